This is an optimization exercise on Yosys and OpenROAD, whose aim is small area, a short achievable clock period and few clock cycles, not a production implementation.
RTL that was checked went through simulation tests only; none was proved equivalent to the original.
Order is by start time. A run may have started before the one above it ended, and the first run may already hold edits.
Not every run is shown, and edits may drop behaviour that the tests do not exercise.
For run 2, only the layout was checked, not whether the RTL still works.
No activity file was given, so power comes from the tool's default toggle rates.

===== design.v =====
package rv32_pkg;
  parameter int DATA_WIDTH = 32;
  parameter logic [4:0] FUNCT3_ADD  = 5'd0;
  parameter logic [4:0] FUNCT3_SUB  = 5'd1;
  parameter logic [4:0] FUNCT3_SLL  = 5'd2;
  parameter logic [4:0] FUNCT3_SLT  = 5'd3;
  parameter logic [4:0] FUNCT3_SLTU = 5'd4;
  parameter logic [4:0] FUNCT3_XOR  = 5'd5;
  parameter logic [4:0] FUNCT3_SRL  = 5'd6;
  parameter logic [4:0] FUNCT3_OR   = 5'd7;
  parameter logic [4:0] FUNCT3_AND  = 5'd8;
  parameter logic [4:0] FUNCT7_SRA  = 5'd9;
endpackage
import rv32_pkg::*;
module division
(
    input logic clk_i, 
    input logic rst_ni,
    input logic Division_START,  
    input logic [31:0] dividend,  
    input logic [31:0] divisor,  
    output logic [63:0] remainder,  
    output logic Division_DONE,  
    output logic [31:0] quotient,  
    output logic stall_o  
    );
    typedef enum logic {IDLE,STALL} state_t;
    typedef enum logic {GREATER_EQUAL_THAN_ZERO,LESS_THAN_ZERO} Test_remainder_flag_t;
    logic [31:0] dividend_reg;  
    logic signed [63:0] divisor_reg;
    logic signed [63:0] remainder_reg;
    logic [31:0] quotient_reg;
    logic [5:0] counter;
    logic Division_DONE_reg;
    state_t current_state, next_state;  
    Test_remainder_flag_t Test_remainder_flag;  
    assign stall_o = current_state;  
 always_ff @(posedge clk_i or negedge rst_ni) begin  
    if(rst_ni == 1'b0) begin  
        current_state <= IDLE;
    end else begin
        current_state <= next_state;  
        end
 end
 always_comb begin  
   next_state = current_state;
    unique case(current_state)
        IDLE:next_state = (Division_START) ? STALL : IDLE;  
        STALL: next_state = (Division_DONE_reg) ? IDLE : STALL;  
        default: next_state = current_state;
    endcase
 end
   logic signed [64:0] remainder_test_comparison;  
   logic [63:0] remainder_test_mux;
   logic [63:0] divisor_comb;
   logic [31:0] quotient_comb; 
   assign  remainder_test_comparison = {1'b0, remainder_reg} - {1'b0, divisor_reg};  
   assign Test_remainder_flag = (remainder_test_comparison[64]) ? LESS_THAN_ZERO : GREATER_EQUAL_THAN_ZERO;  
    always_comb begin
        case(Test_remainder_flag)  
            GREATER_EQUAL_THAN_ZERO: begin
                remainder_test_mux = remainder_test_comparison[63:0];  
                quotient_comb = (quotient_reg << 1) | 1'b1;  
                divisor_comb = divisor_reg >> 1;  
            end
            LESS_THAN_ZERO: begin
                quotient_comb = (quotient_reg << 1) | 1'b0;  
                remainder_test_mux = remainder_reg;  
                divisor_comb = divisor_reg >> 1;  
            end
            default: begin  
                quotient_comb = (quotient_reg << 1) | 1'b0;
                remainder_test_mux = remainder_reg;  
                divisor_comb = divisor_reg >> 1; 
            end
        endcase
    end
    always_ff @(posedge clk_i or negedge rst_ni) begin
        if(rst_ni == 1'b0) begin
            dividend_reg <= 32'd0;
            divisor_reg <= 64'd0;
            remainder_reg <= 64'd0;
            quotient_reg <=  32'd0;
            Division_DONE_reg <= 1'b0; 
            counter <= 6'd0;
        end else begin
            case(current_state)
                IDLE: begin                               
                    dividend_reg <= dividend;  
                    divisor_reg <= divisor << 32;    
                    remainder_reg <= {32'd0,dividend};   
                    Division_DONE_reg <= 1'b0;
                    counter <= 6'd0;
                    quotient_reg <=  32'd0; 
                end
                STALL: begin
                  if(!Division_DONE_reg) begin  
                    remainder_reg <= remainder_test_mux; 
                    quotient_reg <= quotient_comb;                                  
                    divisor_reg <= divisor_comb;
                    counter <= counter + 1'b1;
                    if(counter == 6'd32) begin
                        Division_DONE_reg <= 1'b1;
                    end else begin
                        Division_DONE_reg <= 1'b0;
                    end
                  end else begin
                    Division_DONE_reg <= 1'b0;  
                  end
                end
            endcase
        end 
    end
    assign remainder = remainder_reg;
    assign quotient = quotient_reg;
    assign Division_DONE = Division_DONE_reg;
endmodule
import rv32_pkg::*;
module execute
(
 input  logic                           clk_i,  
 input  logic                           rst_ni,  
 input  logic                           ctrl_i,  
 input  logic  [DATA_WIDTH-1:0]         op_a_i,  
 input  logic  [DATA_WIDTH-1:0]         op_b_i,  
 input  logic  [4:0]                    ALU_OP,
 output logic  [DATA_WIDTH-1:0]         alu_res_o,  
 output logic                           branch_taken_o,  
 output logic                           stall_o  
);
    parameter FUNCT7_MUL = 5'd13;
    parameter FUNCT7_MULH = 5'd14;
    parameter FUNCT7_MULHSU = 5'd15;
    parameter FUNCT_MULHU = 5'd16;
    parameter FUNCT_XOR = 5'd17;
    parameter FUNCT_BEQ = 5'd18;
    parameter FUNCT_BNE = 5'd19;
    parameter FUNCT_BLT = 5'd20;
    parameter FUNCT_BGE = 5'd21;
    parameter FUNCT_BLTU = 5'd22;
    parameter FUNCT_BGEU = 5'd23;
    parameter FUNCT_DIVU = 5'd24;
    parameter FUNCT_REMU = 5'd25;
    parameter FUNCT_DIV = 5'd26;
    parameter FUNCT_REM = 5'd27;
    logic [DATA_WIDTH*2:0] MULTIPLY_REG;  
    logic [DATA_WIDTH-1:0] ALU_OUTPUT_COMB;
    always_ff @(posedge clk_i or negedge rst_ni) begin
        if(rst_ni == 1'b0) 
            alu_res_o <= 32'd0;
        else if(ctrl_i && !stall_o) begin  
            alu_res_o <= ALU_OUTPUT_COMB;           
        end
    end
    logic Division_START; 
    logic Division_DONE;
    logic [DATA_WIDTH-1:0] divisor;  
    logic [DATA_WIDTH-1:0] dividend;  
    logic [DATA_WIDTH-1:0] quotient;  
    logic [DATA_WIDTH-1:0] result_fix;  
    logic [DATA_WIDTH-1:0] remainder;  
    logic sign_bit;  
    logic signed_overflow;
    division Unit(
    .clk_i(clk_i),
    .rst_ni(rst_ni),
    .Division_START(Division_START),
    .dividend(dividend),
    .divisor(divisor),
    .remainder(remainder),
    .Division_DONE(Division_DONE),
    .quotient(quotient),
    .stall_o()
    );
    assign stall_o = Division_START && !Division_DONE;
    always_comb begin  
        ALU_OUTPUT_COMB = 32'b0;  
        MULTIPLY_REG = 64'b0;
        branch_taken_o = 1'b0;
        divisor = 32'b0;
        dividend = 32'b0;
        Division_START = 1'b0;
        sign_bit = 1'b0;
        result_fix = 32'b0;
        signed_overflow = 1'b0;
        case(ALU_OP)
            FUNCT3_ADD: ALU_OUTPUT_COMB = op_a_i + op_b_i; 
            FUNCT3_SUB: ALU_OUTPUT_COMB = $signed(op_a_i) - $signed(op_b_i); 
            FUNCT3_SLL: ALU_OUTPUT_COMB = op_a_i << op_b_i[4:0];
            FUNCT3_SLT: ALU_OUTPUT_COMB = ($signed(op_a_i) < $signed(op_b_i)) ? 32'd1 : 32'd0;  
            FUNCT3_SLTU: ALU_OUTPUT_COMB = (op_a_i < op_b_i) ? 32'd1 : 32'd0;  
            FUNCT3_XOR: ALU_OUTPUT_COMB = op_a_i ^ op_b_i;  
            FUNCT3_SRL: ALU_OUTPUT_COMB = op_a_i >> op_b_i[4:0];
            FUNCT3_OR: ALU_OUTPUT_COMB = op_a_i | op_b_i;
            FUNCT3_AND: ALU_OUTPUT_COMB = op_a_i & op_b_i;
            FUNCT7_SRA: ALU_OUTPUT_COMB = $signed(op_a_i) >>> op_b_i[4:0];
            FUNCT_XOR: ALU_OUTPUT_COMB = op_a_i ^ op_b_i;
            FUNCT_BEQ: branch_taken_o = ($signed(op_a_i) == $signed(op_b_i)) ? 32'd1 : 32'd0;
            FUNCT_BNE: branch_taken_o = ($signed(op_a_i) != $signed(op_b_i)) ? 32'd1 : 32'd0;
            FUNCT_BLT: branch_taken_o = ($signed(op_a_i) < $signed(op_b_i)) ? 32'd1 : 32'd0;
            FUNCT_BLTU: branch_taken_o = (op_a_i < op_b_i) ? 32'd1 : 32'd0;
            FUNCT_BGE: branch_taken_o = ($signed(op_a_i) >= $signed(op_b_i)) ? 32'd1 : 32'd0;
            FUNCT_BGEU: branch_taken_o = (op_a_i >= op_b_i) ? 32'd1 : 32'd0;
            FUNCT7_MUL: begin  
                MULTIPLY_REG = op_a_i * op_b_i; 
                ALU_OUTPUT_COMB = MULTIPLY_REG[31:0];      
            end
            FUNCT7_MULH: begin
                MULTIPLY_REG = $signed(op_a_i) * $signed(op_b_i);   
                ALU_OUTPUT_COMB = MULTIPLY_REG[63:32];             
            end
            FUNCT7_MULHSU: begin  
                MULTIPLY_REG = $signed({op_a_i[31], op_a_i}) * $signed({1'b0, op_b_i});  
                ALU_OUTPUT_COMB = MULTIPLY_REG[63:32]; 
            end
            FUNCT_MULHU: begin  
                MULTIPLY_REG = op_a_i * op_b_i; 
                ALU_OUTPUT_COMB = MULTIPLY_REG[63:32]; 
            end
            FUNCT_DIVU: begin
                dividend = op_a_i;
                divisor =  op_b_i;
                Division_START = (ctrl_i && op_b_i != 32'd0) ? 1'b1 : 1'b0;  
                ALU_OUTPUT_COMB = (op_b_i != 32'd0) ? quotient : 32'hFFFF_FFFF;  
            end
            FUNCT_REMU: begin
                dividend = op_a_i;
                divisor =  op_b_i;
                Division_START = (ctrl_i && op_b_i != 32'd0) ? 1'b1 : 1'b0;  
                ALU_OUTPUT_COMB = (op_b_i != 32'd0) ? remainder : op_a_i;  
            end
            FUNCT_REM: begin
                signed_overflow = (op_a_i == 32'h8000_0000) && (op_b_i == 32'hFFFF_FFFF);  
                dividend = (op_a_i[31] == 1'b1) ? ~op_a_i + 1'b1 : op_a_i;  
                divisor =  (op_b_i[31] == 1'b1) ? ~op_b_i + 1'b1 : op_b_i;  
                Division_START = (ctrl_i && op_b_i != 32'd0 && signed_overflow == 1'b0) ? 1'b1 : 1'b0;  
                sign_bit = op_a_i[31];  
                result_fix = (sign_bit == 1'b1) ? ~remainder + 1'b1 : remainder;  
                if(op_b_i == 32'd0) begin  
                    ALU_OUTPUT_COMB = op_a_i;  
                end else if(signed_overflow) begin
                        ALU_OUTPUT_COMB = 32'b0;  
                    end else begin
                    ALU_OUTPUT_COMB = result_fix;  
                    end            
            end
            FUNCT_DIV: begin            
                signed_overflow = (op_a_i == 32'h8000_0000) && (op_b_i == 32'hFFFF_FFFF);  
                dividend = (op_a_i[31] == 1'b1) ? ~op_a_i + 1'b1 : op_a_i;  
                divisor =  (op_b_i[31] == 1'b1) ? ~op_b_i + 1'b1 : op_b_i;  
                Division_START = (ctrl_i && op_b_i != 32'd0 && signed_overflow == 1'b0) ? 1'b1 : 1'b0;  
                sign_bit = op_a_i[31] ^ op_b_i[31];  
                result_fix = (sign_bit == 1'b1) ? ~quotient + 1'b1 : quotient;  
                if(op_b_i == 32'd0) begin   
                    ALU_OUTPUT_COMB = 32'hFFFF_FFFF;  
                end else if(signed_overflow) begin
                        ALU_OUTPUT_COMB = 32'h8000_0000;  
                    end else begin
                    ALU_OUTPUT_COMB = result_fix;  
                    end
            end
            default: begin
                ALU_OUTPUT_COMB = 32'b0;  
                MULTIPLY_REG = 64'b0;
                branch_taken_o = 1'b0;
                divisor = 32'b0;
                dividend = 32'b0;
                Division_START = 1'b0;
                sign_bit = 1'b0;
                result_fix = 32'b0;
                signed_overflow = 1'b0;
            end
       endcase
    end
endmodule

===== run.sh =====
#!/bin/bash
# synth_recipe.tcl (not shown) runs the flow's synth.tcl, then flattens the netlist and writes it again
# the make line also repeats each setting of config.mk as NAME=value (left out here)
make -C /OpenROAD-flow-scripts/flow DESIGN_CONFIG=/design/flow/config.mk WORK_HOME=/design/flow/orfs CLKGATE_MAP_FILE= SYNTH_SCRIPT=/design/flow/synth_recipe.tcl finish

===== config.mk =====
export PLATFORM = sky130hd
export DESIGN_NAME = execute
export DESIGN_NICKNAME = execute
export VERILOG_FILES = /design/flow/design.v
export SDC_FILE = /design/flow/constraint.sdc
export NUM_CORES = 4
export LEC_CHECK = 0
export CAP_MARGIN = 20
export CORE_MARGIN = 2
export CORE_UTILIZATION = 40
export PLACE_DENSITY = 0.6
export SETUP_SLACK_MARGIN = 0.4
export SLEW_MARGIN = 20

===== constraint.sdc =====
create_clock -name core_clock -period 12.0 [get_ports {clk_i}]
set_input_delay 2.4000 -clock core_clock [delete_from_list [all_inputs] [get_ports {clk_i}]]
set_output_delay 2.4000 -clock core_clock [all_outputs]
set_load 0.01 [all_outputs]

==> impl_results.md, run 1 <==
* Htree depth at 4
* Latest clock arrival within the worst-skew pair at 530 ps
* Final GP Congestion at 1.07
* CTS tree: yes
* Slew margin rel. at 13.0%
* Layout cells sized above 1 at 5.54%
* R2r startpoint: Unit.remainder_reg[8]
* ANT nets after route at 0
* Pins Over Slew Limit at 0
* Outcome: finished clean
* Design Area, Final at 109,000 µm²
* Reg2reg end: Unit.remainder_reg[20]
* Endpoint arrival time on the critical path at 11,870 ps
* Synth Register Bits at 200
* Area post-placement at 108,000 µm²
* Worst slew pin tran at 1290 ps
* Ys Warns at 3
* Mapped Area at 102,000 µm²
* Global-route wire length before repair at 652 mm
* Post-route DRC violation count at 0
* CTS Buffer Depth at 2
* Worst Hold Path EP: Unit.Division_DONE_reg
* PortBufs at 105
* Initial antenna violation count at 49
* Final HPWL DP at 383 mm
* Fin util at 42.9%
* Number of global-route vias before repair at 89,354
* Reg2Reg Depth at 14
* Busiest grt layer: met2
* Crit path max fanout at 21
* Row count at 185
* Filler instances at 25,729
* Clock transition at path regs at 80 ps
* M1 GR Usage at 45.4%
* CP most frequent cell: fa_1
* Tcrit/Tclk final at 95.9%
* Total CTS buffers at 17
* Syn avg cell area at 8.73 µm²
* WL final at 457 mm
* CTS root buf: clkbuf_16
* Met2 Resource Use GR at 52.9%
* Setup Crit Path Kind: in -> reg
* HP Class: reg -> reg
* Critical Path RT at 12,360 ps
* Clock skew at 25.7 ps
* RSZ-0062 raised after global routing: no
* Cell Count, Final, Fillers Out at 15,074
* Via count at 87,185
* Post-synth EDFFs at 0
* Syn Nets at 14,902
* Total gr overflow at 0
* Avg WL per Cell at 30.3 µm
* Met3 global-route usage at 9.61%
* Largest net degree at the start of global routing at 115
* Starting density of the core at 40.3%
* Overall die area at 260,000 µm²
* Sequential fraction of the synthesis area at 4.89%
* Tmin final at 11,510 ps
* Post-synthesis cell type count at 95
* CP max-delay cell: a311oi_1
* # setup viols final at 0
* Crit end category: flop
* Initial DRC Count at 9,972
* Critical Path Start: op_b_i[16]
* First-pass DRT Iterations at 6
* Critical path launch point type: input port
* DP Cell Count at 15,018
* Clock sink count at 200
* Hold Crit Start: Unit.counter[4]
* # IOs at 106
* Global router's overall resource usage at 35.4%
* Max Cap Viol at 0
* Fin nets at 14,849
* DR vias/cell at 5.78
* R2R Setup Slk at 6790 ps
* Max Clk Rate at 86.9 MHz
* Largest stage delay, worst path at 640 ps
* Final hold violations at 0
* Top_reg_cell synth: dfrtp_1
* Worst hold stages at 1
* Core Area at 254,000 µm²
* Post-Synthesis Cells at 11,727
* Die height at 510 µm
* Async set-or-reset flop fraction in the synthesized netlist at 100%
* Area grow syn2layout at 6.59%
* Die Width at 510 µm
-- through the flow --
| step | setup TNS (ps) | hold slack, ps | setup WS [ps] |
|---|---|---|---|
| floorplan | 0 | 448 | 540 |
| global placement | -584 | 470 | -198 |
| detailed placement | -666 | 471 | -199 |
| CTS | 0 | 487 | 578 |
| global route | 0 | 524 | 409 |
| finish | 0 | 488 | 487 |
-- placed cells by master, fill, tap and decap left out, types with 66 or more instances in the layout --
cell,n
inv_1,2862
fa_1,2277
nand2_1,1039
nor2_1,968
ha_1,825
a21oi_1,518
o21ai_0,384
buf_4,379
dfrtp_1,198
xnor2_1,155
mux2i_1,147
nor3_1,134
nand3_1,119
a21o_1,115
nand4_1,100
xor2_1,93
a211oi_1,70
o211ai_1,66
-- repair_timing --
item | in CTS | in global routing
gates resized for setup | 2 | 5
hold buffers | 0 | 0
pin swaps | 0 | 0
setup buffers | 0 | 2
endpoints found under the hold margin | 0 | 0
endpoints found under the setup margin | 2 | 3
-- worst max-delay path by stage --
stage / to / slack, ps / cells past startpoint
after floorplan: alu_res_o[29] / 540 / 33
after global placement: alu_res_o[11] / -200 / 28
after detailed placement: alu_res_o[11] / -200 / 28
after CTS: alu_res_o[26] / 580 / 29
after global routing: alu_res_o[11] / 410 / 32
final: alu_res_o[26] / 490 / 29
-- cells by family (layout without fill, tap and decap cells) --
logic type / count (synthesis) / after routing / synth area share [%]
compound gates: 1785 / 1785 / 11.3
xor+xnor: 248 / 248 / 2.12
fa+ha+maj: 3103 / 3103 / 54.6
buf+inv: 3462 / 3421 / 12.7
flops: 200 / 200 / 4.89
mux: 219 / 219 / 2.90
other cells: 0 / 22 / 0
simple gates: 2710 / 2710 / 11.5
-- synthesized netlist by cell type (all sizes together), types with 93 or more instances --
cell type	n	area, µm²
nor2	978	3680
dfrtp	200	5000
nand3	121	616
buf	150	602
inv	2875	10800
ha	825	10300
nor3	137	686
fa	2278	45600
a21o	115	863
nand2	1040	3910
a21oi	519	2600
xnor2	155	1360
clkbuf	417	1570
mux2i	147	1470
xor2	93	815
o21ai	398	2000
nand4	100	626
-- final cells by class --
| class | count | area (µm²) | area share [%] |
|---|---|---|---|
| multi-input combinational | 8065 | 84500 | 77.4 |
| inverter | 2895 | 10900 | 9.97 |
| sequential | 200 | 5010 | 4.59 |
| tap | 3366 | 4210 | 3.86 |
| timing repair buffer | 495 | 3900 | 3.57 |
| clock buffer | 19 | 453 | 0.415 |
| clock inverter | 12 | 158 | 0.144 |
| antenna | 22 | 55.1 | 0.0504 |
-- per-layer routing --
metal,part of all wire (%),up-vias
met5,0.046,-
met4,8.0,29
met3,11,1195
met2,43,5013
met1,38,44450
li1,-,36498
-- critical path: cells and delay by family --
| kind | cells | cell delay (ps) |
|---|---|---|
| buffers and inverters | 9 | 1500 |
| AOI/OAI and AO/OA | 9 | 2760 |
| xor gates and xnor gates | 1 | 90 |
| adders and majority gates | 10 | 5110 |
Testbench counts, summed over its fixed seeds: cycles 31,958.
Power of run 1 is left out: the tool's default activity adds up to more than one toggle a clock period on the data nets, which glitch-free logic cannot reach.
==> run 2: changes to the inputs <==
==> design.v (replaced) <==
package rv32_pkg;
  parameter int DATA_WIDTH = 32;
  parameter logic [4:0] FUNCT3_ADD  = 5'd0;
  parameter logic [4:0] FUNCT3_SUB  = 5'd1;
  parameter logic [4:0] FUNCT3_SLL  = 5'd2;
  parameter logic [4:0] FUNCT3_SLT  = 5'd3;
  parameter logic [4:0] FUNCT3_SLTU = 5'd4;
  parameter logic [4:0] FUNCT3_XOR  = 5'd5;
  parameter logic [4:0] FUNCT3_SRL  = 5'd6;
  parameter logic [4:0] FUNCT3_OR   = 5'd7;
  parameter logic [4:0] FUNCT3_AND  = 5'd8;
  parameter logic [4:0] FUNCT7_SRA  = 5'd9;
endpackage
module division #(
    parameter int MW = 8
) (
    input  logic        clk_i,
    input  logic        rst_ni,
    input  logic        ctrl_i,
    input  logic [4:0]  op_i,
    input  logic [31:0] a_i,
    input  logic [31:0] b_i,
    output logic        sh_use_o,
    output logic [31:0] sh_val_o,
    output logic [4:0]  sh_amt_o,
    input  logic [31:0] sh_res_i,
    output logic        busy_o,      
    output logic        stall_o,
    output logic [31:0] res_o
);
    localparam int MK = 32 / MW;
    logic is_mul, is_div;
    assign is_mul = (op_i == 5'd13) || (op_i == 5'd14) || (op_i == 5'd15) || (op_i == 5'd16);
    assign is_div = (op_i[4:2] == 3'b110);
    assign busy_o = is_mul | is_div;
    logic [1:0]  ph;
    logic [4:0]  it;
    logic [32:0] acc;
    logic [31:0] lo;
    logic [31:0] dv;
    logic sa, sb;
    assign sa = (op_i == 5'd14) || (op_i == 5'd15);   
    assign sb = (op_i == 5'd14);                       
    logic [4:0] idx;
    assign idx = (ph == 2'd0) ? 5'd0 : (5'(MK - 1) - it);
    logic last_chunk;
    assign last_chunk = (idx == 5'(MK - 1));
    logic [MW-1:0] chunk;
    always_comb begin
        chunk = '0;
        for (int k = 0; k < MK; k++)
            if (idx == 5'(k)) chunk = b_i[k*MW +: MW];
    end
    logic signed [32:0]    a_ext;
    logic signed [MW:0]    c_ext;
    logic signed [32:0]    acc_in;
    logic signed [33+MW:0] msum;
    assign a_ext  = {sa & a_i[31], a_i};
    assign c_ext  = {last_chunk & sb & b_i[31], chunk};
    assign acc_in = (ph == 2'd0) ? 33'sd0 : $signed(acc);
    assign msum   = a_ext * c_ext + acc_in;
    logic [63:0] prod;
    assign prod = {msum[MW+31:0], lo[31:MW]};
    logic dsigned;
    assign dsigned = op_i[1];             
    logic [31:0] abs_a, abs_b;
    assign abs_a = (dsigned & a_i[31]) ? -a_i : a_i;
    assign abs_b = (dsigned & b_i[31]) ? -b_i : b_i;
    logic bz;
    assign bz = (b_i == 32'd0);
    function automatic logic [5:0] bitlen(input logic [31:0] x);
        bitlen = 6'd0;
        for (int k = 0; k < 32; k++)
            if (x[k]) bitlen = 6'(k + 1);
    endfunction
    logic [5:0] len_r, len_d;
    logic [6:0] sdiff;
    assign len_r = bitlen(acc[31:0]);
    assign len_d = bitlen(dv);
    assign sdiff = {1'b0, len_r} - {1'b0, len_d};
    logic q_zero;                  
    assign q_zero = sdiff[6] | (len_d == 6'd0);
    assign sh_use_o = (ph == 2'd1);
    assign sh_val_o = dv;
    assign sh_amt_o = sdiff[4:0];
    logic [32:0] trial;
    logic        ge;
    assign trial = {1'b0, acc[31:0]} - {1'b0, dv};
    assign ge    = ~trial[32];
    logic [31:0] r_next, q_next;
    assign r_next = ge ? trial[31:0] : acc[31:0];
    assign q_next = {lo[30:0], ge};
    logic neg;
    logic [31:0] dsel, dres;
    assign neg  = dsigned & (op_i[0] ? a_i[31] : (a_i[31] ^ b_i[31]) & ~bz);
    assign dsel = op_i[0] ? r_next : q_next;
    assign dres = neg ? -dsel : dsel;
    logic done;
    always_comb begin
        done = 1'b0;
        if (is_mul) done = (ph == 2'd2) && (it == 5'd0);
        if (is_div) done = ((ph == 2'd1) && q_zero) || ((ph == 2'd2) && (it == 5'd0));
    end
    assign stall_o = busy_o & ~done;
    always_comb begin
        res_o = dres;
        if (is_mul) res_o = (op_i == 5'd13) ? prod[31:0] : prod[63:32];
    end
    always_ff @(posedge clk_i or negedge rst_ni) begin
        if (!rst_ni) begin
            ph <= 2'd0;
            it <= 5'd0;
        end else begin
            if (ctrl_i && stall_o) begin
                ph <= (ph == 2'd0 && is_div) ? 2'd1 : 2'd2;
                if (ph == 2'd0) it <= 5'(MK - 2);
                else if (ph == 2'd1) it <= sdiff[4:0];
                else it <= it - 5'd1;
            end else begin
                ph <= 2'd0;
            end
        end
    end
    always_ff @(posedge clk_i) begin
        if (is_mul) begin
            acc <= 33'(msum >>> MW);
            lo  <= {msum[MW-1:0], lo[31:MW]};
        end else if (ph == 2'd0) begin
            acc <= {1'b0, abs_a};
            dv  <= abs_b;
            lo  <= {32{bz}};
        end else if (ph == 2'd1) begin
            dv  <= sh_res_i;
        end else begin
            acc <= {1'b0, r_next};
            dv  <= dv >> 1;
            lo  <= q_next;
        end
    end
endmodule
import rv32_pkg::*;
module execute
(
 input  logic                           clk_i,
 input  logic                           rst_ni,
 input  logic                           ctrl_i,
 input  logic  [DATA_WIDTH-1:0]         op_a_i,
 input  logic  [DATA_WIDTH-1:0]         op_b_i,
 input  logic  [4:0]                    ALU_OP,
 output logic  [DATA_WIDTH-1:0]         alu_res_o,
 output logic                           branch_taken_o,
 output logic                           stall_o
);
    logic        sub;
    logic [32:0] addsub;
    assign sub    = (ALU_OP != FUNCT3_ADD);
    assign addsub = {1'b0, op_a_i} + {1'b0, op_b_i ^ {32{sub}}} + {32'd0, sub};
    logic ltu, lts, eq;
    assign ltu = ~addsub[32];
    assign lts = (op_a_i[31] ^ op_b_i[31]) ? op_a_i[31] : addsub[31];
    assign eq  = (op_a_i == op_b_i);
    logic        sh_use;
    logic [31:0] sh_val, sh_res, md_res;
    logic [4:0]  sh_amt;
    logic        md_busy, md_stall;
    logic        sh_left, sh_arith;
    logic [31:0] sh_in, sh_rev, sh_out;
    logic [4:0]  sh_n;
    assign sh_left  = sh_use | (ALU_OP == FUNCT3_SLL);
    assign sh_arith = ~sh_use & (ALU_OP == FUNCT7_SRA) & op_a_i[31];
    assign sh_in    = sh_use ? sh_val : op_a_i;
    assign sh_n     = sh_use ? sh_amt : op_b_i[4:0];
    always_comb for (int k = 0; k < 32; k++) sh_rev[k] = sh_left ? sh_in[31-k] : sh_in[k];
    assign sh_out = 32'($signed({sh_arith, sh_rev}) >>> sh_n);
    always_comb for (int k = 0; k < 32; k++) sh_res[k] = sh_out[31-k];
    division #(.MW(8)) Unit (
        .clk_i    (clk_i),
        .rst_ni   (rst_ni),
        .ctrl_i   (ctrl_i),
        .op_i     (ALU_OP),
        .a_i      (op_a_i),
        .b_i      (op_b_i),
        .sh_use_o (sh_use),
        .sh_val_o (sh_val),
        .sh_amt_o (sh_amt),
        .sh_res_i (sh_res),
        .busy_o   (md_busy),
        .stall_o  (md_stall),
        .res_o    (md_res)
    );
    assign stall_o = md_stall;
    logic [31:0] res;
    always_comb begin
        res = 32'd0;
        case (ALU_OP)
            5'd0, 5'd1: res = addsub[31:0];
            5'd2:       res = sh_res;
            5'd3:       res = {31'd0, lts};
            5'd4:       res = {31'd0, ltu};
            5'd5, 5'd17: res = op_a_i ^ op_b_i;
            5'd6, 5'd9: res = sh_out;
            5'd7:       res = op_a_i | op_b_i;
            5'd8:       res = op_a_i & op_b_i;
            5'd13, 5'd14, 5'd15, 5'd16,
            5'd24, 5'd25, 5'd26, 5'd27: res = md_res;
            default:    res = 32'd0;
        endcase
    end
    always_comb begin
        case (ALU_OP)
            5'd18:   branch_taken_o = eq;
            5'd19:   branch_taken_o = ~eq;
            5'd20:   branch_taken_o = lts;
            5'd21:   branch_taken_o = ~lts;
            5'd22:   branch_taken_o = ltu;
            5'd23:   branch_taken_o = ~ltu;
            default: branch_taken_o = 1'b0;
        endcase
    end
    always_ff @(posedge clk_i or negedge rst_ni) begin
        if (!rst_ni)
            alu_res_o <= 32'd0;
        else if (ctrl_i && !stall_o)
            alu_res_o <= res;
    end
endmodule
==> run 2 against run 1 <==
Against the previous run: still clean on timing, DRC and antenna; register-to-register slack lost 4600 ps; hold slack better by 8.7 ps; clock-buffer cell count is 2 lower; critical path type is now in -> out.
==> impl_results.md, run 2 <==
* Max Clk Rate at 90.3 MHz (+3.9%)
* Slew margin rel. at 18.1% (+5.0 points)
* Via count at 32,796 (-62%)
* Leakage at 14.9 nW
* Post-route DRC violation count at 0 (unchanged)
* Core Area at 76,100 µm² (-70%)
* CTS root buf: clkbuf_16
* Final HPWL DP at 135 mm (-65%)
* Most frequent cells after synthesis: nand2_1 (527), inv_1 (445), nor2_1 (301), a21oi_1 (298), fa_1 (274)
* Sum of negative setup slack at 0 ps (unchanged)
* HP Class: reg -> reg
* Max reg flops at 33
* Overall die area at 79,300 µm² (-70%)
* Top_reg_cell synth: edfxtp_1
* Post-synthesis cell type count at 107 (+13%)
* Yosys top cell area share at 17.8% (-27 points)
* # setup viols final at 0 (unchanged)
* Largest area contributor in the netlist: fa_1
* Final hold violations at 0 (unchanged)
* Power Density at 291 nW/µm²
* Pins Over Slew Limit at 0 (unchanged)
* Critical path buffer and inverter count at 3 (-6)
* First-pass DRT Iterations at 7 (+1)
* Final GP Congestion at 1.09 (+1.3%)
* Latest clock arrival within the worst-skew pair at 480 ps (-50 ps)
* CTS Buffer Depth at 2 (unchanged)
* Syn avg cell area at 7.65 µm² (-12%)
* WL final at 167 mm (-63%)
* Global router's overall resource usage at 41.8% (+6.4 points)
* PortBufs at 105 (unchanged)
* Critical path launch point type: input port
* Worst slew pin tran at 1220 ps (-71.3 ps)
* Syn Nets at 4,601 (-69%)
* Postcts setup bufs at 0 (unchanged)
* ANT nets after route at 0 (unchanged)
* Total gr overflow at 0 (unchanged)
* Htree depth at 4 (unchanged)
* Sequential fraction of the synthesis area at 12.6% (+7.7 points)
* Filler instances at 7,895 (-69%)
* CTS tree: yes
* Peak supply drop at 296 µV
* Area grow syn2layout at 9.81%
* Count leader, synth: nand2_1
* Initial DRC Count at 4,116 (-59%)
* Fin nets at 4,598 (-69%)
* Layout cells sized above 1 at 6.34% (+0.81 points)
* CP max-delay cell: clkdlybuf4s50_1
* Row count at 101 (-45%)
* DR vias/cell at 6.47 (+12%)
* Post-synth EDFFs at 97 (+97)
* Avg WL per Cell at 33.0 µm (+8.8%)
* Outcome: finished clean
* Largest net degree at the start of global routing at 89 (-23%)
* Endpoint arrival time on the critical path at 8680 ps (-3190 ps)
* Post-Synthesis Cells at 4,025 (-66%)
* Worst-path cell chain: clkdlybuf4s50_1 > nor2_1 > nand2_1 > buf_4 > xnor2_1 > ha_1 > nor2b_1 > o2111ai_1 > and3_1 > o21ai_0 > a221o_1 > a41o_1 > a211oi_1 > nor2b_1 > o21ai_0 > a32oi_1 > xnor2_1 > o22ai_1 > and3_1 > clkdlybuf4s50_1
* Clock sink count at 136 (-32%)
* Mapped Area at 30,800 µm² (-70%)
* Fin util at 44.5% (+1.6 points)
* Critical Path RT at 9600 ps (-2760 ps)
* Ys Warns at 2 (-1)
* Final Total Pwr at 9.84 mW
* RSZ-0062 raised after global routing: no
* Clock skew at 12.0 ps (-13.7 ps)
* # resized after CTS at 0 (-2)
* Die Width at 282 µm (-45%)
* Initial antenna violation count at 14 (-71%)
* Clock transition at path regs at 70 ps (about the same)
* # IOs at 106 (unchanged)
* Number of global-route vias before repair at 30,590 (-66%)
* Crit end category: primary output
* Die height at 282 µm (-45%)
* Synth Register Bits at 136 (-32%)
* Tmin final at 11,080 ps (-437 ps)
* Most frequent cells in the layout: nand2_1 (524), inv_1 (444), nor2_1 (295)
* Largest stage delay, worst path at 860 ps (+220 ps)
* Largest reg by FF count: Unit.acc
* Worst Hold Slack at 496 ps (+8.66 ps)
* Setup Crit Path Kind: in -> out
* Total CTS buffers at 17 (unchanged)
* Crit path max fanout at 32 (+52%)
* Async set-or-reset flop fraction in the synthesized netlist at 28.7% (-71 points)
* Most common cell after layout, fill and taps aside: nand2_1
* Hold-fix buffers at CTS at 0 (unchanged)
* Max Cap Viol at 0 (unchanged)
* Starting density of the core at 40.5% (+0.25 points)
* Top cells by area, synth: fa_1 (18%), edfxtp_1 (9.5%), ha_1 (9.3%), nand2_1 (6.4%), inv_1 (5.4%)
* Tcrit/Tclk final at 92.3% (-3.6 points)
* Global-route wire length before repair at 233 mm (-64%)
* CP top delay family: compound AO/OA/AOI/OAI gates
## run 2: layout make-up
| class | count | area, µm² | area share, % |
|---|---|---|---|
| well taps | 1030 | 1290 | 3.81 |
| multi-input cells | 3191 | 24400 | 72.1 |
| repair buffers | 229 | 1970 | 5.84 |
| diodes | 6 | 15.0 | 0.0444 |
| clock buffers | 17 | 425 | 1.26 |
| flip-flops and latches | 136 | 3890 | 11.5 |
| clock inverters | 15 | 154 | 0.455 |
| inverters | 447 | 1680 | 4.96 |
## run 2: per-layer routing
layer	share of wire (%)	vias to the layer above	wire [µm]	track usage, %
met3	10	481	17300	10.1
met5	0.060	-	100	0
met1	39	16181	65900	54.3
met2	42	2130	71100	62.4
li1	-	13988	-	-
met4	7.7	16	13000	26.0
## run 2: kinds of logic after synthesis
| group | synth area share, % |
|---|---|
| AO/OA/AOI/OAI | 23.1 |
| XOR/XNOR | 5.66 |
| adder cells (fa/ha/maj) | 27.1 |
| buffers and inverters | 8.73 |
| flip-flops | 12.6 |
| multiplexers | 3.46 |
| AND/OR/NAND/NOR | 19.3 |
## run 2: path summary, 6_finish.rpt
check | startpoint | depth (start not counted) | slack [ps] | to
min in group asynchronous | rst_ni | 2 | 2030 | alu_res_o[16]
max in group asynchronous | rst_ni | 2 | 9400 | Unit.ph[1]
min reg2reg | alu_res_o[11] | 1 | 500 | alu_res_o[11]
min | alu_res_o[11] | 1 | 500 | alu_res_o[11]
max reg2reg | Unit.it[2] | 31 | 2230 | alu_res_o[29]
max | ALU_OP[2] | 20 | 920 | branch_taken_o
## run 2: power by group
part / switching, mW / internal (mW) / leakage [nW] / total (mW)
clock: 0.281 / 0.277 / 0.284 / 0.558
combinational: 5.62 / 2.74 / 13.0 / 8.37
sequential: 0.260 / 0.653 / 1.55 / 0.913
## run 2: worst reg2reg max path: cells and delay by family, from the launching register on
family | cells | cell delay (ps)
flip-flops | 1 | 420
AND/OR/NAND/NOR | 6 | 2190
buffers and inverters | 6 | 1090
adder cells (fa/ha/maj) | 7 | 2880
XOR/XNOR | 1 | 200
AO/OA/AOI/OAI | 11 | 2930
## run 2: metrics by stage
step / area, µm² / setup WS, ps / instances
2_1_floorplan: 30800 / 2250 / 4025
3_3_place_gp: 33200 / 952 / 5033
3_5_place_dp: 33200 / 811 / 5033
4_1_cts: 33800 / 1070 / 5065
5_1_grt: 33800 / 700 / 5066
6_report: 33800 / 924 / 5071
==> run 3: changes to the inputs <==
--- a/design.v
+++ b/design.v
@@ -51,21 +51,64 @@
         for (int k = 0; k < MK; k++)
             if (idx == 5'(k)) chunk = b_i[k*MW +: MW];
     end
-    logic signed [32:0]    a_ext;
-    logic signed [MW:0]    c_ext;
-    logic signed [32:0]    acc_in;
-    logic signed [33+MW:0] msum;
-    assign a_ext  = {sa & a_i[31], a_i};
-    assign c_ext  = {last_chunk & sb & b_i[31], chunk};
-    assign acc_in = (ph == 2'd0) ? 33'sd0 : $signed(acc);
-    assign msum   = a_ext * c_ext + acc_in;
+    logic [32:0] A;                        
+    assign A = {sa & a_i[31], a_i};
+    logic [MW:0] bw;                       
+    always_comb begin
+        bw = '0;
+        for (int k = 0; k < MK; k++)
+            if (idx == 5'(k)) bw = (k == 0) ? {b_i[MW-1:0], 1'b0} : b_i[k*MW-1 +: MW+1];
+    end
+    localparam int NW = 34 + MW;           
+    logic [NW-1:0] rows [MW/2];
+    logic [NW-1:0] negs;
+    always_comb begin
+        negs = '0;
+        for (int j = 0; j < MW/2; j++) begin
+            logic b1, b0, bm, one, two, ng;
+            logic [33:0] pp;
+            logic [33:0] A2;
+            bm = bw[2*j]; b0 = bw[2*j+1]; b1 = bw[2*j+2];
+            one = b0 ^ bm;
+            two = (b1 & ~b0 & ~bm) | (~b1 & b0 & bm);
+            ng  = b1;
+            A2  = {A[32], A};
+            for (int k = 0; k < 34; k++)
+                pp[k] = ((one & A2[k]) | (two & ((k == 0) ? 1'b0 : A2[k-1]))) ^ ng;
+            rows[j] = NW'({~pp[33], pp[32:0]}) << (2*j);
+            negs[2*j] = ng;
+        end
+    end
+    logic t;                               
+    assign t = last_chunk & ~sb & b_i[31];
+    logic [32:0] Ac;
+    assign Ac = A & {33{t}};
+    function automatic logic [NW-1:0] kconst(input int dummy);
+        kconst = '0;
+        for (int j = 0; j < MW/2; j++) kconst = kconst - (NW'(1) << (33 + 2*j));
+        kconst = kconst - (NW'(1) << 32);
+        kconst = kconst - (NW'(1) << (32 + MW));
+    endfunction
+    localparam logic [NW-1:0] KC = kconst(0);
+    logic [32:0] acc_in;
+    assign acc_in = (ph == 2'd0) ? 33'd0 : acc;
+    logic [NW-1:0] msum;
+    always_comb begin
+        msum = KC + NW'({~acc_in[32], acc_in[31:0]}) + negs
+             + (NW'({~Ac[32], Ac[31:0]}) << MW);
+        for (int j = 0; j < MW/2; j++) msum = msum + rows[j];
+    end
     logic [63:0] prod;
     assign prod = {msum[MW+31:0], lo[31:MW]};
     logic dsigned;
     assign dsigned = op_i[1];             
+    function automatic logic [31:0] cneg(input logic [31:0] x, input logic n);
+        for (int k = 0; k < 32; k++)
+            cneg[k] = x[k] ^ (n & ((k == 0) ? 1'b0 : |(x & ((32'd1 << k) - 32'd1))));
+    endfunction
     logic [31:0] abs_a, abs_b;
-    assign abs_a = (dsigned & a_i[31]) ? -a_i : a_i;
-    assign abs_b = (dsigned & b_i[31]) ? -b_i : b_i;
+    assign abs_a = cneg(a_i, dsigned & a_i[31]);
+    assign abs_b = cneg(b_i, dsigned & b_i[31]);
     logic bz;
     assign bz = (b_i == 32'd0);
     function automatic logic [5:0] bitlen(input logic [31:0] x);
@@ -87,14 +130,18 @@
     logic        ge;
     assign trial = {1'b0, acc[31:0]} - {1'b0, dv};
     assign ge    = ~trial[32];
-    logic [31:0] r_next, q_next;
+    logic [31:0] r_next, q_next, r_upd, q_upd;
+    logic        ge_upd;
     assign r_next = ge ? trial[31:0] : acc[31:0];
     assign q_next = {lo[30:0], ge};
+    assign ge_upd = ge & ph[1];
+    assign r_upd  = ge_upd ? trial[31:0] : acc[31:0];
+    assign q_upd  = {lo[30:0], ge_upd};
     logic neg;
     logic [31:0] dsel, dres;
     assign neg  = dsigned & (op_i[0] ? a_i[31] : (a_i[31] ^ b_i[31]) & ~bz);
     assign dsel = op_i[0] ? r_next : q_next;
-    assign dres = neg ? -dsel : dsel;
+    assign dres = cneg(dsel, neg);
     logic done;
     always_comb begin
         done = 1'b0;
@@ -123,19 +170,18 @@
     end
     always_ff @(posedge clk_i) begin
         if (is_mul) begin
-            acc <= 33'(msum >>> MW);
+            acc <= msum[MW+32:MW];
             lo  <= {msum[MW-1:0], lo[31:MW]};
         end else if (ph == 2'd0) begin
             acc <= {1'b0, abs_a};
-            dv  <= abs_b;
             lo  <= {32{bz}};
-        end else if (ph == 2'd1) begin
-            dv  <= sh_res_i;
         end else begin
-            acc <= {1'b0, r_next};
-            dv  <= dv >> 1;
-            lo  <= q_next;
+            acc <= {1'b0, r_upd};
+            lo  <= q_upd;
         end
+        if (ph == 2'd0) dv <= abs_b;
+        else if (ph == 2'd1) dv <= sh_res_i;
+        else dv <= dv >> 1;
     end
 endmodule
 import rv32_pkg::*;
@@ -152,13 +198,15 @@
  output logic                           stall_o
 );
     logic        sub;
-    logic [32:0] addsub;
-    assign sub    = (ALU_OP != FUNCT3_ADD);
-    assign addsub = {1'b0, op_a_i} + {1'b0, op_b_i ^ {32{sub}}} + {32'd0, sub};
-    logic ltu, lts, eq;
-    assign ltu = ~addsub[32];
-    assign lts = (op_a_i[31] ^ op_b_i[31]) ? op_a_i[31] : addsub[31];
-    assign eq  = (op_a_i == op_b_i);
+    logic [31:0] addsub;
+    assign sub    = (ALU_OP == FUNCT3_SUB);
+    assign addsub = op_a_i + (op_b_i ^ {32{sub}}) + {31'd0, sub};
+    logic [32:0] diff;
+    logic        ltu, lts, eq;
+    assign diff = {1'b0, op_a_i} - {1'b0, op_b_i};
+    assign ltu  = diff[32];
+    assign lts  = (op_a_i[31] ^ op_b_i[31]) ? op_a_i[31] : diff[31];
+    assign eq   = (op_a_i == op_b_i);
     logic        sh_use;
     logic [31:0] sh_val, sh_res, md_res;
     logic [4:0]  sh_amt;
@@ -193,7 +241,7 @@
     always_comb begin
         res = 32'd0;
         case (ALU_OP)
-            5'd0, 5'd1: res = addsub[31:0];
+            5'd0, 5'd1: res = addsub;
             5'd2:       res = sh_res;
             5'd3:       res = {31'd0, lts};
             5'd4:       res = {31'd0, ltu};
--- a/config.mk
+++ b/config.mk
@@ -7,7 +7,8 @@
 export LEC_CHECK = 0
 export CAP_MARGIN = 20
 export CORE_MARGIN = 2
-export CORE_UTILIZATION = 40
-export PLACE_DENSITY = 0.6
-export SETUP_SLACK_MARGIN = 0.4
+export CORE_UTILIZATION = 35
+export PLACE_DENSITY = 0.5
+export SETUP_SLACK_MARGIN = 4
 export SLEW_MARGIN = 20
+export TNS_END_PERCENT = 10
==> run 3 against run 2 <==
Against the previous run: die area is 5.6% higher; combinational power is 1% lower; routed wire length is 9.8% higher.
==> impl_results.md, run 3 <==
* Peak supply drop at 209 µV (-29%)
* Top_reg_cell synth: dfxtp_1
* Sw frac at 58.7% (-4.0 points)
* Global router's overall resource usage at 42.8% (+1.0 points)
* Sum of negative setup slack at 0 ps (unchanged)
* Power Density at 280 nW/µm² (-3.6%)
* Worst slew pin tran at 1310 ps (+90.4 ps)
* Layout cells sized above 1 at 16.6% (+10 points)
* Crit end category: flop
* Largest net degree at the start of global routing at 89 (unchanged)
* Critical Path RT at 12,310 ps (+2710 ps)
* Htree depth at 4 (unchanged)
* Die height at 289 µm (+2.8%)
* Core Area at 80,500 µm² (+5.9%)
* Busiest grt layer: met2
* Clock power frac at 6.0% (+0.3 points)
* Area post-placement at 30,800 µm² (-7.5%)
* Largest stage delay, worst path at 570 ps (-290 ps)
* Ys Warns at 3 (+1)
* Tcrit/Tclk final at 70.7% (-22 points)
* Count leader, synth: nand2_1
* CTS root buf: clkbuf_16
* Avg WL per Cell at 35.3 µm (+7.0%)
* Die Width at 289 µm (+2.8%)
* CTS Buffer Depth at 2 (unchanged)
* Sw power at 5.74 mW (-6.9%)
* First-pass DRT Iterations at 6 (-1)
* Design Area, Final at 34,900 µm² (+3.2%)
* Starting density of the core at 35.4% (-5.1 points)
* Max reg flops at 33 (unchanged)
* # IOs at 106 (unchanged)
* Most frequent cells in the layout: nand2_1 (405), nor2_1 (358), a21oi_1 (346)
* Syn avg cell area at 7.03 µm² (-8.2%)
* PortBufs at 105 (unchanged)
* Most common cell after layout, fill and taps aside: nand2_1
* Initial DRC Count at 5,080 (+23%)
* Post-synth EDFFs at 32 (-67%)
* Combinational Power Share at 84.7% (-0.4 points)
* M1 GR Usage at 54.6% (+0.27 points)
* Sequential fraction of the synthesis area at 11.4% (-1.3 points)
* WL final at 184 mm (+9.8%)
* Clock transition at path regs at 70 ps (about the same)
* CTS tree: yes
* Critical path launch point type: input port
* Max Clk Rate at 118 MHz (+31%)
* Met3 global-route usage at 14.3% (+4.2 points)
* Synth Register Bits at 136 (unchanged)
* Latest clock arrival within the worst-skew pair at 480 ps (about the same)
* Tmin final at 8480 ps (-2590 ps)
* Crit path max fanout at 14 (-56%)
* Post-route DRC violation count at 0 (unchanged)
* Largest area contributor in the netlist: ha_1
* Final GP Congestion at 1.05 (-3.6%)
* Final hold violations at 0 (unchanged)
* Outcome: finished clean
* Mapped Area at 28,500 µm² (-7.5%)
* Fin nets at 4,556 (-0.91%)
* CP most frequent cell: fa_2
* Endpoint arrival time on the critical path at 8800 ps (+120 ps)
* Initial antenna violation count at 14 (unchanged)
* Total gr overflow at 0 (unchanged)
* Area grow syn2layout at 22.5%
* Fin util at 43.3% (-1.1 points)
* Async set-or-reset flop fraction in the synthesized netlist at 28.7% (unchanged)
* Yosys top cell area share at 9.79% (-8.0 points)
* # setup viols final at 0 (unchanged)
* Most frequent cells after synthesis: nand2_1 (410), o21ai_0 (401), a21oi_1 (377), nor2_1 (373), clkbuf_1 (289)
* HP Class: reg -> reg
* Via count at 35,232 (+7.4%)
* Row count at 104 (+3.0%)
* Setup Crit Path Kind: in -> reg
* Overall die area at 83,700 µm² (+5.6%)
* Syn Nets at 4,479 (-2.7%)
* Worst-path cell chain: buf_6 > buf_6 > a222oi_1 > a21oi_2 > buf_4 > or2_4 > and3_4 > buf_4 > buf_8 > a221oi_4 > fa_2 > fa_2 > inv_1 > fa_2 > ha_4 > and4_4 > a221oi_4 > nand2_2 > a221o_1 > a21o_1 > xnor2_1 > o21ai_0 > o211ai_1 > o21ai_0
* Final Total Pwr at 9.78 mW (-0.57%)
* Int Pwr at 4.04 mW (+10%)
* Final HPWL DP at 131 mm (-3.3%)
* Number of global-route vias before repair at 32,804 (+7.2%)
* Clock skew at 14.3 ps (+2.30 ps)
* Met2 Resource Use GR at 60.5% (-1.9 points)
* ANT nets after route at 0 (unchanged)
* RSZ-0062 raised after global routing: yes
* Global-route wire length before repair at 253 mm (+8.7%)
* DR vias/cell at 6.77 (+4.6%)
* Cell Count, Final, Fillers Out at 5,206 (+2.7%)
* CP max-delay cell: fa_2
* DP Cell Count at 5,010 (-0.46%)
* Dpl ws at 1390 ps (+577 ps)
* Worst Hold Slack at 469 ps (-27.5 ps)
* Clock sink count at 136 (unchanged)
* Slew margin rel. at 11.7% (-6.3 points)
* Pins Over Slew Limit at 0 (unchanged)
* Min setup slack post-route at 3520 ps (+2590 ps)
* Max Cap Viol at 0 (unchanged)
* Total CTS buffers at 17 (unchanged)
* Top cells by area, synth: ha_1 (9.8%), fa_1 (9.1%), o21ai_0 (7.0%), a21oi_1 (6.6%), nand2_1 (5.4%)
* Sequential share of power at 9.3% (about the same)
* Leakage at 13.9 nW (-6.2%)
* Post-synthesis cell type count at 99 (-7.5%)
* Post-Synthesis Cells at 4,054 (+0.72%)
* Largest reg by FF count: Unit.acc
run 3: cells by family after synthesis:
kind of cell	Yosys count	synth area share, %
compound gates	1536	34.5
simple gates	1157	18.7
buf+inv	606	8.05
fa+ha+maj	354	19.0
xor+xnor	205	6.30
flops	136	11.4
mux	60	2.16
run 3: metal layers:
layer	vias to the layer above	share of wire, %
met5	-	0.060
met4	16	8.8
met3	725	14
met1	16910	38
li1	14852	-
met2	2729	40
run 3: final timing paths:
| check | startpoint | slack, ps | to | cells past startpoint |
|---|---|---|---|---|
| setup reg to reg | Unit.it[2] | 3690 | alu_res_o[12] | 26 |
| hold / removal | Unit.lo[1] | 470 | Unit.lo[2] | 2 |
| min in group asynchronous | rst_ni | 2010 | Unit.it[1] | 2 |
| setup / recovery | op_b_i[0] | 3520 | alu_res_o[17] | 24 |
| hold reg to reg | Unit.lo[1] | 470 | Unit.lo[2] | 2 |
| max in group asynchronous | rst_ni | 9530 | Unit.ph[0] | 2 |
run 3: timing repair:
action                     CTS  global route
pin swaps                   91           123
gates cloned                30             3
hold buffers                 0             0
setup endpoints to repair   67            53
gates resized for setup    376           214
setup buffers               99            30
run 3: area by class of cell:
type	count	area [µm²]
clock buffers	20	468
multi-input cells	3334	25000
repair buffers	359	3550
well taps	1060	1330
diodes	2	5.00
flip-flops and latches	136	3240
inverters	283	1180
fillers	8254	45600
clock inverters	12	138
run 3: power groups by stage:
stage / registers [mW] / clock network (mW) / logic (mW)
2_1_floorplan: 0.742 / 0 / 3.91
3_3_place_gp: 0.896 / 0 / 6.36
3_5_place_dp: 0.896 / 0 / 6.34
4_1_cts: 0.886 / 0.585 / 7.12
5_1_grt: 0.903 / 0.600 / 8.58
6_report: 0.914 / 0.585 / 8.28
run 3: critical path: cells and delay by family:
kind,cells,cell delay [ps]
compound gates,9,2550
xor+xnor,1,420
fa+ha+maj,4,1840
buf+inv,6,750
simple gates,4,800
Testbench counts for the RTL of run 3, summed over its fixed seeds: cycles 23,623.
==> run 4: changes to the inputs <==
==> design.v (replaced) <==
package rv32_pkg;
  parameter int DATA_WIDTH = 32;
  parameter logic [4:0] FUNCT3_ADD  = 5'd0;
  parameter logic [4:0] FUNCT3_SUB  = 5'd1;
  parameter logic [4:0] FUNCT3_SLL  = 5'd2;
  parameter logic [4:0] FUNCT3_SLT  = 5'd3;
  parameter logic [4:0] FUNCT3_SLTU = 5'd4;
  parameter logic [4:0] FUNCT3_XOR  = 5'd5;
  parameter logic [4:0] FUNCT3_SRL  = 5'd6;
  parameter logic [4:0] FUNCT3_OR   = 5'd7;
  parameter logic [4:0] FUNCT3_AND  = 5'd8;
  parameter logic [4:0] FUNCT7_SRA  = 5'd9;
endpackage
module division (
    input  logic        clk_i,
    input  logic        rst_ni,
    input  logic        ctrl_i,
    input  logic [4:0]  op_i,
    input  logic [31:0] a_i,
    input  logic [31:0] b_i,
    output logic        sh_use_o,
    output logic [31:0] sh_val_o,
    output logic [4:0]  sh_amt_o,
    input  logic [31:0] sh_res_i,
    output logic        first_o,     
    output logic        stall_o,
    output logic [31:0] res_o        
);
    localparam int NW = 43;             
    logic is_mul, is_div, is_br;
    assign is_mul = (op_i == 5'd13) || (op_i == 5'd14) || (op_i == 5'd15) || (op_i == 5'd16);
    assign is_div = (op_i[4:2] == 3'b110);
    assign is_br  = (op_i >= 5'd18) && (op_i <= 5'd23);
    logic [1:0]  ph;
    logic [4:0]  it;
    logic [34:0] sa, ca;                
    logic [7:0]  sl, cl;                
    logic [31:0] lo;                    
    assign first_o = (ph == 2'd0);
    logic sgna, sgnb;
    assign sgna = (op_i == 5'd14) || (op_i == 5'd15);   
    assign sgnb = (op_i == 5'd14);                       
    logic [1:0] idx;
    assign idx = (ph == 2'd0) ? 2'd0 : 2'(3'd4 - it[2:0]);
    logic last_chunk;
    assign last_chunk = (ph != 2'd0) && (it == 5'd1);
    logic [32:0] A;                        
    assign A = {sgna & a_i[31], a_i};
    logic [8:0] bw;                        
    always_comb begin
        case (idx)
            2'd0:    bw = {b_i[7:0], 1'b0};
            2'd1:    bw = b_i[15:7];
            2'd2:    bw = b_i[23:15];
            default: bw = b_i[31:23];
        endcase
    end
    logic [NW-1:0] rows [4];
    logic [3:0]    negs;
    always_comb begin
        for (int j = 0; j < 4; j++) begin
            logic b1, b0, bm, one, two;
            logic [33:0] pp;
            logic [33:0] A2;
            bm = bw[2*j]; b0 = bw[2*j+1]; b1 = bw[2*j+2];
            one = b0 ^ bm;
            two = (b1 & ~b0 & ~bm) | (~b1 & b0 & bm);
            negs[j] = b1;
            A2 = {A[32], A};
            for (int k = 0; k < 34; k++)
                pp[k] = ((one & A2[k]) | (two & ((k == 0) ? 1'b0 : A2[k-1]))) ^ b1;
            rows[j] = NW'({~pp[33], pp[32:0]}) << (2*j);
        end
        for (int j = 0; j < 3; j++) rows[j+1][2*j] = negs[j];
    end
    logic sgnb_q;
    always_ff @(posedge clk_i) sgnb_q <= sgnb;
    logic t;
    assign t = last_chunk & ~sgnb_q & b_i[31];
    logic [32:0] Ac;
    assign Ac = A & {33{t}};
    logic [8:0] lsum;
    assign lsum = {1'b0, sl} + {1'b0, cl};
    logic first;
    assign first = (ph == 2'd0);
    logic [NW-1:0] xrow;                   
    assign xrow = {1'b0, last_chunk & ~Ac[32], Ac[31:0], 1'b0, negs[3], 5'b0, ~first & lsum[8]};
    logic [NW-1:0] sin, cin;
    assign sin = first ? '0 : NW'(sa);
    assign cin = first ? '0 : NW'(ca);
    function automatic logic [2*NW-1:0] csa(input logic [NW-1:0] x, input logic [NW-1:0] y,
                                           input logic [NW-1:0] z);
        logic [NW-1:0] s, c;
        s = x ^ y ^ z;
        c = (x & y) | (x & z) | (y & z);
        csa = {c[NW-2:0], 1'b0, s};
    endfunction
    logic [NW-1:0] s1, c1, s2, c2, s3, c3, s4, c4, s5, c5;
    assign {c1, s1} = csa(rows[0], rows[1], rows[2]);
    assign {c2, s2} = csa(rows[3], xrow, sin);
    assign {c3, s3} = csa(s1, c1, s2);
    assign {c4, s4} = csa(c2, cin, s3);
    assign {c5, s5} = csa(c3, s4, c4);
    localparam logic [31:0] KHI = 32'h5555_5556;   
    logic [31:0] fs, fc, hi;
    assign fs = sa[31:0] ^ ca[31:0] ^ KHI;
    assign fc = {((sa[30:0] & ca[30:0]) | (sa[30:0] & KHI[30:0]) | (ca[30:0] & KHI[30:0])), 1'b0};
    assign hi = fs + fc + {31'd0, lsum[8]};
    logic [31:0] mres;
    assign mres = (op_i == 5'd13) ? {lsum[7:0], lo[31:8]} : hi;
    logic dsigned;
    assign dsigned = op_i[1];             
    function automatic logic [31:0] cneg(input logic [31:0] x, input logic n);
        for (int k = 0; k < 32; k++)
            cneg[k] = x[k] ^ (n & ((k == 0) ? 1'b0 : |(x & ((32'd1 << k) - 32'd1))));
    endfunction
    logic [31:0] abs_a, abs_b;
    assign abs_a = cneg(a_i, dsigned & a_i[31]);
    assign abs_b = cneg(b_i, dsigned & b_i[31]);
    logic bz;
    assign bz = (b_i == 32'd0);
    function automatic logic [5:0] bitlen(input logic [31:0] x);
        bitlen = 6'd0;
        for (int k = 0; k < 32; k++)
            if (x[k]) bitlen = 6'(k + 1);
    endfunction
    logic [31:0] acc, dv;
    assign acc = sa[31:0];
    assign dv  = ca[31:0];
    logic [5:0] len_r, len_d;
    logic [6:0] sdiff;
    assign len_r = bitlen(acc);
    assign len_d = bitlen(dv);
    assign sdiff = {1'b0, len_r} - {1'b0, len_d};
    logic q_zero;                  
    assign q_zero = sdiff[6] | (len_d == 6'd0);
    assign sh_use_o = (ph == 2'd1);
    assign sh_val_o = dv;
    assign sh_amt_o = sdiff[4:0];
    logic [32:0] trial;
    logic        ge;
    logic [31:0] r1, q1;
    assign trial = {1'b0, acc} - {1'b0, dv};
    assign ge = ~trial[32];                 
    assign r1 = ge ? trial[31:0] : acc;
    assign q1 = {lo[30:0], ge};
    logic [31:0] r_next, q_next;
    assign r_next = ph[1] ? r1 : acc;
    assign q_next = ph[1] ? q1 : lo;
    logic neg;
    logic [31:0] dsel, dres;
    assign neg  = dsigned & (op_i[0] ? a_i[31] : (a_i[31] ^ b_i[31]) & ~bz);
    assign dsel = op_i[0] ? r_next : q_next;
    assign dres = cneg(dsel, neg);
    assign res_o = is_mul ? mres : dres;
    logic done;
    always_comb begin
        done = 1'b0;
        if (is_mul || is_br) done = (ph == 2'd2) && (it == 5'd0);
        if (is_div) done = ((ph == 2'd1) && q_zero) || ((ph == 2'd2) && (it == 5'd0));
    end
    assign stall_o = (is_mul | is_div | is_br) & ~done;
    always_ff @(posedge clk_i or negedge rst_ni) begin
        if (!rst_ni) begin
            ph <= 2'd0;
            it <= 5'd0;
        end else begin
            if (ctrl_i && stall_o) begin
                ph <= (ph == 2'd0 && is_div) ? 2'd1 : 2'd2;
                if (ph == 2'd0) it <= is_mul ? 5'd3 : 5'd0;
                else if (ph == 2'd1) it <= sdiff[4:0];
                else it <= it - 5'd1;
            end else begin
                ph <= 2'd0;
            end
        end
    end
    always_ff @(posedge clk_i) begin
        if (is_mul) begin
            sa <= s5[42:8];
            ca <= c5[42:8];
            sl <= s5[7:0];
            cl <= c5[7:0];
            lo <= {lsum[7:0], lo[31:8]};
        end else if (ph == 2'd0) begin
            sa <= {3'b0, abs_a};
            ca <= {3'b0, abs_b};
            lo <= {32{bz}};
        end else begin
            sa <= {3'b0, r_next};
            ca <= {3'b0, (ph == 2'd1) ? sh_res_i : (dv >> 1)};
            lo <= q_next;
        end
    end
endmodule
import rv32_pkg::*;
module execute
(
 input  logic                           clk_i,
 input  logic                           rst_ni,
 input  logic                           ctrl_i,
 input  logic  [DATA_WIDTH-1:0]         op_a_i,
 input  logic  [DATA_WIDTH-1:0]         op_b_i,
 input  logic  [4:0]                    ALU_OP,
 output logic  [DATA_WIDTH-1:0]         alu_res_o,
 output logic                           branch_taken_o,
 output logic                           stall_o
);
    logic        sub;
    logic [31:0] addsub;
    assign sub    = (ALU_OP == FUNCT3_SUB);
    assign addsub = op_a_i + (op_b_i ^ {32{sub}}) + {31'd0, sub};
    logic [32:0] diff;                    
    logic        ltu, lts, eq;
    assign diff = {1'b0, op_a_i} - {1'b0, op_b_i};
    assign ltu  = diff[32];
    assign lts  = (op_a_i[31] ^ op_b_i[31]) ? op_a_i[31] : diff[31];
    assign eq   = (op_a_i == op_b_i);
    logic        sh_use;
    logic [31:0] sh_val, sh_res, md_res;
    logic [4:0]  sh_amt;
    logic        md_first;
    logic        sh_left, sh_arith;
    logic [31:0] sh_in, sh_rev, sh_out;
    logic [4:0]  sh_n;
    assign sh_left  = sh_use | (ALU_OP == FUNCT3_SLL);
    assign sh_arith = ~sh_use & (ALU_OP == FUNCT7_SRA) & op_a_i[31];
    assign sh_in    = sh_use ? sh_val : op_a_i;
    assign sh_n     = sh_use ? sh_amt : op_b_i[4:0];
    always_comb for (int k = 0; k < 32; k++) sh_rev[k] = sh_left ? sh_in[31-k] : sh_in[k];
    assign sh_out = 32'($signed({sh_arith, sh_rev}) >>> sh_n);
    always_comb for (int k = 0; k < 32; k++) sh_res[k] = sh_out[31-k];
    division Unit (
        .clk_i    (clk_i),
        .rst_ni   (rst_ni),
        .ctrl_i   (ctrl_i),
        .op_i     (ALU_OP),
        .a_i      (op_a_i),
        .b_i      (op_b_i),
        .sh_use_o (sh_use),
        .sh_val_o (sh_val),
        .sh_amt_o (sh_amt),
        .sh_res_i (sh_res),
        .first_o  (md_first),
        .stall_o  (stall_o),
        .res_o    (md_res)
    );
    logic cond;
    always_comb begin
        case (ALU_OP)
            5'd18:   cond = eq;
            5'd19:   cond = ~eq;
            5'd20:   cond = lts;
            5'd21:   cond = ~lts;
            5'd22:   cond = ltu;
            5'd23:   cond = ~ltu;
            default: cond = 1'b0;
        endcase
    end
    always_ff @(posedge clk_i or negedge rst_ni) begin
        if (!rst_ni)
            branch_taken_o <= 1'b0;
        else
            branch_taken_o <= ctrl_i & md_first & cond;
    end
    logic [31:0] res;
    always_comb begin
        res = 32'd0;
        case (ALU_OP)
            5'd0, 5'd1: res = addsub;
            5'd2:       res = sh_res;
            5'd3:       res = {31'd0, lts};
            5'd4:       res = {31'd0, ltu};
            5'd5, 5'd17: res = op_a_i ^ op_b_i;
            5'd6, 5'd9: res = sh_out;
            5'd7:       res = op_a_i | op_b_i;
            5'd8:       res = op_a_i & op_b_i;
            5'd13, 5'd14, 5'd15, 5'd16,
            5'd24, 5'd25, 5'd26, 5'd27: res = md_res;
            default:    res = 32'd0;
        endcase
    end
    always_ff @(posedge clk_i or negedge rst_ni) begin
        if (!rst_ni)
            alu_res_o <= 32'd0;
        else if (ctrl_i && !stall_o)
            alu_res_o <= res;
    end
endmodule
--- a/config.mk
+++ b/config.mk
@@ -9,6 +9,6 @@
 export CORE_MARGIN = 2
 export CORE_UTILIZATION = 35
 export PLACE_DENSITY = 0.5
-export SETUP_SLACK_MARGIN = 4
+export SETUP_SLACK_MARGIN = 5
 export SLEW_MARGIN = 20
 export TNS_END_PERCENT = 10
==> run 4 against run 3 <==
Against the previous run: still clean on timing, DRC and antenna; final area rose by 0.81%; synthesized area rose by 11%; clock skew rose by 6.0 ps; sequential cell count rose by 19; hold slack improved by 16 ps; via count rose by 2.1%; critical path depth fell by 10; utilization fell by 4.1 points; power fell by 23%; critical endpoint is now alu_res_o[3]; highest routed layer unchanged.
==> impl_results.md, run 4 <==
* Fin nets at 4,856 (+6.6%)
* Clock skew at 20.3 ps (+5.99 ps)
* Initial DRC Count at 5,342 (+5.2%)
* CTS tree: yes
* Row count at 110 (+5.8%)
* RSZ-0062 raised after global routing: yes
* Cell Count, Final, Fillers Out at 5,548 (+6.6%)
* Most frequent cells after synthesis: nor2_1 (497), nand2_1 (395), o21ai_0 (369), a21oi_1 (367), inv_1 (353)
* DP Cell Count at 5,474 (+9.3%)
* Leakage at 14.4 nW (+3.7%)
* Sequential share of power at 13.1% (+3.8 points)
* Largest stage delay, worst path at 780 ps (+210 ps)
* Sequential fraction of the synthesis area at 10.9% (-0.45 points)
* Critical Path RT at 12,430 ps (+120 ps)
* Worst hold stages at 2 (unchanged)
* Post-route DRC violation count at 0 (unchanged)
* Largest net degree at the start of global routing at 93 (+4.5%)
* Total gr overflow at 0 (unchanged)
* Worst slew pin tran at 1250 ps (-60.9 ps)
* Total CTS buffers at 17 (unchanged)
* Most common cell after layout, fill and taps aside: nor2_1
* Global-route wire length before repair at 260 mm (+2.5%)
* Sw power at 4.55 mW (-21%)
* Synth Register Bits at 155 (+14%)
* Die height at 304 µm (+5.2%)
* Critical path launch point type: input port
* Overall die area at 92,600 µm² (+11%)
* Crit path max fanout at 17 (+3)
* Layout cells sized above 1 at 8.95% (-7.6 points)
* Reg2Reg Depth at 25 (-3.8%)
* Critical path buffer and inverter count at 2 (-4)
* Setup Crit Path Kind: in -> reg
* CP max-delay cell: clkdlybuf4s50_1
* Yosys top cell area share at 10.5% (+0.68 points)
* Htree depth at 4 (unchanged)
* Sw frac at 60.0% (+1.3 points)
* Ys Warns at 3 (unchanged)
* PortBufs at 105 (unchanged)
* Tmin final at 7180 ps (-1310 ps)
* Async set-or-reset flop fraction in the synthesized netlist at 25.8% (-2.9 points)
* Post-Synthesis Cells at 4,419 (+9.0%)
* Clock power frac at 8.1% (+2.1 points)
* Crit end category: flop
* First-pass DRT Iterations at 6 (unchanged)
* Worst-path cell chain: clkdlybuf4s50_1 > or4_4 > nor4_4 > buf_4 > nand3_2 > or4_1 > or4_4 > nor3_4 > nor4_1 > a21o_2 > o21ai_0 > xor2_1 > a21oi_1 > o21ai_0
* Final hold violations at 0 (unchanged)
* Syn avg cell area at 7.14 µm² (+1.6%)
* Hold-fix buffers at CTS at 0 (unchanged)
* R2r startpoint: Unit.sa[1]
* Tcrit/Tclk final at 59.8% (-11 points)
* Top_reg_cell synth: dfxtp_1
* Endpoint arrival time on the critical path at 7610 ps (-1190 ps)
* Int Pwr at 3.03 mW (-25%)
* DR vias/cell at 6.48 (-4.2%)
* Worst Hold Path EP: alu_res_o[3]
* Area grow syn2layout at 11.6%
* Core Area at 89,700 µm² (+11%)
* CP top delay family: simple AND/OR/NAND/NOR gates
* Avg WL per Cell at 34.1 µm (-3.5%)
* Combinational Power Share at 78.8% (-5.9 points)
* Most frequent cells in the layout: nor2_1 (488), nand2_1 (394), o21ai_0 (359)
* Top cells by area, synth: ha_1 (10%), fa_1 (10%), dfxtp_1 (6.4%), nor2_1 (5.9%), o21ai_0 (5.9%)
* Final HPWL DP at 146 mm (+11%)
* # setup viols final at 0 (unchanged)
* Post-synth EDFFs at 14 (-56%)
* Peak supply drop at 96.1 µV (-54%)
* Filler instances at 9,703 (+18%)
* Outcome: finished clean
* Largest area contributor in the netlist: ha_1
* Via count at 35,960 (+2.1%)
* Mapped Area at 31,600 µm² (+11%)
* Initial antenna violation count at 8 (-6)
* HP Class: reg -> reg
* FF+latch area at 3460 µm² (+6.8%)
* Multi-input combinational cell area at 26,000 µm² (+3.9%)
* R2R Setup Slk at 5100 ps (+1410 ps)
* Max Cap Viol at 0 (unchanged)
* CTS Buffer Depth at 2 (unchanged)
* Hold Crit Start: alu_res_o[3]
* WL final at 189 mm (+2.8%)
* Die Width at 304 µm (+5.2%)
* Starting density of the core at 35.2% (-0.22 points)
* # IOs at 106 (unchanged)
* Max Clk Rate at 139 MHz (+18%)
* Syn Nets at 4,919 (+9.8%)
* Sum of negative setup slack at 0 ps (unchanged)
* Post-synthesis cell type count at 103 (+4.0%)
* Latest clock arrival within the worst-skew pair at 520 ps (+40 ps)
* Reg2reg end: alu_res_o[13]
* Number of global-route vias before repair at 32,588 (-0.66%)
* Global router's overall resource usage at 39.2% (-3.6 points)
* Power Density at 215 nW/µm² (-23%)
* Final GP Congestion at 1.05 (about the same)
* Count leader, synth: nor2_1
* Pins Over Slew Limit at 0 (unchanged)
* Clock sink count at 155 (+14%)
* Clock transition at path regs at 80 ps (about the same)
* CTS root buf: clkbuf_16
* ANT nets after route at 0 (unchanged)
* Slew margin rel. at 16.7% (+5.0 points)
## run 4: repair_timing
item                                    CTS  global route
endpoints found under the hold margin     0             0
endpoints found under the setup margin  101            87
gates resized for setup                  41            70
buffers inserted                          5            27
cloned                                    5             2
pin swaps                                15            25
## run 4: final cells by class
cell class	count	share of cell area, %
multi-input cells	3557	73.8
clock buffers	19	1.26
inverters	377	4.05
repair buffers	248	6.37
clock inverters	13	0.451
flip-flops and latches	155	9.84
diodes	3	0.0213
well taps	1176	4.18
## run 4: kinds of logic after synthesis
family	Yosys count	share of synthesized area, %
adders and majority gates	428	20.9
xor gates and xnor gates	196	5.44
DFF	155	10.9
AOI/OAI and AO/OA	1522	31.5
buffers and inverters	714	8.63
and+or+nand+nor	1271	18.1
muxes	133	4.54
## run 4: worst max path at each step
stage               start             to  depth (start not counted)
6_report        op_b_i[1]   alu_res_o[3]                         14
5_1_grt        Unit.sa[1]        stall_o                         22
4_1_cts        Unit.sa[7]        stall_o                         18
3_5_place_dp    ALU_OP[4]  alu_res_o[29]                         17
3_3_place_gp    ALU_OP[4]  alu_res_o[29]                         17
2_1_floorplan   ALU_OP[4]  alu_res_o[30]                         19
## run 4: per-layer routing
layer	up-vias	global-route usage [%]	wire length (µm)
li1	15704	-	-
met1	17538	54.6	79600
met2	2320	53.7	73600
met3	386	10.8	22300
met4	12	22.4	13400
met5	-	0	85
## run 4: power groups by stage
stage                     logic (mW)  registers (mW)  clock network (mW)
after global routing            6.35           0.992               0.636
after floorplan                 3.46           0.823                   0
after CTS                       5.72           0.968               0.619
final                           5.97           0.993               0.615
after detailed placement        5.65           0.977                   0
after global placement          5.67           0.979                   0
## run 4: tightest hold or removal path, stage by stage (launching register included)
cell and delay (ps):
dfrtp_1 350, nand2_1 50, o21ai_0 60
## run 4: metrics by stage
step                      power (mW)  worst slack (ps)  area (µm²)  utilization, %  hold WS [ps]
after floorplan                 4.28              5380       31600               -           443
after global placement          6.65              3710       33800            37.7           467
after detailed placement        6.63              3620       33800            37.7           473
after CTS                       7.31              4800       34600            38.6           490
after global routing            7.98              4830       35200            39.2           519
final                           7.58              4820       35200            39.2           484
Testbench counts for the RTL of run 4, summed over its fixed seeds: cycles 27,986.
==> run 5: changes to the inputs <==
--- a/design.v
+++ b/design.v
@@ -46,13 +46,15 @@
     assign last_chunk = (ph != 2'd0) && (it == 5'd1);
     logic [32:0] A;                        
     assign A = {sgna & a_i[31], a_i};
+    logic [31:7] bq;
+    always_ff @(posedge clk_i) bq <= b_i[31:7];
     logic [8:0] bw;                        
     always_comb begin
         case (idx)
             2'd0:    bw = {b_i[7:0], 1'b0};
-            2'd1:    bw = b_i[15:7];
-            2'd2:    bw = b_i[23:15];
-            default: bw = b_i[31:23];
+            2'd1:    bw = bq[15:7];
+            2'd2:    bw = bq[23:15];
+            default: bw = bq[31:23];
         endcase
     end
     logic [NW-1:0] rows [4];
@@ -76,7 +78,7 @@
     logic sgnb_q;
     always_ff @(posedge clk_i) sgnb_q <= sgnb;
     logic t;
-    assign t = last_chunk & ~sgnb_q & b_i[31];
+    assign t = last_chunk & ~sgnb_q & bq[31];
     logic [32:0] Ac;
     assign Ac = A & {33{t}};
     logic [8:0] lsum;
@@ -95,12 +97,12 @@
         c = (x & y) | (x & z) | (y & z);
         csa = {c[NW-2:0], 1'b0, s};
     endfunction
-    logic [NW-1:0] s1, c1, s2, c2, s3, c3, s4, c4, s5, c5;
+    logic [NW-1:0] se, ce, s1, c1, s2, c2, s3, c3, s5, c5;
+    assign {ce, se} = csa(sin, cin, xrow);
     assign {c1, s1} = csa(rows[0], rows[1], rows[2]);
-    assign {c2, s2} = csa(rows[3], xrow, sin);
+    assign {c2, s2} = csa(rows[3], se, ce);
     assign {c3, s3} = csa(s1, c1, s2);
-    assign {c4, s4} = csa(c2, cin, s3);
-    assign {c5, s5} = csa(c3, s4, c4);
+    assign {c5, s5} = csa(s3, c3, c2);
     localparam logic [31:0] KHI = 32'h5555_5556;   
     logic [31:0] fs, fc, hi;
     assign fs = sa[31:0] ^ ca[31:0] ^ KHI;
@@ -117,8 +119,9 @@
     logic [31:0] abs_a, abs_b;
     assign abs_a = cneg(a_i, dsigned & a_i[31]);
     assign abs_b = cneg(b_i, dsigned & b_i[31]);
-    logic bz;
+    logic bz, bz_q;                        
     assign bz = (b_i == 32'd0);
+    always_ff @(posedge clk_i) bz_q <= bz;
     function automatic logic [5:0] bitlen(input logic [31:0] x);
         bitlen = 6'd0;
         for (int k = 0; k < 32; k++)
@@ -132,8 +135,13 @@
     assign len_r = bitlen(acc);
     assign len_d = bitlen(dv);
     assign sdiff = {1'b0, len_r} - {1'b0, len_d};
-    logic q_zero;                  
-    assign q_zero = sdiff[6] | (len_d == 6'd0);
+    function automatic logic [31:0] smear(input logic [31:0] x);   
+        smear = x;
+        for (int k = 1; k < 32; k = k * 2) smear = smear | (smear >> k);
+    endfunction
+    logic q_zero, q_zero_q;
+    assign q_zero = ((abs_b & ~smear(abs_a)) != 32'd0) | bz;
+    always_ff @(posedge clk_i) q_zero_q <= q_zero;
     assign sh_use_o = (ph == 2'd1);
     assign sh_val_o = dv;
     assign sh_amt_o = sdiff[4:0];
@@ -149,7 +157,7 @@
     assign q_next = ph[1] ? q1 : lo;
     logic neg;
     logic [31:0] dsel, dres;
-    assign neg  = dsigned & (op_i[0] ? a_i[31] : (a_i[31] ^ b_i[31]) & ~bz);
+    assign neg  = dsigned & (op_i[0] ? a_i[31] : (a_i[31] ^ b_i[31]) & ~bz_q);
     assign dsel = op_i[0] ? r_next : q_next;
     assign dres = cneg(dsel, neg);
     assign res_o = is_mul ? mres : dres;
@@ -157,7 +165,7 @@
     always_comb begin
         done = 1'b0;
         if (is_mul || is_br) done = (ph == 2'd2) && (it == 5'd0);
-        if (is_div) done = ((ph == 2'd1) && q_zero) || ((ph == 2'd2) && (it == 5'd0));
+        if (is_div) done = ((ph == 2'd1) && q_zero_q) || ((ph == 2'd2) && (it == 5'd0));
     end
     assign stall_o = (is_mul | is_div | is_br) & ~done;
     always_ff @(posedge clk_i or negedge rst_ni) begin
@@ -206,11 +214,9 @@
  output logic                           branch_taken_o,
  output logic                           stall_o
 );
-    logic        sub;
-    logic [31:0] addsub;
-    assign sub    = (ALU_OP == FUNCT3_SUB);
-    assign addsub = op_a_i + (op_b_i ^ {32{sub}}) + {31'd0, sub};
-    logic [32:0] diff;                    
+    logic [31:0] sum;
+    assign sum = op_a_i + op_b_i;
+    logic [32:0] diff;
     logic        ltu, lts, eq;
     assign diff = {1'b0, op_a_i} - {1'b0, op_b_i};
     assign ltu  = diff[32];
@@ -267,7 +273,8 @@
     always_comb begin
         res = 32'd0;
         case (ALU_OP)
-            5'd0, 5'd1: res = addsub;
+            5'd0:       res = sum;
+            5'd1:       res = diff[31:0];
             5'd2:       res = sh_res;
             5'd3:       res = {31'd0, lts};
             5'd4:       res = {31'd0, ltu};
==> flow/run.sh (new file) <==
#!/bin/bash
# The standard layout (standard.sh, unchanged synthesis), with two changes to
# how the layout is made:
#  - the port buffers that placement inserts are buf_4; left to itself,
#    buffer_ports picks clkdlybuf4s50_1, a slow delay buffer;
#  - timing repair aims at a larger setup margin than config.mk may set, and
#    works on the worst 10% of the failing endpoints.
# The clock period, constraints and every other setting are the standard ones.
export BUFFER_PORTS_ARGS="-buffer_cell sky130_fd_sc_hd__buf_4"
export SETUP_SLACK_MARGIN=6.5
export TNS_END_PERCENT=10
bash standard.sh > standard.log 2>&1
==> standard.sh (new file) <==
#!/bin/bash
# synth_recipe.tcl (not shown) runs the flow's synth.tcl, then flattens the netlist and writes it again
# the make line also repeats each setting of config.mk as NAME=value (left out here)
make -C /OpenROAD-flow-scripts/flow DESIGN_CONFIG=/design/flow/config.mk WORK_HOME=/design/flow/orfs CLKGATE_MAP_FILE= SYNTH_SCRIPT=/design/flow/synth_recipe.tcl "${@:-finish}"
--- a/config.mk
+++ b/config.mk
@@ -7,8 +7,6 @@
 export LEC_CHECK = 0
 export CAP_MARGIN = 20
 export CORE_MARGIN = 2
-export CORE_UTILIZATION = 35
-export PLACE_DENSITY = 0.5
-export SETUP_SLACK_MARGIN = 5
+export CORE_UTILIZATION = 45
+export PLACE_DENSITY = 0.55
 export SLEW_MARGIN = 20
-export TNS_END_PERCENT = 10
removed: run.sh
==> run 5 against run 4 <==
Against the previous run: first-iteration DRC count grew 28%; final area rose by 9.3%; critical path depth is the same; setup slack gained 1100 ps; clock-buffer cell count decreased by 2; sequential share of layout area rose by 0.56 points; synthesized area up 4.8%; largest cell class unchanged.
==> impl_results.md, run 5 <==
* Outcome: finished clean
* Avg WL per Cell at 36.3 µm (+6.7%)
* Post-synth EDFFs at 14 (unchanged)
* Power Density at 272 nW/µm² (+26%)
* Post-route DRC violation count at 0 (unchanged)
* Sum of negative setup slack at 0 ps (unchanged)
* Most frequent cells after synthesis: nor2_1 (475), o21ai_0 (474), inv_1 (426), a21oi_1 (393), nand2_1 (391)
* Sequential fraction of the synthesis area at 12.0% (+1.1 points)
* Critical Path Start: op_a_i[31]
* Starting density of the core at 45.4% (+10 points)
* Total gr overflow at 0 (unchanged)
* Crit end category: flop
* Synth Area in Compound Gates at 32.2% (+0.72 points)
* Mux contribution to synthesized area at 5.14% (+0.61 points)
* Count leader, synth: nor2_1
* Global-route wire length before repair at 279 mm (+7.4%)
* CTS Buffer Depth at 2 (unchanged)
* Synth Register Bits at 181 (+17%)
* Slew margin rel. at 13.7% (-3.0 points)
* CP most frequent cell: fa_1
* Setup Crit Path Kind: in -> reg
* Die Width at 275 µm (-9.6%)
* Pins Over Slew Limit at 0 (unchanged)
* CTS tree: yes
* Max Clk Rate at 165 MHz (+19%)
* Top cells by area, synth: fa_1 (10%), ha_1 (8.7%), dfxtp_1 (7.7%), o21ai_0 (7.2%), a21oi_1 (5.9%)
* Dpl ws at 4700 ps (+1080 ps)
* Most common cell after layout, fill and taps aside: nor2_1
* Largest stage delay, worst path at 660 ps (-120 ps)
* Via count at 40,108 (+12%)
* Main combinational cell family by area after synthesis: compound AO/OA/AOI/OAI gates
* Total CTS buffers at 17 (unchanged)
* ANT nets after route at 0 (unchanged)
* Htree depth at 4 (unchanged)
* Ys Warns at 3 (unchanged)
* Top_reg_cell synth: dfxtp_1
* # IOs at 106 (unchanged)
* Post-Synth Adder-Cell Area at 18.8% (-2.1 points)
* Final GP Congestion at 1.10 (+5.2%)
* Largest reg by FF count: Unit.ca
* Latest clock arrival within the worst-skew pair at 540 ps (+20 ps)
* Syn avg cell area at 7.03 µm² (-1.5%)
* HP Class: reg -> reg
* PortBufs at 105 (unchanged)
* Simple logic cell fraction of the synthesized area at 18.4% (+0.24 points)
* WL final at 205 mm (+8.4%)
* Yosys top cell area share at 10.0% (-0.42 points)
* Xor/xnor cell area share of the yosys netlist at 4.28% (-1.2 points)
* Filler instances at 7,365 (-24%)
* Mapped Area at 33,100 µm² (+4.8%)
* Number of global-route vias before repair at 35,806 (+9.9%)
* Multi-input combinational cell area at 27,600 µm² (+6.3%)
* Post-synthesis cell type count at 93 (-9.7%)
* Worst-path cell chain: buf_4 > clkinv_4 > nor4_4 > buf_4 > nand2_1 > o21ai_0 > a21oi_1 > fa_1 > inv_1 > fa_1 > inv_1 > fa_1 > nand2_1 > o21ai_0
* Overall die area at 75,700 µm² (-18%)
* Core Area at 72,800 µm² (-19%)
* Peak supply drop at 330 µV (+240%)
* Global router's overall resource usage at 52.2% (+13 points)
* DR vias/cell at 7.12 (+9.8%)
* CP max-delay cell: fa_1
* Worst slew pin tran at 1290 ps (+36.2 ps)
* Endpoint arrival time on the critical path at 6430 ps (-1180 ps)
* Async set-or-reset flop fraction in the synthesized netlist at 22.1% (-3.7 points)
* Die height at 275 µm (-9.6%)
* # setup viols final at 0 (unchanged)
* Critical Path RT at 12,380 ps (-50 ps)
* Post-Synthesis Cells at 4,702 (+6.4%)
* Fin util at 52.8% (+14 points)
* Final HPWL DP at 152 mm (+4.3%)
* RSZ-0062 raised after global routing: yes
* Most frequent cells in the layout: nor2_1 (460), o21ai_0 (431), inv_1 (395)
* Crit path max fanout at 25 (+8)
* Worst Hold Slack at 490 ps (+5.25 ps)
* FF+latch area at 4000 µm² (+16%)
* Initial antenna violation count at 13 (+5)
* Tcrit/Tclk final at 50.4% (-9.4 points)
* Max Cap Viol at 0 (unchanged)
* Clock skew at 32.3 ps (+11.9 ps)
* Final hold violations at 0 (unchanged)
* Hold Crit Start: Unit.lo[31]
* Layout cells sized above 1 at 15.1% (+6.1 points)
* First-pass DRT Iterations at 9 (+3)
* Largest net degree at the start of global routing at 131 (+41%)
* Min setup slack post-route at 5950 ps (+1130 ps)
* Max reg flops at 34
* R2r startpoint: Unit.it[0]
* Row count at 99 (-10%)
* Syn Nets at 5,169 (+5.1%)
* Largest area contributor in the netlist: fa_1
* Tmin final at 6050 ps (-1130 ps)
* Fin nets at 5,121 (+5.5%)
* Initial DRC Count at 6,852 (+28%)
* Clock sink count at 181 (+17%)
* Clock transition at path regs at 100 ps (+20 ps)
* Critical path launch point type: input port
* Leakage at 16.0 nW (+11%)
* CTS root buf: clkbuf_16
* Area grow syn2layout at 16.4%
-- run 5: worst paths after layout --
kind	endpoint	slack [ps]	cells after the start
setup / recovery	Unit.sa[25]	5950	14
hold / removal	Unit.lo[23]	490	2
setup reg to reg	Unit.sa[25]	6020	21
hold reg to reg	Unit.lo[23]	490	2
max in group asynchronous	Unit.ph[1]	9640	1
min in group asynchronous	alu_res_o[25]	1860	1
-- run 5: cell families (layout without fill, tap and decap cells) --
family | after synthesis | after routing
AOI/OAI and AO/OA | 1662 | 1663
and+or+nand+nor | 1330 | 1333
buffers and inverters | 813 | 771
adders and majority gates | 397 | 397
DFF | 181 | 181
xor gates and xnor gates | 160 | 160
muxes | 159 | 162
other | 0 | 10
-- run 5: routing by layer --
| layer | vias up | part of all wire [%] | wire length, µm | track usage (%) |
|---|---|---|---|---|
| li1 | 16711 | - | - | - |
| met1 | 19187 | 37 | 75000 | 63.9 |
| met2 | 3349 | 38 | 78600 | 71.8 |
| met3 | 847 | 15 | 31200 | 24.2 |
| met4 | 14 | 9.7 | 19800 | 36.8 |
| met5 | - | 0.083 | 170 | 0.877 |
-- run 5: repair_timing --
item | in CTS | in global routing
endpoints found under the hold margin | 0 | 0
hold buffers | 0 | 0
buffers inserted | 46 | 47
gates cloned | 19 | 7
gates resized for setup | 264 | 162
endpoints found under the setup margin | 142 | 138
pin swaps | 28 | 38
-- run 5: area by class of cell --
| class | instances | area share [%] |
|---|---|---|
| Clock buffer | 17 | 1.11 |
| Clock inverter | 15 | 0.455 |
| Tap cell | 959 | 3.12 |
| Timing Repair Buffer | 293 | 8.16 |
| Inverter | 445 | 4.89 |
| Antenna cell | 10 | 0.0650 |
| Multi-Input combinational cell | 3715 | 71.8 |
| Sequential cell | 181 | 10.4 |
| Timing Repair inverter | 1 | 0.0423 |
-- run 5: stage by stage --
stage | cell area [µm²] | total power, mW | std cells
6_report | 38500 | 10.5 | 5636
5_1_grt | 38500 | 10.8 | 5626
4_1_cts | 37300 | 9.62 | 5572
3_5_place_dp | 34700 | 8.76 | 5475
3_3_place_gp | 34700 | 8.76 | 5475
2_1_floorplan | 33700 | 5.42 | 4702
-- run 5: report_power, final --
group / total [mW] / internal, mW / switching [mW] / leakage, nW
Clock: 0.630 / 0.282 / 0.348 / 0.291
Sequential: 1.13 / 0.810 / 0.316 / 1.73
Combinational: 8.70 / 2.83 / 5.87 / 14.0
Total: 10.5 / 3.92 / 6.53 / 16.0
-- run 5: worst max-delay path: cells and delay by family --
family	cells	cell delay, ps
AO/OA/AOI/OAI	3	350
adder cells (fa/ha/maj)	3	1570
buffers and inverters	5	1370
AND/OR/NAND/NOR	3	660
Testbench counts for the RTL of run 5, summed over its fixed seeds: cycles 27,986.
==> run 6: changes to the inputs <==
--- a/flow/run.sh
+++ b/flow/run.sh
@@ -7,6 +7,6 @@
 #    works on the worst 10% of the failing endpoints.
 # The clock period, constraints and every other setting are the standard ones.
 export BUFFER_PORTS_ARGS="-buffer_cell sky130_fd_sc_hd__buf_4"
-export SETUP_SLACK_MARGIN=6.5
+export SETUP_SLACK_MARGIN=6.0
 export TNS_END_PERCENT=10
 bash standard.sh > standard.log 2>&1
--- a/config.mk
+++ b/config.mk
@@ -5,8 +5,8 @@
 export SDC_FILE = /design/flow/constraint.sdc
 export NUM_CORES = 4
 export LEC_CHECK = 0
-export CAP_MARGIN = 20
+export CAP_MARGIN = 30
 export CORE_MARGIN = 2
 export CORE_UTILIZATION = 45
 export PLACE_DENSITY = 0.55
-export SLEW_MARGIN = 20
+export SLEW_MARGIN = 30
==> run 6 against run 5 <==
Against the previous run: still clean on timing, DRC and antenna; first-iteration DRC count down 10%; sequential cell count unchanged; power decreased by 3.6%; final area down 4.3%; sequential share of layout area grew 0.41 points; clock-buffer cell count did not move.
==> impl_results.md, run 6 <==
* Outcome: finished clean
* R2r startpoint: Unit.ca[3]
* Crit path max fanout at 7 (-72%)
* Worst Hold Slack at 491 ps (+1.55 ps)
* Highest routed layer: met5
* WL final at 193 mm (-5.8%)
* Design Area, Final at 36,800 µm² (-4.3%)
* Starting density of the core at 45.4% (unchanged)
* Critical Path RT at 12,400 ps (+20 ps)
* Max Clk Rate at 163 MHz (-1.4%)
* Critical Path Start: Unit.ca[3]
* Pins Over Slew Limit at 0 (unchanged)
* Via count at 38,743 (-3.4%)
* Worst hold stages at 2 (unchanged)
* Final Total Pwr at 10.1 mW (-3.6%)
* Die height at 275 µm (unchanged)
* Largest area contributor in the netlist: fa_1
* Met3 routed WL at 27.0 mm (-14%)
* Dpl ws at 4620 ps (-86.2 ps)
* Final GP Congestion at 1.11 (+0.34%)
* Row count at 99 (unchanged)
* Worst Hold Path EP: Unit.lo[4]
* Critical path launch point type: flop
* CTS Buffer Depth at 2 (unchanged)
* Post-synthesis cell type count at 93 (unchanged)
* Mapped Area at 33,100 µm² (unchanged)
* Overall die area at 75,700 µm² (unchanged)
* # setup viols final at 0 (unchanged)
* Post-Synthesis Cells at 4,702 (unchanged)
* Crit end category: flop
* Clock skew at 33.3 ps (+1.08 ps)
* Endpoint arrival time on the critical path at 6530 ps (+100 ps)
* Hold-fix buffers at CTS at 0 (unchanged)
* Avg WL per Cell at 34.7 µm (-4.5%)
* Global router's overall resource usage at 49.3% (-2.9 points)
* Initial antenna violation count at 14 (+1)
* Global-route wire length before repair at 266 mm (-4.6%)
* HP Class: reg -> reg
* Sum of negative setup slack at 0 ps (unchanged)
* Layout cells sized above 1 at 11.9% (-3.1 points)
* Post-route DRC violation count at 0 (unchanged)
* Most frequent cells after synthesis: nor2_1 (475), o21ai_0 (474), inv_1 (426), a21oi_1 (393), nand2_1 (391)
* Sequential fraction of the synthesis area at 12.0% (unchanged)
* Initial DRC Count at 6,141 (-10%)
* Top cells by area, synth: fa_1 (10%), ha_1 (8.7%), dfxtp_1 (7.7%), o21ai_0 (7.2%), a21oi_1 (5.9%)
* Ys Warns at 3 (unchanged)
* Setup Crit Path Kind: reg -> reg
* Largest reg by FF count: Unit.ca
* Peak supply drop at 359 µV (+8.6%)
* First-pass DRT Iterations at 8 (-1)
* Die Width at 275 µm (unchanged)
* Final hold violations at 0 (unchanged)
* Tmin final at 6140 ps (+87.8 ps)
* RSZ-0062 raised after global routing: yes
* Min setup slack post-route at 5860 ps (-87.8 ps)
* Count leader, synth: nor2_1
* CTS root buf: clkbuf_16
* Core Area at 72,800 µm² (unchanged)
* PortBufs at 105 (unchanged)
* Async set-or-reset flop fraction in the synthesized netlist at 22.1% (unchanged)
* Top_reg_cell synth: dfxtp_1
* Most frequent cells in the layout: nor2_1 (466), o21ai_0 (449), inv_1 (402)
* Syn avg cell area at 7.03 µm² (unchanged)
* Max reg flops at 34 (unchanged)
* R2R Setup Slk at 5860 ps (-160 ps)
* Area post-placement at 34,600 µm² (-0.26%)
* Latest clock arrival within the worst-skew pair at 540 ps (about the same)
* Total CTS buffers at 17 (unchanged)
* Post-synth EDFFs at 14 (unchanged)
* # IOs at 106 (unchanged)
* Tcrit/Tclk final at 51.1% (+0.73 points)
* CTS tree: yes
* Final HPWL DP at 149 mm (-2.1%)
* Largest net degree at the start of global routing at 89 (-32%)
* Syn Nets at 5,169 (unchanged)
* Total gr overflow at 0 (unchanged)
* Hold Crit Start: Unit.lo[12]
* Most common cell after layout, fill and taps aside: nor2_1
* Number of global-route vias before repair at 34,821 (-2.8%)
* Met2 routed WL at 77.4 mm (-1.5%)
* Clock transition at path regs at 110 ps (about the same)
* ANT nets after route at 0 (unchanged)
* DR vias/cell at 6.97 (-2.0%)
* Worst slew pin tran at 1100 ps (-183 ps)
* Reg2reg end: Unit.ca[18]
* Synth Register Bits at 181 (unchanged)
* Htree depth at 4 (unchanged)
* Clock sink count at 181 (unchanged)
* Power Density at 274 nW/µm² (+0.77%)
* Reg2Reg Depth at 22 (+4.8%)
* Yosys top cell area share at 10.0% (unchanged)
* Fin nets at 5,048 (-1.4%)
* Area grow syn2layout at 11.4%
* WL met1 at 71.4 mm (-4.8%)
* Leakage at 15.3 nW (-4.4%)
* Slew margin rel. at 26.0% (+12 points)
* Max Cap Viol at 0 (unchanged)
run 6: cell counts after synthesis:
Identical to the previous run, type by type.
run 6: what timing repair did:
item,CTS,global route
cloned,1,6
resized for setup,131,153
pin swaps,12,27
buffers inserted,16,21
setup endpoints to repair,133,134
run 6: layer usage:
layer	vias up	global-route usage, %
li1	16526	-
met1	18504	60.7
met2	3003	70.1
met5	-	0.815
met3	698	19.9
met4	12	33.6
run 6: cells by family after synthesis:
group,after synthesis,share of synthesized area [%]
AO/OA/AOI/OAI,1662,32.2
adder cells (fa/ha/maj),397,18.8
AND/OR/NAND/NOR,1330,18.4
XOR/XNOR,160,4.28
buffers and inverters,813,9.25
flip-flops,181,12.0
multiplexers,159,5.14
run 6: worst max-delay path, stage by stage (launching register included):
cell and delay [ps]:
dfxtp_2 420, inv_1 150, o211ai_1 120, a311oi_2 360
nor3_1 90, nor3_1 170, nor3_1 70, nor3_1 170
nor3_1 70, o311ai_1 330, a311oi_1 150, o311ai_1 360
and2_1 210, fa_2 510, mux2_4 370, buf_4 170
mux4_2 490, mux2i_1 350, nand2_1 110, a31oi_1 650
a211oi_1 360, a21oi_1 220, o21ai_0 90
run 6: report_power, final:
part | switching (mW) | internal [mW] | total (mW)
Combinational | 5.59 | 2.66 | 8.25
Sequential | 0.349 | 0.805 | 1.15
Clock | 0.385 | 0.292 | 0.677
Total | 6.33 | 3.76 | 10.1
run 6: cell type report:
type / instances / area (µm²)
sequential: 181 / 3980
fill: 7532 / 36000
clock inverter: 15 / 206
tap: 959 / 1200
antenna: 5 / 12.5
timing repair buffer: 225 / 2070
inverter: 445 / 1790
multi-input combinational: 3711 / 27100
clock buffer: 17 / 425
run 6: worst max-delay path by stage:
| stage | end | slack [ps] | cells past startpoint |
|---|---|---|---|
| floorplan | alu_res_o[31] | 5920 | 22 |
| global placement | alu_res_o[31] | 4560 | 19 |
| detailed placement | Unit.lo[12] | 4620 | 11 |
| CTS | Unit.sa[12] | 5870 | 17 |
| global route | Unit.q_zero_q | 5760 | 14 |
| finish | Unit.ca[18] | 5860 | 22 |
run 6: through the flow:
step / util, % / cells
after floorplan: - / 4702
after global placement: 47.5 / 5476
after detailed placement: 47.6 / 5476
after CTS: 49.3 / 5525
after global routing: 50.5 / 5553
final: 50.6 / 5558
==> run 7: changes to the inputs <==
==> flow/run.sh (replaced) <==
#!/bin/bash
# The standard layout (standard.sh, unchanged synthesis), with two changes to
# how the layout is made:
#  - the port buffers that placement inserts are buf_4; left to itself,
#    buffer_ports picks clkdlybuf4s50_1, a slow delay buffer;
#  - timing repair aims at a larger setup margin than config.mk may set, and
#    works on the worst 3% of the failing endpoints.
# The clock period, constraints and every other setting are the standard ones.
export BUFFER_PORTS_ARGS="-buffer_cell sky130_fd_sc_hd__buf_4"
export SETUP_SLACK_MARGIN=6.0
export TNS_END_PERCENT=3
bash standard.sh > standard.log 2>&1
==> run 7 against run 6 <==
Against the previous run: setup slack lost 11 ps; critical path type is now in -> reg; critical path depth shrank 10; still clean on timing, DRC and antenna; largest cell class unchanged; hold slack improved by 6.5 ps; first-iteration DRC count rose by 7.6%; sequential cell count did not move; via count increased by 0.11%; critical endpoint is now alu_res_o[2]; clock skew up 1.4 ps.
==> impl_results.md, run 7 <==
* Outcome: finished clean
* Largest area contributor in the netlist: fa_1
* Initial antenna violation count at 15 (+1)
* Top cells by area, synth: fa_1 (10%), ha_1 (8.7%), dfxtp_1 (7.7%), o21ai_0 (7.2%), a21oi_1 (5.9%)
* CP top delay family: compound AO/OA/AOI/OAI gates
* Critical Path RT at 12,400 ps (about the same)
* CTS tree: yes
* Post-Synthesis Cells at 4,702 (unchanged)
* Starting density of the core at 45.4% (unchanged)
* Row count at 99 (unchanged)
* Crit path max fanout at 25 (+18)
* Synth Register Bits at 181 (unchanged)
* Worst Hold Slack at 498 ps (+6.50 ps)
* WL final at 194 mm (+0.79%)
* R2R Setup Slk at 5950 ps (+90 ps)
* Leakage at 15.2 nW (-0.64%)
* Reg2reg end: alu_res_o[2]
* Latest clock arrival within the worst-skew pair at 520 ps (-20 ps)
* HP Class: reg -> reg
* Area grow syn2layout at 10.6%
* Final hold violations at 0 (unchanged)
* CTS Buffer Depth at 2 (unchanged)
* PortBufs at 105 (unchanged)
* Total CTS buffers at 17 (unchanged)
* Max Clk Rate at 163 MHz (-0.17%)
* Slew margin rel. at 13.3% (-13 points)
* Peak supply drop at 383 µV (+6.7%)
* Syn avg cell area at 7.03 µm² (unchanged)
* Avg WL per Cell at 35.0 µm (+0.91%)
* Worst-path cell chain: buf_4 > clkinv_2 > ha_1 > nand2_1 > o22ai_1 > and2_1 > o31ai_1 > a211oi_1 > xor2_1 > a21oi_1 > a21oi_1 > o21ai_0
* Final GP Congestion at 1.14 (+2.6%)
* Max Cap Viol at 0 (unchanged)
* Critical Path Stages at 12 (-45%)
* Critical Path Start: op_a_i[31]
* Global-route wire length before repair at 268 mm (+1.0%)
* Endpoint arrival time on the critical path at 6550 ps (+20 ps)
* Sw frac at 63.2% (+0.45 points)
* Post-synthesis cell type count at 93 (unchanged)
* Sequential fraction of the synthesis area at 12.0% (unchanged)
* Post-synth EDFFs at 14 (unchanged)
* Tcrit/Tclk final at 51.2% (+0.088 points)
* Largest net degree at the start of global routing at 88 (-1.1%)
* Critical path launch point type: input port
* Tmin final at 6150 ps (+10.6 ps)
* Layout cells sized above 1 at 11.3% (-0.66 points)
* Number of global-route vias before repair at 34,935 (+0.33%)
* CTS root buf: clkbuf_16
* Crit end category: flop
* Count leader, synth: nor2_1
* Max reg flops at 34 (unchanged)
* Ys Warns at 3 (unchanged)
* Top_reg_cell synth: dfxtp_1
* Worst slew pin tran at 1290 ps (+184 ps)
* RSZ-0062 raised after global routing: yes
* Core Area at 72,800 µm² (unchanged)
* Sw power at 6.41 mW (+1.4%)
* Initial DRC Count at 6,605 (+7.6%)
* Overall die area at 75,700 µm² (unchanged)
* Clock transition at path regs at 110 ps (about the same)
* # setup viols final at 0 (unchanged)
* Most frequent cells after synthesis: nor2_1 (475), o21ai_0 (474), inv_1 (426), a21oi_1 (393), nand2_1 (391)
* # IOs at 106 (unchanged)
* Die height at 275 µm (unchanged)
* DR vias/cell at 6.99 (+0.24%)
* Htree depth at 4 (unchanged)
* Via count at 38,787 (+0.11%)
* Pins Over Slew Limit at 0 (unchanged)
* Largest stage delay, worst path at 660 ps (about the same)
* R2r startpoint: Unit.ca[3]
* Mapped Area at 33,100 µm² (unchanged)
* Reg2Reg Depth at 24 (+9.1%)
* Yosys top cell area share at 10.0% (unchanged)
* Combinational Power Share at 82.7% (+0.9 points)
* Final HPWL DP at 151 mm (+1.7%)
* Int Pwr at 3.73 mW (-0.59%)
* Most common cell after layout, fill and taps aside: nor2_1
* Clock skew at 34.7 ps (+1.41 ps)
* CP max-delay cell: and2_1
* Post-route DRC violation count at 0 (unchanged)
* First-pass DRT Iterations at 9 (+1)
* Sum of negative setup slack at 0 ps (unchanged)
* Power Density at 277 nW/µm² (+1.3%)
* Die Width at 275 µm (unchanged)
* ANT nets after route at 0 (unchanged)
* Critical path buffer and inverter count at 2 (unchanged)
* Syn Nets at 5,169 (unchanged)
* CP most frequent cell: a21oi_1
* Total gr overflow at 0 (unchanged)
* Clock power frac at 6.4% (-0.3 points)
* Global router's overall resource usage at 49.9% (+0.63 points)
* Setup Crit Path Kind: in -> reg
* CP endpoint: alu_res_o[2]
* Async set-or-reset flop fraction in the synthesized netlist at 22.1% (unchanged)
* Sequential share of power at 10.9% (-0.5 points)
* Fin nets at 5,041 (-0.14%)
* Clock sink count at 181 (unchanged)
* Largest reg by FF count: Unit.ca
* Most frequent cells in the layout: nor2_1 (464), o21ai_0 (452), inv_1 (402)
run 7: timing repair:
| item | CTS | global route |
|---|---|---|
| cloned | 2 | 1 |
| setup buffers | 15 | 18 |
| setup endpoints to repair | 130 | 133 |
| pin swaps | 8 | 21 |
| resized for setup | 86 | 144 |
| hold buffers | 0 | 0 |
run 7: logic make-up (layout without fill, tap and decap cells):
family	Yosys count	after routing	synth area share [%]
XOR/XNOR	160	160	4.28
adder cells (fa/ha/maj)	397	397	18.8
AND/OR/NAND/NOR	1330	1330	18.4
buffers and inverters	813	696	9.25
other	0	5	0
flip-flops	181	181	12.0
multiplexers	159	161	5.14
AO/OA/AOI/OAI	1662	1662	32.2
run 7: worst min path at each step:
stage | startpoint | end | slack [ps] | cells after the start
2_1_floorplan | Unit.lo[31] | Unit.lo[23] | 440 | 2
3_3_place_gp | alu_res_o[3] | alu_res_o[3] | 470 | 2
3_5_place_dp | alu_res_o[3] | alu_res_o[3] | 480 | 2
4_1_cts | alu_res_o[3] | alu_res_o[3] | 500 | 2
5_1_grt | alu_res_o[17] | alu_res_o[17] | 510 | 1
6_report | alu_res_o[3] | alu_res_o[3] | 500 | 2
run 7: per-stage QoR:
| stage | utilization [%] | power [mW] | setup WS (ps) | instance area [µm²] | instances |
|---|---|---|---|---|---|
| 6_report | 50.2 | 10.1 | 5850 | 36600 | 5551 |
| 4_1_cts | 49.0 | 9.51 | 5850 | 35700 | 5527 |
| 2_1_floorplan | - | 5.37 | 5920 | 33400 | 4702 |
| 5_1_grt | 50.2 | 10.5 | 5800 | 36600 | 5546 |
| 3_5_place_dp | 47.6 | 8.79 | 4770 | 34700 | 5478 |
| 3_3_place_gp | 47.5 | 8.80 | 4780 | 34600 | 5478 |
run 7: cell type report:
type / instances / area [µm²]
Clock inverter: 15 / 194
Tap cell: 959 / 1200
Clock buffer: 17 / 425
Multi-Input combinational cell: 3710 / 27000
Inverter: 445 / 1790
Timing Repair Buffer: 219 / 1930
Antenna cell: 5 / 12.5
Fill cell: 7379 / 36300
Sequential cell: 181 / 3970
run 7: worst min-delay path, stage by stage, from the launching register on:
cell and delay [ps]:
dfrtp_1 360, nand2_1 50, o21ai_0 60
run 7: metal layers:
layer / up-vias / track usage [%] / share of wire (%)
met4: 8 / 33.7 / 8.8
met2: 3031 / 70.8 / 40
li1: 16493 / - / -
met3: 652 / 19.4 / 14
met1: 18603 / 62.2 / 37
met5: - / 0 / 0.042
run 7: power groups by stage:
stage / Sequential [mW] / Combinational [mW] / Clock, mW
after floorplan: 0.961 / 4.40 / 0
after global placement: 1.08 / 7.72 / 0
after detailed placement: 1.08 / 7.70 / 0
after CTS: 1.07 / 7.79 / 0.647
after global routing: 1.11 / 8.74 / 0.663
final: 1.10 / 8.39 / 0.653

what the ideal ports hide:
How much do the figures lean on ideal ports? The routed layouts below were timed once more, with nothing changed but the port constraints. Step 1 assumes that a clkbuf_16 drives the clock port and a buf_2 every other input. Step 2 also shifts input and output timing later by t, the mid clock arrival at the registers, as if the neighbouring blocks saw the same clock. a / b / c = ideal ports / drivers / drivers and shift; a / b = the first two.
run	t (ns)	setup slack, ns	hold WS [ns]	worst data-port slew with drivers (ns)	pins driven straight from the clock port
run 1	0.637	0.487 / 0.581 / -0.056	0.488 / 0.488 / 0.488	0.28	1
run 2	0.534	0.924 / 0.869 / 0.672	0.496 / 0.496 / 0.496	0.14	1
run 3	0.532	3.517 / 3.533 / 3.009	0.469 / 0.469 / 0.469	0.09	1
run 4	0.569	4.823 / 4.849 / 4.281	0.484 / 0.484 / 0.484	0.05	1
run 5	0.592	5.952 / 5.794 / 5.282	0.490 / 0.490 / 0.490	0.35	1
run 6	0.605	5.864 / 5.822 / 5.267	0.491 / 0.491 / 0.491	0.24	1
run 7	0.583	5.853 / 5.858 / 5.275	0.498 / 0.498 / 0.498	0.26	1
Met with ideal ports but missed after step 2: setup timing in run 1. The setup slack of run 5, which loses most, moves by -0.158 ns with the drivers and by -0.670 ns with both steps.
